Background: an optimization exercise with open tools, aiming at small area, a short achievable clock period and few clock cycles per item. Do not read the settings as production practice.
The RTL was checked by simulation tests, not by an equivalence proof against the original design.
Runs are listed by start time; runs that overlapped did not see each other's results, and the first one shown may already differ from the original design.
Some runs may be left out. An edit can pass the tests and still lose a function that they never use.
Power and IR drop assume default switching activity.

<file path="flow/config.mk">
export PLATFORM = sky130hd
export DESIGN_NAME = lab08_md5
export DESIGN_NICKNAME = lab08_md5
export VERILOG_FILES = /design/flow/design.v
export SDC_FILE = /design/flow/constraint.sdc
export NUM_CORES = 4
export LEC_CHECK = 0
export CAP_MARGIN = 20
export CORE_MARGIN = 2
export CORE_UTILIZATION = 40
export SLEW_MARGIN = 20
</file>
<file path="flow/constraint.sdc">
create_clock -name core_clock -period 11.0 [get_ports {clk}]
set_input_delay 2.2000 -clock core_clock [delete_from_list [all_inputs] [get_ports {clk}]]
set_output_delay 2.2000 -clock core_clock [all_outputs]
set_load 0.01 [all_outputs]
</file>
<file path="flow/design.v">
`timescale 1ns / 1ps
module lab08_md5(
  input            clk,
  input            reset_n,
  input            start,
  input  [63:0]    msg_in,
  output           ready,
  output           done,
  output [127:0]   digest
);
localparam [3:0]  S_MAIN_INIT = 4'b0000, S_MAIN_SMD5 = 4'b0001,
                  S_MAIN_16WD = 4'b0010, S_MAIN_FGCA = 4'b0011,
                  S_MAIN_SHIF = 4'b0100, S_ADD2_ANSW = 4'b0101,
                  S_ANS2_HASH = 4'b0110, S_HASH2_128 = 4'b0111;
reg  [3:0] P, P_next;
reg  [0:511] msg;
reg  [0:31] h0,h1,h2,h3;
reg  [31:0] a,b,c,d;
reg  [31:0] f,g;
reg  [9:0] i;
reg  [0:63] guess_num;
reg  [0:127] guess_hash;
reg  [4:0]  r_i;
reg  [31:0] k_i;
always @(*) begin
  case (i[5:4])
    2'd0: case (i[1:0]) 2'd0: r_i = 5'd7; 2'd1: r_i = 5'd12; 2'd2: r_i = 5'd17; default: r_i = 5'd22; endcase
    2'd1: case (i[1:0]) 2'd0: r_i = 5'd5; 2'd1: r_i = 5'd9;  2'd2: r_i = 5'd14; default: r_i = 5'd20; endcase
    2'd2: case (i[1:0]) 2'd0: r_i = 5'd4; 2'd1: r_i = 5'd11; 2'd2: r_i = 5'd16; default: r_i = 5'd23; endcase
    default: case (i[1:0]) 2'd0: r_i = 5'd6; 2'd1: r_i = 5'd10; 2'd2: r_i = 5'd15; default: r_i = 5'd21; endcase
  endcase
end
always @(*) begin
  case (i[5:0])
    6'd0:  k_i = 32'hd76aa478; 6'd1:  k_i = 32'he8c7b756; 6'd2:  k_i = 32'h242070db; 6'd3:  k_i = 32'hc1bdceee;
    6'd4:  k_i = 32'hf57c0faf; 6'd5:  k_i = 32'h4787c62a; 6'd6:  k_i = 32'ha8304613; 6'd7:  k_i = 32'hfd469501;
    6'd8:  k_i = 32'h698098d8; 6'd9:  k_i = 32'h8b44f7af; 6'd10: k_i = 32'hffff5bb1; 6'd11: k_i = 32'h895cd7be;
    6'd12: k_i = 32'h6b901122; 6'd13: k_i = 32'hfd987193; 6'd14: k_i = 32'ha679438e; 6'd15: k_i = 32'h49b40821;
    6'd16: k_i = 32'hf61e2562; 6'd17: k_i = 32'hc040b340; 6'd18: k_i = 32'h265e5a51; 6'd19: k_i = 32'he9b6c7aa;
    6'd20: k_i = 32'hd62f105d; 6'd21: k_i = 32'h02441453; 6'd22: k_i = 32'hd8a1e681; 6'd23: k_i = 32'he7d3fbc8;
    6'd24: k_i = 32'h21e1cde6; 6'd25: k_i = 32'hc33707d6; 6'd26: k_i = 32'hf4d50d87; 6'd27: k_i = 32'h455a14ed;
    6'd28: k_i = 32'ha9e3e905; 6'd29: k_i = 32'hfcefa3f8; 6'd30: k_i = 32'h676f02d9; 6'd31: k_i = 32'h8d2a4c8a;
    6'd32: k_i = 32'hfffa3942; 6'd33: k_i = 32'h8771f681; 6'd34: k_i = 32'h6d9d6122; 6'd35: k_i = 32'hfde5380c;
    6'd36: k_i = 32'ha4beea44; 6'd37: k_i = 32'h4bdecfa9; 6'd38: k_i = 32'hf6bb4b60; 6'd39: k_i = 32'hbebfbc70;
    6'd40: k_i = 32'h289b7ec6; 6'd41: k_i = 32'heaa127fa; 6'd42: k_i = 32'hd4ef3085; 6'd43: k_i = 32'h04881d05;
    6'd44: k_i = 32'hd9d4d039; 6'd45: k_i = 32'he6db99e5; 6'd46: k_i = 32'h1fa27cf8; 6'd47: k_i = 32'hc4ac5665;
    6'd48: k_i = 32'hf4292244; 6'd49: k_i = 32'h432aff97; 6'd50: k_i = 32'hab9423a7; 6'd51: k_i = 32'hfc93a039;
    6'd52: k_i = 32'h655b59c3; 6'd53: k_i = 32'h8f0ccc92; 6'd54: k_i = 32'hffeff47d; 6'd55: k_i = 32'h85845dd1;
    6'd56: k_i = 32'h6fa87e4f; 6'd57: k_i = 32'hfe2ce6e0; 6'd58: k_i = 32'ha3014314; 6'd59: k_i = 32'h4e0811a1;
    6'd60: k_i = 32'hf7537e82; 6'd61: k_i = 32'hbd3af235; 6'd62: k_i = 32'h2ad7d2bb; default: k_i = 32'heb86d391;
  endcase
end
always @(posedge clk) begin
  if (~reset_n)
    P <= S_MAIN_INIT;
  else
    P <= P_next;
end
always @(*) begin
  case (P)
    S_MAIN_INIT:
      if (start == 1) P_next = S_MAIN_SMD5;
      else P_next = S_MAIN_INIT;
    S_MAIN_SMD5:
      P_next = S_MAIN_16WD;
    S_MAIN_16WD:
      if (i < 64) P_next = S_MAIN_FGCA;
      else P_next = S_ADD2_ANSW;
    S_MAIN_FGCA:
      P_next = S_MAIN_SHIF;
    S_MAIN_SHIF:
      P_next = S_MAIN_16WD;
    S_ADD2_ANSW:
      P_next = S_ANS2_HASH;
    S_ANS2_HASH:
      P_next = S_HASH2_128;
    S_HASH2_128:
      P_next = S_MAIN_INIT;
    default:
      P_next = S_MAIN_INIT;
  endcase
end
assign ready  = (P == S_MAIN_INIT);
assign done   = (P == S_HASH2_128);
assign digest = guess_hash;
always @(posedge clk) begin
  if (P == S_MAIN_INIT && start)
    guess_num <= msg_in;
end
always @(posedge clk) begin
  if (~reset_n || P_next == S_MAIN_SMD5)
    msg <= 0;
  else if (P == S_MAIN_SMD5) begin
    msg[0:63]    <= guess_num;
    msg[64:71]   <= 128;
    msg[448:455] <= 64;
  end
end
always @(posedge clk) begin
  if (~reset_n || (P == S_MAIN_SMD5)) begin
    a <= h0; b <= h1; c <= h2; d <= h3; i <= 0;
  end
  else if (P == S_MAIN_16WD && P_next == S_MAIN_FGCA) begin
    if (i < 16) begin
      f <= (b & c) | ((~b) & d);
      g <= i;
    end else if (i < 32) begin
      f <= (d & b) | ((~d) & c);
      g <= 5*i + 1;
    end else if (i < 48) begin
      f <= b ^ c ^ d;
      g <= 3*i + 5;
    end else if (i < 64) begin
      f <= c ^ (b | (~d));
      g <= 7*i;
    end
  end
  else if (P == S_MAIN_FGCA && P_next == S_MAIN_SHIF) begin
    if (i > 15) g <= {28'b0, g[3:0]};  
  end else if (P == S_MAIN_SHIF && P_next == S_MAIN_16WD) begin
    i <= i + 1;
    d <= c;
    c <= b;
    a <= d;
    b <= b + (((a + f + k_i + {msg[(32*g+24)+:8], msg[(32*g+16)+:8], msg[(32*g+8)+:8], msg[(32*g)+:8]}) << (r_i)) |
              ((a + f + k_i + {msg[(32*g+24)+:8], msg[(32*g+16)+:8], msg[(32*g+8)+:8], msg[(32*g)+:8]}) >> (32 - r_i)));
  end
end
always @(posedge clk) begin
  if (~reset_n || P_next == S_MAIN_SMD5) begin
    h0 <= 32'h67452301;
    h1 <= 32'hefcdab89;
    h2 <= 32'h98badcfe;
    h3 <= 32'h10325476;
  end else if (P == S_ADD2_ANSW && P_next == S_ANS2_HASH) begin
    h0 <= h0 + a;
    h1 <= h1 + b;
    h2 <= h2 + c;
    h3 <= h3 + d;
  end
end
always @(posedge clk) begin
  if (~reset_n || P_next == S_MAIN_SMD5)
    guess_hash <= 0;
  else if (P == S_ANS2_HASH && P_next == S_HASH2_128) begin
    guess_hash[ 0:  7] <= h0[24:31]; guess_hash[  8: 15] <= h0[16:23]; guess_hash[ 16: 23] <= h0[8:15]; guess_hash[ 24: 31] <= h0[0:7];
    guess_hash[32: 39] <= h1[24:31]; guess_hash[ 40: 47] <= h1[16:23]; guess_hash[ 48: 55] <= h1[8:15]; guess_hash[ 56: 63] <= h1[0:7];
    guess_hash[64: 71] <= h2[24:31]; guess_hash[ 72: 79] <= h2[16:23]; guess_hash[ 80: 87] <= h2[8:15]; guess_hash[ 88: 95] <= h2[0:7];
    guess_hash[96:103] <= h3[24:31]; guess_hash[104:111] <= h3[16:23]; guess_hash[112:119] <= h3[8:15]; guess_hash[120:127] <= h3[0:7];
  end
end
endmodule
</file>
<file path="flow/run.sh">
#!/bin/bash
# synth_recipe.tcl (not shown) runs the flow's synth.tcl, then flattens the netlist and writes it again
# the make line also repeats each setting of config.mk as NAME=value (left out here)
make -C /OpenROAD-flow-scripts/flow DESIGN_CONFIG=/design/flow/config.mk WORK_HOME=/design/flow/orfs CLKGATE_MAP_FILE= SYNTH_SCRIPT=/design/flow/synth_recipe.tcl finish
</file>
==> flow_summary_export.csv, run 1 <==
group,metric,value,unit
timing,fmax,110,MHz
worst_setup_path,arrival,9.46,ns
routing,via_count,39700,
logic_synthesis,synth-main-ff-cell,"dfxtp_1",
grt,grt_overflow,0,
grt,grtUsageTotal,28.0,%
clocking,cts_made_buffers,72,
timing,setup_viol,0,
logic_synthesis,yosysWarnings,1,
routing,wl,155000,microns
grt,antenna_found_initial,12,
power,power_leakage,18.1,nW
min_path,hp-start,"guess_hash[2]$_SDFFE_PP0P_",
floorplanning,core,104000,sq um
cells_and_area,nets,5604,
cells_and_area,syn_to_final_growth,12.3,%
logic_synthesis,synth-edff-count,230,
power,power.density,178,nW/um^2
routing,drc,0,
clocking,max-clock-path-buffers,3,
logic_synthesis,async_flop_share,0,%
min_path,hold_class,"reg -> reg",
logic_synthesis,seq_area_frac_synth,33.9,%
timing,tightest_slew,1.28,ns
timing,min_period_over_period,82.6,%
floorplanning,dieHeight,328,microns
logic_synthesis,ys_types,105,
timing,clock_skew,0.0366,ns
routing,drt-initial-drc-count,4583,
worst_setup_path,cp_common_cell,"fa_1",
worst_setup_path,critPathMaxStageDelay,0.65,ns
worst_setup_path,worst-path-max-fanout,30,
floorplanning,start_util,40.4,%
worst_setup_path,cp-start-kind,"register",
power,ir_worst_vdd,0.106,mV
floorplanning,rows,118,
logic_synthesis,netlist_instances,5283,
grt,grt_pass1_vias,36400,
timing,report.final.slew_viol_count,0,
clocking,clock-root-buffer,"clkbuf_16",
cells_and_area,layout-drive-gt1-share,5.86,%
cells_and_area,seqCellArea,14200,sq um
logic_synthesis,syn_area,42000,sq um
grt,grt_pass1_wl,231000,microns
power,power,0.00839,W
placement,port_buffers,196,
run,cap_violations,0,
clocking,htree_levels,3,
floorplanning,ioPinCount,197,
timing,final.min_clock_period,9.08,ns
clocking,clkTransAtPathRegs,0.06,ns
logic_synthesis,synth_nets,5654,
grt,grt_max_degree,165,
timing,fin_tns_setup,0,ns
floorplanning,die-area,108000,sq um
routing,ant_nets,0,
clocking,postCtsHoldBufs,0,
worst_setup_path,required,11.37,ns
cells_and_area,multi_input_area,26000,sq um
worst_setup_path,crit_path_start,"g[3]$_DFFE_PP_",
routing,routedWlPerCell,23.3,microns
timing,hold_viol,0,
cells_and_area,nFillCells,10300,
clocking,clock_latency,0.66,ns
clocking,tritoncts,"built",
routing,vias_per_cell,5.95,
worst_setup_path,critPathCaptureType,"register",
floorplanning,die_w,328,microns
placement,hpwl,113000,microns
logic_synthesis,synth_seq_cells,596,
placement,gp_congestion,0.993,
clocking,post_cts.repair.setup_buffers,0,
worst_setup_path,slowest_stage,"a2111oi_0",
worst_setup_path,r2r_start,"g[3]$_DFFE_PP_",
routing,drt_first_pass_iters,6,
run_status,status,"no timing/DRC/antenna violations",
logic_synthesis,synth_area_per_cell,7.95,sq um
timing,relSlewSlack,14.4,%
clocking,cts_resized,0,
worst_setup_path,critPathKind,"reg -> reg",
timing,rsz0062_at_grt,"no",
clocking,clock-sinks,596,
## through the flow
step,setup WS (ns),instance area (sq um),hold WS [ns],util (%),cells
after floorplan,3.18,42000,0.436,-,5283
after global placement,1.90,44800,0.441,43.2,6538
after detailed placement,1.80,44800,0.446,43.2,6538
after CTS,1.75,47100,0.453,45.4,6671
after global routing,1.31,47100,0.475,45.4,6672
final,1.92,47100,0.451,45.4,6673
## cell type report
cell class | count | area share [%]
Clock buffer | 102 | 4.38
Antenna cell | 1 | 0.00531
Timing Repair Buffer | 260 | 5.22
Inverter | 94 | 0.749
Sequential cell | 596 | 30.2
Tap cell | 1380 | 3.66
Multi-Input combinational cell | 4209 | 55.2
Clock inverter | 31 | 0.541
## layer usage
layer	vias to the layer above	GRT usage (%)	part of all wire (%)
met2	1697	42.6	43
met4	2	11.2	4.1
met3	279	5.14	9.0
met5	-	0.177	0.0084
li1	18800	-	-
met1	19000	39.2	44
## cell families (layout without fill, tap and decap cells)
logic type,count (synthesis),in the layout,synth area share [%]
xor gates and xnor gates,209,209,4.39
AOI/OAI and AO/OA,1608,1608,23.7
adders and majority gates,304,304,10.3
DFF,596,596,33.9
buffers and inverters,478,487,4.39
and+or+nand+nor,1939,1939,19.2
other,0,1,0
muxes,149,149,4.00
## flip-flops by register name (all words and copies together) (netlist names)
| signal | flops |
|---|---|
| b | 32 |
| h3 | 32 |
| a | 32 |
| k_i | 32 |
| guess_num | 64 |
| guess_hash | 128 |
| P | 3 |
| i | 10 |
| h1 | 32 |
| d | 32 |
| h2 | 32 |
| g | 6 |
| h0 | 32 |
| msg | 65 |
| c | 32 |
| f | 32 |
## worst max-delay path: cells and delay by family (launching register included)
kind	cells	cell delay, ns
AOI/OAI and AO/OA	16	4.30
adders and majority gates	5	1.86
and+or+nand+nor	6	1.38
muxes	2	0.44
DFF	1	0.41
buffers and inverters	1	0.25
xor gates and xnor gates	1	0.17
## report_power, final
part	switching (W)	internal (W)
sequential	0.000349	0.00248
clock	0.00102	0.00135
combinational	0.00191	0.00127
total	0.00328	0.00510
## worst paths after layout
kind         slack, ns  cells after the start                         end
max               1.92                     31             b[24]$_DFFE_PP_
min               0.45                      2  guess_hash[2]$_SDFFE_PP0P_
max reg2reg       1.92                     31             b[24]$_DFFE_PP_
min reg2reg       0.45                      2  guess_hash[2]$_SDFFE_PP0P_
## synth_stat cells, types with 27 or more instances
cell type  number  area share, %
mux2i_1        90            2.1
clkbuf_1      323            2.9
a21oi_1       668            8.0
nand3_1        88            1.0
fa_1           72            3.4
ha_1          232            6.9
a211oi_1       65            1.2
o21ai_0       254            3.0
o22ai_1        78            1.2
nand2b_1       29           0.43
buf_1          33           0.30
nor2_1        415            3.7
xnor2_1       144            3.0
inv_1          90           0.80
a21o_1        107            1.9
nor3_1         80           0.95
mux2_2         49            1.3
a31oi_1        65           0.97
nand2_1      1149             10
edfxtp_1      230             16
or3_1          31           0.46
nand4_1        27           0.40
dfxtp_1       366             17
o211ai_1       70            1.3
o21a_1         35           0.63
xor2_1         64            1.3
## cell usage in the layout, fill, tap and decap left out, types with 24 or more instances in the layout
cell type and count:
a211oi_1 65, a21o_1 107, a21oi_1 668, a31oi_1 65, buf_4 62, clkbuf_16 74, clkdlybuf4s50_1 196, dfxtp_1 366
edfxtp_1 230, fa_1 72, ha_1 232, inv_1 88, mux2_2 49, mux2i_1 90, nand2_1 1142, nand2b_1 27
nand3_1 87, nand4_1 27, nor2_1 412, nor3_1 78, o211ai_1 70, o21a_1 35, o21ai_0 253, o21bai_1 25
o221ai_1 25, o22ai_1 78, o31ai_1 24, or3_1 31, xnor2_1 141, xor2_1 64
Testbench counts, summed over its fixed seeds: cycles 38,016, hashes 192.
==> inputs of run 2 (changes only) <==
==> flow/design.v (replaced) <==
`timescale 1ns / 1ps
module lab08_md5(
  input            clk,
  input            reset_n,
  input            start,
  input  [63:0]    msg_in,
  output           ready,
  output           done,
  output [127:0]   digest
);
reg  [6:0]  i;
reg         pend;             
reg         dn;
reg  [31:0] w0, w1;           
reg  [31:0] q, b, c, d;
wire acc  = start & ready;
wire idle = (i == 7'd127);
wire go   = idle & pend;
wire fin  = i[6];
assign ready  = ~pend & (i >= 7'd54);
assign done   = dn;
function [31:0] bswap(input [31:0] x);
  bswap = {x[7:0], x[15:8], x[23:16], x[31:24]};
endfunction
assign digest = {bswap(d), bswap(q), bswap(b), bswap(c)};
wire [6:0] n = i + 7'd1;
reg  [31:0] kn;
always @(*) begin
  case (n)
      7'd0: kn = 32'h3eafc779;
      7'd1: kn = 32'he8c7b756;
      7'd2: kn = 32'h2420715b;
      7'd3: kn = 32'hc1bdceee;
      7'd4: kn = 32'hf57c0faf;
      7'd5: kn = 32'h4787c62a;
      7'd6: kn = 32'ha8304613;
      7'd7: kn = 32'hfd469501;
      7'd8: kn = 32'h698098d8;
      7'd9: kn = 32'h8b44f7af;
      7'd10: kn = 32'hffff5bb1;
      7'd11: kn = 32'h895cd7be;
      7'd12: kn = 32'h6b901122;
      7'd13: kn = 32'hfd987193;
      7'd14: kn = 32'ha67943ce;
      7'd15: kn = 32'h49b40821;
      7'd16: kn = 32'hf61e2562;
      7'd17: kn = 32'hc040b340;
      7'd18: kn = 32'h265e5a51;
      7'd19: kn = 32'he9b6c7aa;
      7'd20: kn = 32'hd62f105d;
      7'd21: kn = 32'h02441453;
      7'd22: kn = 32'hd8a1e681;
      7'd23: kn = 32'he7d3fbc8;
      7'd24: kn = 32'h21e1cde6;
      7'd25: kn = 32'hc3370816;
      7'd26: kn = 32'hf4d50d87;
      7'd27: kn = 32'h455a14ed;
      7'd28: kn = 32'ha9e3e905;
      7'd29: kn = 32'hfcefa478;
      7'd30: kn = 32'h676f02d9;
      7'd31: kn = 32'h8d2a4c8a;
      7'd32: kn = 32'hfffa3942;
      7'd33: kn = 32'h8771f681;
      7'd34: kn = 32'h6d9d6122;
      7'd35: kn = 32'hfde5384c;
      7'd36: kn = 32'ha4beea44;
      7'd37: kn = 32'h4bdecfa9;
      7'd38: kn = 32'hf6bb4b60;
      7'd39: kn = 32'hbebfbc70;
      7'd40: kn = 32'h289b7ec6;
      7'd41: kn = 32'heaa127fa;
      7'd42: kn = 32'hd4ef3085;
      7'd43: kn = 32'h04881d05;
      7'd44: kn = 32'hd9d4d039;
      7'd45: kn = 32'he6db99e5;
      7'd46: kn = 32'h1fa27cf8;
      7'd47: kn = 32'hc4ac56e5;
      7'd48: kn = 32'hf4292244;
      7'd49: kn = 32'h432aff97;
      7'd50: kn = 32'hab9423e7;
      7'd51: kn = 32'hfc93a039;
      7'd52: kn = 32'h655b59c3;
      7'd53: kn = 32'h8f0ccc92;
      7'd54: kn = 32'hffeff47d;
      7'd55: kn = 32'h85845dd1;
      7'd56: kn = 32'h6fa87e4f;
      7'd57: kn = 32'hfe2ce6e0;
      7'd58: kn = 32'ha3014314;
      7'd59: kn = 32'h4e0811a1;
      7'd60: kn = 32'hf7537e82;
      7'd61: kn = 32'hbd3af235;
      7'd62: kn = 32'h2ad7d33b;
      7'd63: kn = 32'heb86d391;
      7'd64: kn = 32'h67452301;
      7'd65: kn = 32'h10325476;
      7'd66: kn = 32'h98badcfe;
      7'd67: kn = 32'hefcdab89;
    default: kn = 32'h0;
  endcase
end
reg [3:0] gn;
always @(*) begin
  case (n[5:4])
    2'd0: gn = n[3:0];
    2'd1: gn = n[3:0] * 4'd5 + 4'd1;
    2'd2: gn = n[3:0] * 4'd3 + 4'd5;
    default: gn = n[3:0] * 4'd7;
  endcase
end
wire [31:0] wn = n[6] ? 32'h0 : (gn == 4'd0) ? w0 : (gn == 4'd1) ? w1 : 32'h0;
reg [31:0] f;
always @(*) begin
  if (fin) f = 32'h0;
  else case (i[5:4])
    2'd0: f = d ^ (b & (c ^ d));
    2'd1: f = c ^ (d & (b ^ c));
    2'd2: f = b ^ c ^ d;
    default: f = c ^ (b | ~d);
  endcase
end
reg [4:0] s;
always @(*) begin
  if (fin) s = 5'd0;
  else case ({i[5:4], i[1:0]})
    4'd0:  s = 5'd7;  4'd1:  s = 5'd12; 4'd2:  s = 5'd17; 4'd3:  s = 5'd22;
    4'd4:  s = 5'd5;  4'd5:  s = 5'd9;  4'd6:  s = 5'd14; 4'd7:  s = 5'd20;
    4'd8:  s = 5'd4;  4'd9:  s = 5'd11; 4'd10: s = 5'd16; 4'd11: s = 5'd23;
    4'd12: s = 5'd6;  4'd13: s = 5'd10; 4'd14: s = 5'd15; default: s = 5'd21;
  endcase
end
wire [31:0] t  = q + f;
wire [31:0] r0 = s[0] ? {t[30:0],  t[31]}     : t;
wire [31:0] r1 = s[1] ? {r0[29:0], r0[31:30]} : r0;
wire [31:0] r2 = s[2] ? {r1[27:0], r1[31:28]} : r1;
wire [31:0] r3 = s[3] ? {r2[23:0], r2[31:24]} : r2;
wire [31:0] r4 = s[4] ? {r3[15:0], r3[31:16]} : r3;
wire [31:0] bn = (fin ? 32'h0 : b) + r4;
wire [31:0] qn = (go ? 32'h0 : d) + kn + wn;
always @(posedge clk) begin
  q <= qn;
  b <= go ? 32'hefcdab89 : bn;
  c <= go ? 32'h98badcfe : b;
  d <= go ? 32'h10325476 : c;
end
always @(posedge clk) begin
  if (acc) begin
    w0 <= bswap(msg_in[63:32]);
    w1 <= bswap(msg_in[31:0]);
  end
end
always @(posedge clk) begin
  if (~reset_n) begin
    i    <= 7'd127;
    pend <= 1'b0;
    dn   <= 1'b0;
  end else begin
    dn <= (i == 7'd66);
    if (acc) pend <= 1'b1;
    else if (go) pend <= 1'b0;
    if (i == 7'd66) i <= 7'd127;
    else if (~idle | go) i <= n;
  end
end
endmodule
==> run 2 against run 1 <==
- cell area shrank 50%
- area after synthesis shrank 53%
- synthesized cell count shrank 52%
- register-to-register slack lost 0.17 ns
- via count shrank 48%
- still clean on timing, DRC and antenna
- die area shrank 52%
- highest routed layer is now met4
- sequential share of layout area shrank 9.8 points
- flip-flop and latch count shrank 390
- critical endpoint is now b[30]$_SDFF_PP1_
- routed wire length shrank 48%
- utilization grew 2.4 points
- fmax shrank 1.8%
==> flow_summary_export.csv, run 2 <==
group,metric,value,unit
run_status,status,"no timing/DRC/antenna violations",
logic_synthesis,synth-main-ff-cell,"dfxtp_1",
placement,hpwl,62000,microns
placement,port_buffers,196,
worst_setup_path,r2r_start,"i[4]$_SDFFE_PP1N_",
routing,ant_nets,0,
clocking,clock-root-buffer,"clkbuf_16",
cells_and_area,syn_to_final_growth,17.8,%
timing,setup_viol,0,
floorplanning,die-area,51500,sq um
clocking,clock-sinks,206,
logic_synthesis,async_flop_share,0,%
timing,fin_tns_setup,0,ns
worst_setup_path,cp-start-kind,"register",
timing,min_period_over_period,84.1,%
cells_and_area,stdcell_count,3324,
placement,gp_congestion,1.03,
worst_setup_path,critPathKind,"reg -> reg",
floorplanning,core,49000,sq um
timing,tightest_slew,1.19,ns
logic_synthesis,synth_commonest_cells,"260 x nand2_1, 254 x o21ai_0, 217 x a21oi_1, 199 x nor2_1, 142 x dfxtp_1",
worst_setup_path,critPathCaptureType,"register",
clocking,max-clock-path-buffers,3,
logic_synthesis,synth_compound_area_share,28.0,%
logic_synthesis,synth_top_family_by_area,"compound AO/OA/AOI/OAI gates",
worst_setup_path,crit_path_start,"i[4]$_SDFFE_PP1N_",
min_path,hold_class,"reg -> reg",
grt,antenna_found_initial,1,
clocking,clock_latency,0.59,ns
logic_synthesis,synth_nets,2760,
placement,dp_cells,3276,
logic_synthesis,synth_fa_ha_area_share,11.3,%
clocking,clkTransAtPathRegs,0.06,ns
logic_synthesis,synth_area_per_cell,7.84,sq um
timing,rsz0062_at_grt,"no",
cells_and_area,final_cell_mix,"260 x nand2_1, 253 x o21ai_0, 217 x a21oi_1",
timing,final.min_clock_period,9.25,ns
cells_and_area,nets,2864,
timing,hold_viol,0,
logic_synthesis,seq_area_frac_synth,24.0,%
clocking,htree_levels,1,
cells_and_area,layout_commonest_cell,"nand2_1",
worst_setup_path,arrival,9.70,ns
clocking,tritoncts,"built",
timing,relSlewSlack,19.7,%
logic_synthesis,synth_area_leaders,"dfxtp_1 14%, edfxtp_1 9.7%, ha_1 7.6%",
worst_setup_path,required,11.45,ns
grt,grt_max_degree,80,
routing,drt_first_pass_iters,7,
logic_synthesis,netlist_instances,2536,
timing,fmax,108,MHz
grt,grtUsageTotal,30.9,%
routing,wl,81300,microns
worst_setup_path,worst-path-max-fanout,60,
timing,report.final.slew_viol_count,0,
logic_synthesis,yosysWarnings,1,
floorplanning,rows,81,
floorplanning,die_w,227,microns
min_path,hp-start,"c[13]$_SDFF_PP0_",
logic_synthesis,synth_top_area_share,14.3,%
clocking,cts_resized,0,
grt,grt_pass1_vias,19200,
run,cap_violations,0,
cells_and_area,final_area,23400,sq um
grt,grt_pass1_wl,121000,microns
clocking,post_cts.repair.setup_buffers,0,
routing,routedWlPerCell,24.5,microns
grt,grt_overflow,0,
logic_synthesis,syn_area,19900,sq um
routing,drc,0,
routing,vias_per_cell,6.22,
logic_synthesis,yosys.area_share.simple,19.5,%
logic_synthesis,synth-edff-count,64,
logic_synthesis,synth_seq_cells,206,
floorplanning,dieHeight,227,microns
clocking,cts_made_buffers,26,
floorplanning,ioPinCount,197,
routing,drt-initial-drc-count,2575,
logic_synthesis,synthMuxAreaShare,6.90,%
cells_and_area,fin_util,47.8,%
routing,via_count,20700,
logic_synthesis,yosys.area.top_type,"dfxtp_1",
timing,clock_skew,0.0476,ns
logic_synthesis,synth.most_common_cell,"nand2_1",
floorplanning,start_util,40.6,%
cells_and_area,layout-drive-gt1-share,8.31,%
worst_setup_path,slowest_stage,"dfxtp_4",
worst_setup_path,critPathMaxStageDelay,0.69,ns
logic_synthesis,synthXorXnorAreaFrac,5.63,%
clocking,postCtsHoldBufs,0,
placement,dpl_cell_area,22500,sq um
logic_synthesis,ys_types,90,
==> run 2: cell types whose count changed after synthesis, sizes merged, moves of 43 or more <==
cell / before / now
o211ai: 70 / 27
ha: 232 / 121
clkbuf: 324 / 139
a21o: 107 / 39
nor2: 415 / 200
dfxtp: 366 / 142
xnor2: 144 / 92
nand2: 1150 / 260
edfxtp: 230 / 64
nand3: 89 / 44
a21oi: 670 / 218
o22ai: 79 / 10
==> run 2: path summary, 6_finish.rpt <==
path / to / slack [ns] / cells after the start
max: b[30]$_SDFF_PP1_ / 1.75 / 30
min: d[13]$_SDFF_PP0_ / 0.54 / 1
max reg2reg: b[30]$_SDFF_PP1_ / 1.75 / 30
min reg2reg: d[13]$_SDFF_PP0_ / 0.54 / 1
==> run 2: cell type report <==
| type | instances | area, sq um |
|---|---|---|
| Clock inverter | 15 | 229 |
| Multi-Input combinational cell | 2082 | 14300 |
| Sequential cell | 206 | 4770 |
| Clock buffer | 32 | 693 |
| Inverter | 81 | 304 |
| Timing Repair Buffer | 243 | 2310 |
| Fill cell | 4817 | 25500 |
| Antenna cell | 1 | 2.50 |
| Tap cell | 664 | 831 |
==> run 2: critical path: cells and delay by family (launching register included) <==
family	cells	cell delay (ns)
AO/OA/AOI/OAI	18	4.87
adder cells (fa/ha/maj)	3	1.13
multiplexers	2	0.82
flip-flops	1	0.69
buffers and inverters	1	0.68
AND/OR/NAND/NOR	4	0.48
XOR/XNOR	2	0.36
==> run 2: logic make-up (layout without fill, tap and decap cells) <==
| family | count (synthesis) | after routing |
|---|---|---|
| AO/OA/AOI/OAI | 872 | 872 |
| AND/OR/NAND/NOR | 816 | 816 |
| buffers and inverters | 248 | 371 |
| other | 0 | 1 |
| flip-flops | 206 | 206 |
| XOR/XNOR | 127 | 127 |
| multiplexers | 109 | 109 |
| adder cells (fa/ha/maj) | 158 | 158 |
==> run 2: stage by stage <==
| stage | hold slack (ns) | setup slack (ns) |
|---|---|---|
| after floorplan | 0.516 | 3.19 |
| after global placement | 0.517 | 2.03 |
| after detailed placement | 0.527 | 1.90 |
| after CTS | 0.535 | 1.91 |
| after global routing | 0.561 | 1.17 |
| final | 0.539 | 1.75 |
==> run 2: routing by layer <==
layer / wire (microns) / track usage (%) / part of all wire (%) / vias up
met5: 0 / 0 / 0 / -
met4: 3260 / 11.7 / 4.0 / 0
li1: - / - / - / 9493
met3: 7090 / 4.81 / 8.7 / 174
met2: 36500 / 48.5 / 45 / 1075
met1: 34500 / 42.6 / 42 / 9936
Testbench counts for the RTL of run 2, summed over its fixed seeds: cycles 13,072, hashes 192.
Power of run 2 is left out: the tool's default activity adds up to more than one toggle a clock period on the data nets, which glitch-free logic cannot reach.
==> inputs of run 3 (changes only) <==
--- a/flow/config.mk
+++ b/flow/config.mk
@@ -5,6 +5,7 @@
 export SDC_FILE = /design/flow/constraint.sdc
 export NUM_CORES = 4
 export LEC_CHECK = 0
+export ABC_AREA = 1
 export CAP_MARGIN = 20
 export CORE_MARGIN = 2
 export CORE_UTILIZATION = 40
==> run 3 against run 2 <==
- fmax rose by 10%
- non-clock buffer count fell by 18
- die area rose by 0.98%
- still clean on timing, DRC and antenna
- critical path type unchanged
==> flow_summary_export.csv, run 3 <==
group,metric,value,unit
logic_synthesis,yosysWarnings,1,
grt,grtUsageMet3,8.23,%
logic_synthesis,synth_seq_cells,206,
worst_setup_path,required,11.42,ns
cells_and_area,n_antenna_cell,0,
floorplanning,dieHeight,228,microns
worst_setup_path,slowest_stage,"a21boi_0",
logic_synthesis,syn_area,20100,sq um
timing,rsz0062_at_grt,"no",
logic_synthesis,ys_types,65,
grt,grt_overflow,0,
worst_setup_path,worst-path-max-fanout,60,
logic_synthesis,synth_area_per_cell,6.40,sq um
timing,min_period_over_period,76.3,%
worst_setup_path,arrival,8.81,ns
placement,gp_congestion,1.07,
grt,antenna_found_initial,3,
logic_synthesis,synth-main-ff-cell,"dfxtp_1",
worst_setup_path,critPathCaptureType,"register",
clocking,cts_made_buffers,27,
routing,ant_nets,0,
timing,report.final.slew_viol_count,0,
clocking,clock-root-buffer,"clkbuf_16",
cells_and_area,syn_to_final_growth,17.1,%
grt,gr-max-usage-layer,"met2",
cells_and_area,nFillCells,5213,
cells_and_area,layout-drive-gt1-share,4.47,%
cells_and_area,nets,3489,
timing,hold_slack,0.511,ns
logic_synthesis,netlist_instances,3139,
grt,grtUsageMet1,50.3,%
timing,fin_tns_setup,0,ns
routing,wl,93800,microns
logic_synthesis,synth_top_area_share,14.2,%
clocking,clkTransAtPathRegs,0.06,ns
logic_synthesis,async_flop_share,0,%
worst_setup_path,cp-start-kind,"register",
clocking,cts_resized,0,
routing,vias_per_cell,5.77,
floorplanning,die-area,52000,sq um
worst_setup_path,critPathKind,"reg -> reg",
cells_and_area,layout_commonest_cell,"nand2_1",
logic_synthesis,seq_area_frac_synth,23.7,%
min_path,hold_class,"reg -> reg",
floorplanning,start_util,40.3,%
logic_synthesis,synth.most_common_cell,"nand2_1",
timing,clock_skew,0.0153,ns
routing,drt-initial-drc-count,2636,
logic_synthesis,synth_area_leaders,"dfxtp_1 14%, nand2_1 13%, edfxtp_1 9.6%",
clocking,clock_latency,0.57,ns
grt,met2_usage,51.2,%
cells_and_area,final_cell_mix,"712 x nand2_1, 416 x inv_1, 372 x nand3_1",
grt,grt_max_degree,74,
clocking,htree_levels,1,
worst_setup_path,r2r_slack,2.61,ns
logic_synthesis,yosys.area.top_type,"dfxtp_1",
clocking,postCtsHoldBufs,0,
timing,setup_viol,0,
clocking,max-clock-path-buffers,3,
timing,fmax,119,MHz
routing,routedWlPerCell,23.7,microns
routing,via_count,22800,
logic_synthesis,synth-edff-count,64,
grt,grtUsageTotal,35.0,%
clocking,post_cts.repair.setup_buffers,0,
logic_synthesis,synth_nets,3363,
floorplanning,core,49900,sq um
clocking,clock-sinks,206,
run_status,status,"no timing/DRC/antenna violations",
routing,drc,0,
floorplanning,rows,82,
floorplanning,die_w,228,microns
timing,final.min_clock_period,8.39,ns
grt,grt_pass1_vias,21200,
floorplanning,ioPinCount,197,
grt,grt_pass1_wl,138000,microns
placement,port_buffers,196,
run,cap_violations,0,
timing,hold_viol,0,
timing,tightest_slew,1.13,ns
routing,drt_first_pass_iters,8,
logic_synthesis,synth_commonest_cells,"712 x nand2_1, 417 x inv_1, 372 x nand3_1, 301 x nor2_1, 234 x o21ai_0",
timing,relSlewSlack,23.9,%
clocking,tritoncts,"built",
placement,hpwl,75200,microns
worst_setup_path,critPathMaxStageDelay,0.88,ns
[run 3: cell count changes after synthesis, sizes merged, moves of 52 or more]
cell,delta
nand2,+460
inv,+345
a211oi,-68
nand2b,-52
mux2i,-53
nor2,+107
clkbuf,-64
nand3,+339
[run 3: worst paths after layout]
kind                                        start          endpoint  depth (start not counted)
worst max-delay path            i[4]$_SDFFE_PP1N_  b[24]$_SDFF_PP1_                         36
worst min-delay path              c[0]$_SDFF_PP0_   d[0]$_SDFF_PP0_                          2
worst max register to register  i[4]$_SDFFE_PP1N_  b[24]$_SDFF_PP1_                         36
worst min register to register    c[0]$_SDFF_PP0_   d[0]$_SDFF_PP0_                          2
[run 3: cells by family (layout without fill, tap and decap cells)]
logic type	Yosys count	count (layout)	share of synthesized area, %
buf+inv	558	705	11.0
xor+xnor	77	77	3.36
compound gates	616	616	18.1
mux	3	3	0.150
flops	206	206	23.7
simple gates	1522	1522	32.5
fa+ha+maj	157	157	11.1
[run 3: final cells by class]
class	count	area (sq um)	area share (%)
clock inverters	20	282	1.20
clock buffers	30	707	3.01
well taps	672	841	3.58
flip-flops and latches	206	4770	20.3
multi-input cells	2375	13100	55.8
repair buffers	225	2180	9.27
inverters	430	1620	6.89
[run 3: per-stage QoR]
| stage | cell area [sq um] | instances | util, % | setup WS (ns) |
|---|---|---|---|---|
| floorplan | 20100 | 3139 | - | 5.03 |
| global placement | 22500 | 3908 | 45.2 | 3.11 |
| detailed placement | 22500 | 3908 | 45.2 | 2.98 |
| CTS | 23500 | 3958 | 47.2 | 2.98 |
| global route | 23500 | 3958 | 47.2 | 1.99 |
| finish | 23500 | 3958 | 47.2 | 2.61 |
[run 3: routing by layer]
| layer | vias up | part of all wire (%) |
|---|---|---|
| li1 | 10700 | - |
| met1 | 10700 | 45 |
| met2 | 1207 | 41 |
| met3 | 146 | 11 |
| met4 | 4 | 3.6 |
| met5 | - | 0.029 |
[run 3: worst max-delay path, delay by kind of cell (launching register included)]
family                     cells  cell delay [ns]
and+or+nand+nor               15             2.00
buffers and inverters          5             1.46
AOI/OAI and AO/OA             12             3.12
xor gates and xnor gates       1             0.23
DFF                            1             0.31
adders and majority gates      3             1.05
Power of run 3 is left out for the same reason.
==> inputs of run 4 (changes only) <==
--- a/flow/design.v
+++ b/flow/design.v
@@ -11,19 +11,44 @@
 reg  [6:0]  i;
 reg         pend;             
 reg         dn;
+reg         go;               
 reg  [31:0] w0, w1;           
 reg  [31:0] q, b, c, d;
+reg  [3:0]  fs;               
+reg  [4:0]  s;                
+reg         fin;              
+reg  [6:0]  n;                
 wire acc  = start & ready;
 wire idle = (i == 7'd127);
-wire go   = idle & pend;
-wire fin  = i[6];
 assign ready  = ~pend & (i >= 7'd54);
 assign done   = dn;
 function [31:0] bswap(input [31:0] x);
   bswap = {x[7:0], x[15:8], x[23:16], x[31:24]};
 endfunction
 assign digest = {bswap(d), bswap(q), bswap(b), bswap(c)};
-wire [6:0] n = i + 7'd1;
+wire [6:0] i_nx = (~reset_n | (i == 7'd66)) ? 7'd127 : (go | ~idle) ? i + 7'd1 : i;
+wire pend_nx = reset_n & (acc | (pend & ~go));
+wire go_nx   = (i_nx == 7'd127) & pend_nx;
+reg  [4:0] s_nx;
+always @(*) begin
+  case ({i_nx[5:4], i_nx[1:0]})
+    4'd0:  s_nx = 5'd7;  4'd1:  s_nx = 5'd12; 4'd2:  s_nx = 5'd17; 4'd3:  s_nx = 5'd22;
+    4'd4:  s_nx = 5'd5;  4'd5:  s_nx = 5'd9;  4'd6:  s_nx = 5'd14; 4'd7:  s_nx = 5'd20;
+    4'd8:  s_nx = 5'd4;  4'd9:  s_nx = 5'd11; 4'd10: s_nx = 5'd16; 4'd11: s_nx = 5'd23;
+    4'd12: s_nx = 5'd6;  4'd13: s_nx = 5'd10; 4'd14: s_nx = 5'd15; default: s_nx = 5'd21;
+  endcase
+  if (i_nx[6]) s_nx = 5'd0;
+end
+always @(posedge clk) begin
+  i    <= i_nx;
+  pend <= pend_nx;
+  go   <= go_nx;
+  dn   <= reset_n & (i == 7'd66);
+  fin  <= i_nx[6];
+  fs   <= i_nx[6] ? 4'b0000 : (4'b0001 << i_nx[5:4]);
+  s    <= s_nx;
+  n    <= i_nx + 7'd1;
+end
 reg  [31:0] kn;
 always @(*) begin
   case (n)
@@ -108,26 +133,10 @@
   endcase
 end
 wire [31:0] wn = n[6] ? 32'h0 : (gn == 4'd0) ? w0 : (gn == 4'd1) ? w1 : 32'h0;
-reg [31:0] f;
-always @(*) begin
-  if (fin) f = 32'h0;
-  else case (i[5:4])
-    2'd0: f = d ^ (b & (c ^ d));
-    2'd1: f = c ^ (d & (b ^ c));
-    2'd2: f = b ^ c ^ d;
-    default: f = c ^ (b | ~d);
-  endcase
-end
-reg [4:0] s;
-always @(*) begin
-  if (fin) s = 5'd0;
-  else case ({i[5:4], i[1:0]})
-    4'd0:  s = 5'd7;  4'd1:  s = 5'd12; 4'd2:  s = 5'd17; 4'd3:  s = 5'd22;
-    4'd4:  s = 5'd5;  4'd5:  s = 5'd9;  4'd6:  s = 5'd14; 4'd7:  s = 5'd20;
-    4'd8:  s = 5'd4;  4'd9:  s = 5'd11; 4'd10: s = 5'd16; 4'd11: s = 5'd23;
-    4'd12: s = 5'd6;  4'd13: s = 5'd10; 4'd14: s = 5'd15; default: s = 5'd21;
-  endcase
-end
+wire [31:0] f = ({32{fs[0]}} & (d ^ (b & (c ^ d)))) |
+                ({32{fs[1]}} & (c ^ (d & (b ^ c)))) |
+                ({32{fs[2]}} & (b ^ c ^ d)) |
+                ({32{fs[3]}} & (c ^ (b | ~d)));
 wire [31:0] t  = q + f;
 wire [31:0] r0 = s[0] ? {t[30:0],  t[31]}     : t;
 wire [31:0] r1 = s[1] ? {r0[29:0], r0[31:30]} : r0;
@@ -148,17 +157,4 @@
     w1 <= bswap(msg_in[31:0]);
   end
 end
-always @(posedge clk) begin
-  if (~reset_n) begin
-    i    <= 7'd127;
-    pend <= 1'b0;
-    dn   <= 1'b0;
-  end else begin
-    dn <= (i == 7'd66);
-    if (acc) pend <= 1'b1;
-    else if (go) pend <= 1'b0;
-    if (i == 7'd66) i <= 7'd127;
-    else if (~idle | go) i <= n;
-  end
-end
 endmodule
--- a/flow/config.mk
+++ b/flow/config.mk
@@ -9,4 +9,5 @@
 export CAP_MARGIN = 20
 export CORE_MARGIN = 2
 export CORE_UTILIZATION = 40
+export SETUP_SLACK_MARGIN = 5
 export SLEW_MARGIN = 20
==> run 4 against run 3 <==
- fmax grew 46%
- clock skew is 0.012 ns higher
- routed wire length down 1.7%
- sequential share of layout area is 1.9 points higher
- flip-flop and latch count rose by 44
- still clean
- synthesized cell count increased by 10%
- global-route usage down 2.8 points
- cell area up 9.0%
- die area increased by 7.8%
- critical path depth is 16 lower
- non-clock buffer count up 6
- critical endpoint is now kn[30]$_DFF_P_
==> flow_summary_export.csv, run 4 <==
group,metric,value,unit
logic_synthesis,synthXorXnorAreaFrac,2.22,%
worst_setup_path,worst-path-max-fanout,26,
worst_setup_path,ff2ff_path_depth,34,
logic_synthesis,ys_types,52,
placement,hpwl,71900,microns
timing,clock_skew,0.0277,ns
logic_synthesis,synth_area_per_cell,6.27,sq um
logic_synthesis,yosys.area_share.simple,37.2,%
routing,drt_first_pass_iters,8,
grt,grt_max_degree,99,
routing,via_count,24000,
logic_synthesis,async_flop_share,0,%
worst_setup_path,worstPathCellList,"clkdlybuf4s50_1 -> nand2_2 -> inv_2 -> nand2_2 -> ha_1 -> inv_1 -> ha_4 -> clkinvlp_4 -> buf_4 -> nor2_1 -> inv_1 -> nand2_1 -> nand2_1 -> nand2_1 -> nand2_1 -> o21ai_1 -> nand2_1 -> nand2_1 -> nand2_1 -> nand2_1",
worst_setup_path,slowest_stage,"ha_4",
logic_synthesis,synth-edff-count,64,
logic_synthesis,syn_area,21700,sq um
timing,relSlewSlack,35.6,%
timing,rsz0062_at_grt,"yes",
cells_and_area,layout-drive-gt1-share,6.18,%
timing,hold_viol,0,
logic_synthesis,yosys.area.top_type,"nand2_1",
min_path,holdPathStages,2,
timing,fmax,173,MHz
worst_setup_path,arrival,6.28,ns
worst_setup_path,r2r_end,"b[24]$_SDFF_PP1_",
clocking,postCtsHoldBufs,0,
timing,report.final.slew_viol_count,0,
clocking,clock-root-buffer,"clkbuf_16",
timing,min_period_over_period,52.4,%
worst_setup_path,cp-start-kind,"input port",
clocking,cts_made_buffers,31,
worst_setup_path,r2r_slack,5.29,ns
routing,dr_wl_met2,41600,microns
placement,port_buffers,196,
min_path,hold_end,"d[0]$_SDFF_PP0_",
clocking,clock-sinks,250,
cells_and_area,n_antenna_cell,0,
floorplanning,die_w,237,microns
floorplanning,dieHeight,237,microns
logic_synthesis,synth_area_leaders,"nand2_1 18%, dfxtp_1 17%, nand3_1 10%",
timing,tightest_slew,0.962,ns
logic_synthesis,synth-main-ff-cell,"dfxtp_1",
cells_and_area,layout_commonest_cell,"nand2_1",
grt,grt_pass1_wl,138000,microns
logic_synthesis,synth.most_common_cell,"nand2_1",
timing,setup_viol,0,
logic_synthesis,synth_nets,3678,
cells_and_area,final_cell_mix,"1006 x nand2_1, 434 x inv_1, 434 x nand3_1",
logic_synthesis,synth_commonest_cells,"1012 x nand2_1, 437 x inv_1, 437 x nand3_1, 313 x nor2_1, 208 x o21ai_0",
worst_setup_path,r2r_start,"fs[2]$_SDFF_PP0_",
floorplanning,die-area,56000,sq um
logic_synthesis,synth_compound_area_share,14.0,%
worst_setup_path,critPathKind,"in -> reg",
floorplanning,core,53700,sq um
logic_synthesis,synth_fa_ha_area_share,10.2,%
logic_synthesis,netlist_instances,3456,
cells_and_area,multi_input_area,14000,sq um
cells_and_area,nets,3822,
clocking,clock_latency,0.60,ns
timing,fin_tns_setup,0,ns
logic_synthesis,synth_top_area_share,17.5,%
run,cap_violations,0,
placement,gp_congestion,1.05,
routing,drt-initial-drc-count,2573,
floorplanning,start_util,40.3,%
floorplanning,ioPinCount,197,
clocking,max-clock-path-buffers,3,
grt,antenna_found_initial,1,
routing,dr_wl_met3,6980,microns
routing,ant_nets,0,
routing,wl,92200,microns
worst_setup_path,critPathMaxStageDelay,0.50,ns
clocking,htree_levels,1,
logic_synthesis,synth_seq_cells,250,
routing,vias_per_cell,5.56,
logic_synthesis,seq_area_frac_synth,26.1,%
routing,drc,0,
clocking,tritoncts,"built",
routing,top_layer_used,"met4",
grt,grt_overflow,0,
clocking,clkTransAtPathRegs,0.06,ns
grt,grt_pass1_vias,22200,
cells_and_area,syn_to_final_growth,18.2,%
logic_synthesis,synth_top_family_by_area,"simple AND/OR/NAND/NOR gates",
routing,m1WireLength,38600,microns
worst_setup_path,critPathCaptureType,"register",
min_path,hp-start,"c[0]$_SDFF_PP0_",
cells_and_area,seqCellArea,5680,sq um
cells_and_area,nFillCells,5615,
timing,final.min_clock_period,5.76,ns
floorplanning,rows,85,
worst_setup_path,cp_common_cell,"nand2_1",
logic_synthesis,synthMuxAreaShare,0,%
logic_synthesis,yosysWarnings,1,
grt,grtUsageTotal,32.2,%
min_path,hold_class,"reg -> reg",
run_status,status,"no timing/DRC/antenna violations",
worst_setup_path,required,11.51,ns
routing,routedWlPerCell,21.3,microns
worst_setup_path,crit_path_start,"reset_n",
==> run 4: metal layers <==
metal,GRT usage (%),up-vias
li1,-,11600
met3,4.19,194
met1,42.6,11200
met2,52.1,1076
met5,0,-
met4,14.9,0
==> run 4: cell families after synthesis <==
logic type,Yosys count
AND/OR/NAND/NOR,1892
buffers and inverters,574
AO/OA/AOI/OAI,530
flip-flops,250
adder cells (fa/ha/maj),155
XOR/XNOR,55
==> run 4: how the worst max path moves through the flow <==
stage                                  end  slack [ns]
after floorplan              q[23]$_DFF_P_        5.95
after global placement      kn[12]$_DFF_P_        4.33
after detailed placement    kn[30]$_DFF_P_        4.11
after CTS                 b[24]$_SDFF_PP1_        5.00
after global routing      b[24]$_SDFF_PP1_        4.82
final                       kn[30]$_DFF_P_        5.24
==> run 4: final cells by class <==
class                      instances  share of cell area [%]
multi-input combinational       2632                    54.7
sequential                       250                    22.2
timing repair buffer             231                    8.94
inverter                         454                    6.71
tap                              696                    3.40
clock buffer                      38                    3.21
clock inverter                    19                   0.840
==> run 4: through the flow <==
stage          hold WS [ns]  util (%)  cell area, sq um  setup slack (ns)  std cells
2_1_floorplan         0.505         -             21700              5.95       3456
3_3_place_gp          0.501      45.0             24200              4.33       4256
3_5_place_dp          0.506      45.0             24200              4.11       4256
4_1_cts               0.514      47.0             25300              5.00       4315
5_1_grt               0.500      47.7             25600              4.82       4320
6_report              0.492      47.7             25600              5.24       4320
==> run 4: critical path: cells and delay by family <==
| kind | cells | cell delay [ns] |
|---|---|---|
| adder cells (fa/ha/maj) | 2 | 0.93 |
| AND/OR/NAND/NOR | 11 | 1.48 |
| AO/OA/AOI/OAI | 1 | 0.10 |
| buffers and inverters | 6 | 1.54 |
==> run 4: timing repair <==
action	in CTS	in global routing
pin swaps	1	11
buffers inserted	2	5
endpoints found under the setup margin	34	58
gates resized for setup	6	105
Testbench counts for the RTL of run 4, summed over its fixed seeds: cycles 13,072, hashes 192.
Power of run 4 is left out for the same reason.
==> inputs of run 5 (changes only) <==
--- a/flow/config.mk
+++ b/flow/config.mk
@@ -9,5 +9,5 @@
 export CAP_MARGIN = 20
 export CORE_MARGIN = 2
 export CORE_UTILIZATION = 40
-export SETUP_SLACK_MARGIN = 5
+export SETUP_SLACK_MARGIN = 3
 export SLEW_MARGIN = 20
==> run 5 against run 4 <==
- still clean
- count of clock-buffer cells in the layout unchanged
- clock skew decreased by 0.0074 ns
- area after synthesis unchanged
- die area unchanged
- flip-flop and latch count unchanged
==> flow_summary_export.csv, run 5 <==
group,metric,value,unit
clocking,max-clock-path-buffers,3,
timing,relSlewSlack,33.1,%
logic_synthesis,synth_top_area_share,17.5,%
logic_synthesis,ys_types,52,
clocking,clock_latency,0.60,ns
run,cap_violations,0,
floorplanning,die_w,237,microns
cells_and_area,layout-drive-gt1-share,4.12,%
timing,report.final.slew_viol_count,0,
worst_setup_path,cp-start-kind,"input port",
placement,gp_congestion,1.05,
worst_setup_path,r2r_start,"fs[2]$_SDFF_PP0_",
grt,grt_max_degree,99,
routing,drc,0,
floorplanning,start_util,40.3,%
logic_synthesis,yosys.area.top_type,"nand2_1",
timing,min_period_over_period,58.7,%
timing,clock_skew,0.0203,ns
cells_and_area,layout_commonest_cell,"nand2_1",
worst_setup_path,critPathKind,"in -> reg",
logic_synthesis,synth.most_common_cell,"nand2_1",
worst_setup_path,required,11.52,ns
cells_and_area,nFillCells,5638,
floorplanning,die-area,56000,sq um
run_status,status,"no timing/DRC/antenna violations",
logic_synthesis,seq_area_frac_synth,26.1,%
clocking,clkTransAtPathRegs,0.06,ns
routing,vias_per_cell,5.54,
logic_synthesis,synth_seq_cells,250,
grt,antenna_found_initial,0,
cells_and_area,syn_to_final_growth,16.4,%
cells_and_area,nets,3815,
worst_setup_path,r2r_slack,4.74,ns
routing,via_count,23900,
logic_synthesis,async_flop_share,0,%
grt,grtUsageTotal,32.1,%
logic_synthesis,synth-edff-count,64,
timing,final.min_clock_period,6.46,ns
timing,rsz0062_at_grt,"no",
clocking,cts_resized,0,
clocking,postCtsHoldBufs,0,
timing,fmax,155,MHz
routing,drt_first_pass_iters,6,
worst_setup_path,ff2ff_path_depth,35,
grt,grt_overflow,0,
cells_and_area,n_antenna_cell,0,
logic_synthesis,synth_nets,3678,
floorplanning,ioPinCount,197,
timing,fin_tns_setup,0,ns
worst_setup_path,crit_end,"kn[30]$_DFF_P_",
logic_synthesis,synth_commonest_cells,"1012 x nand2_1, 437 x inv_1, 437 x nand3_1, 313 x nor2_1, 208 x o21ai_0",
clocking,clock-sinks,250,
worst_setup_path,worst-path-max-fanout,26,
logic_synthesis,synth_area_per_cell,6.27,sq um
timing,hold_viol,0,
logic_synthesis,yosysWarnings,1,
routing,drt-initial-drc-count,2488,
worst_setup_path,crit_path_start,"reset_n",
worst_setup_path,r2r_end,"b[24]$_SDFF_PP1_",
worst_setup_path,arrival,6.98,ns
grt,grt_pass1_wl,138000,microns
clocking,post_cts.repair.setup_buffers,0,
logic_synthesis,synth-main-ff-cell,"dfxtp_1",
clocking,htree_levels,1,
floorplanning,core,53700,sq um
floorplanning,rows,85,
cells_and_area,final_cell_mix,"1012 x nand2_1, 437 x nand3_1, 435 x inv_1",
clocking,clock-root-buffer,"clkbuf_16",
routing,routedWlPerCell,21.3,microns
timing,tightest_slew,0.999,ns
timing,setup_viol,0,
placement,hpwl,71900,microns
worst_setup_path,critPathCaptureType,"register",
logic_synthesis,synth_area_leaders,"nand2_1 18%, dfxtp_1 17%, nand3_1 10%",
min_path,hold_class,"reg -> reg",
logic_synthesis,syn_area,21700,sq um
clocking,cts_made_buffers,31,
logic_synthesis,netlist_instances,3456,
routing,ant_nets,0,
routing,wl,91800,microns
grt,grt_pass1_vias,22100,
placement,port_buffers,196,
floorplanning,dieHeight,237,microns
clocking,tritoncts,"built",
-- run 5: how the worst min path moves through the flow --
stage,depth (start not counted),startpoint,slack (ns),endpoint
after global placement,2,b[26]$_SDFF_PP1_,0.50,c[26]$_SDFF_PP0_
after floorplan,2,b[0]$_SDFF_PP1_,0.51,c[0]$_SDFF_PP0_
after CTS,2,b[0]$_SDFF_PP1_,0.51,c[0]$_SDFF_PP0_
after global routing,2,c[0]$_SDFF_PP0_,0.54,d[0]$_SDFF_PP0_
final,2,c[25]$_SDFF_PP0_,0.52,d[25]$_SDFF_PP0_
after detailed placement,2,b[0]$_SDFF_PP1_,0.51,c[0]$_SDFF_PP0_
-- run 5: kinds of logic after synthesis --
| group | synth area share, % |
|---|---|
| simple gates | 37.2 |
| fa+ha+maj | 10.2 |
| buf+inv | 10.4 |
| flops | 26.1 |
| compound gates | 14.0 |
| xor+xnor | 2.22 |
-- run 5: through the flow --
stage / hold slack [ns] / instance area [sq um] / instances / util [%] / setup WS [ns]
6_report: 0.520 / 25200 / 4313 / 47.0 / 4.54
5_1_grt: 0.541 / 25200 / 4313 / 47.0 / 4.24
4_1_cts: 0.514 / 25200 / 4313 / 47.0 / 4.70
3_5_place_dp: 0.506 / 24200 / 4256 / 45.0 / 4.11
3_3_place_gp: 0.501 / 24200 / 4256 / 45.0 / 4.33
2_1_floorplan: 0.505 / 21700 / 3456 / - / 5.95
-- run 5: final cells by class --
class	count	area (sq um)	share of cell area, %
timing repair buffer	224	2170	8.61
sequential	250	5650	22.4
multi-input combinational	2632	13800	54.6
clock inverter	19	215	0.853
tap	696	871	3.45
clock buffer	38	822	3.26
inverter	454	1710	6.79
-- run 5: worst max-delay path, stage by stage --
cell and delay, ns:
clkdlybuf4s50_1 0.43, nand2_2 0.13, inv_2 0.09, nand2_2 0.32
ha_1 0.43, inv_1 0.17, ha_1 0.89, clkinv_1 0.61
buf_4 0.39, nor2_1 0.32, inv_1 0.17, nand2_1 0.17
nand2_1 0.11, nand2_1 0.11, nand2_1 0.05, o21ai_1 0.10
nand2_1 0.06, nand2_1 0.07, nand2_1 0.05, nand2_1 0.07
-- run 5: routing by layer --
layer	global-route usage, %	vias up	part of all wire [%]
met4	14.9	0	5.4
met2	52.0	1027	45
met5	0	-	0
met3	4.10	209	7.3
met1	42.7	11100	42
li1	-	11600	-
Power of run 5 is left out for the same reason.
==> inputs of run 6 (changes only) <==
==> flow/design.v (replaced) <==
`timescale 1ns / 1ps
module lab08_md5(
  input            clk,
  input            reset_n,
  input            start,
  input  [63:0]    msg_in,
  output           ready,
  output           done,
  output [127:0]   digest
);
function [31:0] bswap(input [31:0] x);
  bswap = {x[7:0], x[15:8], x[23:16], x[31:24]};
endfunction
function [31:0] rotr4(input [31:0] x);
  rotr4 = {x[3:0], x[31:4]};
endfunction
reg         ph;                  
reg         ap;                  
reg  [1:0]  pend;                
reg         rdy;
reg  [31:0] w0a, w1a, w0b, w1b;    
reg  [31:0] q, b, c, d;          
reg  [6:0]  im;
reg  [3:0]  fs;                  
reg  [1:0]  dl;                  
reg         dn;
reg  [31:0] u, bm, cm, dm;       
reg  [6:0]  ix;
reg  [1:0]  bs;                  
reg         fin;
reg         go;                  
reg  [31:0] kr;                  
reg  [3:0]  ws;                  
wire acc = start & rdy;
assign ready = rdy;
assign done  = dn;
assign digest = {bswap(rotr4(d)), bswap(q), bswap(rotr4(b)), bswap(rotr4(c))};
wire [31:0] f = ({32{fs[0]}} & (d ^ (b & (c ^ d)))) |
                ({32{fs[1]}} & (c ^ (d & (b ^ c)))) |
                ({32{fs[2]}} & (b ^ c ^ d)) |
                ({32{fs[3]}} & (c ^ (b | ~d)));
wire [31:0] t = q + f;
reg  [31:0] t1;
always @(*) begin
  case (dl)
    2'd0: t1 = t;
    2'd1: t1 = {t[30:0], t[31]};
    2'd2: t1 = {t[29:0], t[31:30]};
    default: t1 = {t[28:0], t[31:29]};
  endcase
end
reg  [31:0] r;
always @(*) begin
  case (bs)
    2'd0: r = {u[27:0], u[31:28]};
    2'd1: r = {u[22:0], u[31:23]};
    2'd2: r = {u[17:0], u[31:18]};
    default: r = {u[11:0], u[31:12]};
  endcase
end
wire [31:0] bn = (fin ? 32'h0 : bm) + r;
wire [31:0] wn = ({32{ws[0]}} & w0a) | ({32{ws[1]}} & w1a) |
                 ({32{ws[2]}} & w0b) | ({32{ws[3]}} & w1b);
wire [31:0] qn = (go ? 32'h0 : dm) + kr + wn;
always @(posedge clk) begin
  u  <= t1;
  bm <= b;
  cm <= c;
  dm <= d;
  q  <= qn;
  b  <= go ? 32'hefcdab89 : bn;
  c  <= go ? 32'h98badcfe : bm;
  d  <= go ? 32'h10325476 : cm;
end
wire [6:0] i_nx = go ? 7'd0 : (ix == 7'd66 || ix == 7'd127) ? 7'd127 : ix + 7'd1;
wire [6:0] n1   = im + 7'd1;       
reg [1:0] dl_nx;
always @(*) begin
  case ({i_nx[5:4], i_nx[1:0]})
    4'd0: dl_nx = 2'd3; 4'd1: dl_nx = 2'd3; 4'd2: dl_nx = 2'd3; 4'd3: dl_nx = 2'd2;
    4'd4: dl_nx = 2'd1; 4'd5: dl_nx = 2'd0; 4'd6: dl_nx = 2'd0; 4'd7: dl_nx = 2'd0;
    4'd8: dl_nx = 2'd0; 4'd9: dl_nx = 2'd2; 4'd10: dl_nx = 2'd2; 4'd11: dl_nx = 2'd3;
    4'd12: dl_nx = 2'd2; 4'd13: dl_nx = 2'd1; 4'd14: dl_nx = 2'd1; default: dl_nx = 2'd1;
  endcase
  if (i_nx[6]) dl_nx = 2'd0;
end
reg [31:0] k_nx;
always @(*) begin
  case (n1)
      7'd0: k_nx = 32'h3eafc779;
      7'd1: k_nx = 32'he8c7b756;
      7'd2: k_nx = 32'h2420715b;
      7'd3: k_nx = 32'hc1bdceee;
      7'd4: k_nx = 32'hf57c0faf;
      7'd5: k_nx = 32'h4787c62a;
      7'd6: k_nx = 32'ha8304613;
      7'd7: k_nx = 32'hfd469501;
      7'd8: k_nx = 32'h698098d8;
      7'd9: k_nx = 32'h8b44f7af;
      7'd10: k_nx = 32'hffff5bb1;
      7'd11: k_nx = 32'h895cd7be;
      7'd12: k_nx = 32'h6b901122;
      7'd13: k_nx = 32'hfd987193;
      7'd14: k_nx = 32'ha67943ce;
      7'd15: k_nx = 32'h49b40821;
      7'd16: k_nx = 32'hf61e2562;
      7'd17: k_nx = 32'hc040b340;
      7'd18: k_nx = 32'h265e5a51;
      7'd19: k_nx = 32'he9b6c7aa;
      7'd20: k_nx = 32'hd62f105d;
      7'd21: k_nx = 32'h02441453;
      7'd22: k_nx = 32'hd8a1e681;
      7'd23: k_nx = 32'he7d3fbc8;
      7'd24: k_nx = 32'h21e1cde6;
      7'd25: k_nx = 32'hc3370816;
      7'd26: k_nx = 32'hf4d50d87;
      7'd27: k_nx = 32'h455a14ed;
      7'd28: k_nx = 32'ha9e3e905;
      7'd29: k_nx = 32'hfcefa478;
      7'd30: k_nx = 32'h676f02d9;
      7'd31: k_nx = 32'h8d2a4c8a;
      7'd32: k_nx = 32'hfffa3942;
      7'd33: k_nx = 32'h8771f681;
      7'd34: k_nx = 32'h6d9d6122;
      7'd35: k_nx = 32'hfde5384c;
      7'd36: k_nx = 32'ha4beea44;
      7'd37: k_nx = 32'h4bdecfa9;
      7'd38: k_nx = 32'hf6bb4b60;
      7'd39: k_nx = 32'hbebfbc70;
      7'd40: k_nx = 32'h289b7ec6;
      7'd41: k_nx = 32'heaa127fa;
      7'd42: k_nx = 32'hd4ef3085;
      7'd43: k_nx = 32'h04881d05;
      7'd44: k_nx = 32'hd9d4d039;
      7'd45: k_nx = 32'he6db99e5;
      7'd46: k_nx = 32'h1fa27cf8;
      7'd47: k_nx = 32'hc4ac56e5;
      7'd48: k_nx = 32'hf4292244;
      7'd49: k_nx = 32'h432aff97;
      7'd50: k_nx = 32'hab9423e7;
      7'd51: k_nx = 32'hfc93a039;
      7'd52: k_nx = 32'h655b59c3;
      7'd53: k_nx = 32'h8f0ccc92;
      7'd54: k_nx = 32'hffeff47d;
      7'd55: k_nx = 32'h85845dd1;
      7'd56: k_nx = 32'h6fa87e4f;
      7'd57: k_nx = 32'hfe2ce6e0;
      7'd58: k_nx = 32'ha3014314;
      7'd59: k_nx = 32'h4e0811a1;
      7'd60: k_nx = 32'hf7537e82;
      7'd61: k_nx = 32'hbd3af235;
      7'd62: k_nx = 32'h2ad7d33b;
      7'd63: k_nx = 32'heb86d391;
      7'd64: k_nx = 32'h67452301;
      7'd65: k_nx = 32'h10325476;
      7'd66: k_nx = 32'h98badcfe;
      7'd67: k_nx = 32'hefcdab89;
    default: k_nx = 32'h0;
  endcase
end
reg [3:0] g1;
always @(*) begin
  case (n1[5:4])
    2'd0: g1 = n1[3:0];
    2'd1: g1 = n1[3:0] * 4'd5 + 4'd1;
    2'd2: g1 = n1[3:0] * 4'd3 + 4'd5;
    default: g1 = n1[3:0] * 4'd7;
  endcase
end
wire w0sel = ~n1[6] & (g1 == 4'd0);
wire w1sel = ~n1[6] & (g1 == 4'd1);
wire [1:0] pend_nx;
assign pend_nx[0] = (acc & ~ap) | (pend[0] & ~(go &  ph));
assign pend_nx[1] = (acc &  ap) | (pend[1] & ~(go & ~ph));
wire       ap_nx  = ap ^ acc;
wire [6:0] step_ap = (ap_nx == ~ph) ? i_nx : im;
wire       rdy_nx  = ~pend_nx[ap_nx] & (step_ap >= 7'd55);
always @(posedge clk) begin
  if (~reset_n) begin
    ph   <= 1'b0;
    ap   <= 1'b0;
    pend <= 2'b00;
    rdy  <= 1'b1;
    im   <= 7'd127;
    ix   <= 7'd127;
    go   <= 1'b0;
    dn   <= 1'b0;
  end else begin
    ph   <= ~ph;
    ap   <= ap_nx;
    pend <= pend_nx;
    rdy  <= rdy_nx;
    im   <= i_nx;
    ix   <= im;
    go   <= (im == 7'd127) & pend_nx[ph];
    dn   <= (ix == 7'd66);
  end
end
always @(posedge clk) begin
  fs  <= i_nx[6] ? 4'b0000 : (4'b0001 << i_nx[5:4]);
  dl  <= dl_nx;
  bs  <= im[6] ? 2'd0 : im[1:0];
  fin <= im[6];
  kr  <= k_nx;
  ws  <= ph ? {w1sel, w0sel, 2'b00} : {2'b00, w1sel, w0sel};
end
always @(posedge clk) begin
  if (acc & ~ap) begin
    w0a <= bswap(msg_in[63:32]);
    w1a <= bswap(msg_in[31:0]);
  end
  if (acc & ap) begin
    w0b <= bswap(msg_in[63:32]);
    w1b <= bswap(msg_in[31:0]);
  end
end
endmodule
==> flow/flow/run.sh (new file) <==
#!/bin/bash
set -euo pipefail
bash standard.sh SETUP_SLACK_MARGIN=7.7 "BUFFER_PORTS_ARGS=-buffer_cell sky130_fd_sc_hd__buf_1" finish > flow_make.log 2>&1
==> flow/standard.sh (new file) <==
#!/bin/bash
# synth_recipe.tcl (not shown) runs the flow's synth.tcl, then flattens the netlist and writes it again
# the make line also repeats each setting of config.mk as NAME=value (left out here)
make -C /OpenROAD-flow-scripts/flow DESIGN_CONFIG=/design/flow/config.mk WORK_HOME=/design/flow/orfs CLKGATE_MAP_FILE= SYNTH_SCRIPT=/design/flow/synth_recipe.tcl "${@:-finish}"
--- a/flow/config.mk
+++ b/flow/config.mk
@@ -9,5 +9,4 @@
 export CAP_MARGIN = 20
 export CORE_MARGIN = 2
 export CORE_UTILIZATION = 40
-export SETUP_SLACK_MARGIN = 3
 export SLEW_MARGIN = 20
removed: flow/run.sh
==> run 6 against run 5 <==
- worst setup slack improved by 3.1 ns
- utilization increased by 2.3 points
- highest routed layer is now met5
- synthesized cell count up 4.1%
- non-clock buffer count is 107 higher
- die area rose by 22%
- fmax rose by 90%
- hold slack got worse by 0.13 ns
- cell count rose by 11%
- global-route usage down 3.6 points
- routed wire length grew 9.6%
- flip-flop and latch count up 200
- register-to-register slack better by 3.0 ns
==> flow_summary_export.csv, run 6 <==
group,metric,value,unit
run_status,status,"no timing/DRC/antenna violations",
timing,hold_slack,0.385,ns
floorplanning,die_w,261,microns
grt,antenna_found_initial,3,
clocking,htree_levels,2,
timing,report.final.slew_viol_count,0,
grt,grt_pass1_vias,24700,
logic_synthesis,synth.most_common_cell,"nand2_1",
logic_synthesis,seq_area_frac_synth,38.9,%
routing,drt-initial-drc-count,2721,
worst_setup_path,worstPathCellList,"buf_6",
clocking,clkTransAtPathRegs,0.06,ns
worst_setup_path,r2r_end,"q[26]$_DFF_P_",
logic_synthesis,synth-edff-count,128,
placement,port_buffers,196,
clocking,clock_latency,0.61,ns
cells_and_area,nFillCells,6472,
timing,relSlewSlack,27.1,%
cells_and_area,layout_commonest_cell,"nand2_1",
placement,gp_congestion,1.06,
logic_synthesis,synth_commonest_cells,"838 x nand2_1, 537 x inv_1, 343 x nor2_1, 322 x dfxtp_1, 273 x o21ai_0",
grt,grt_overflow,0,
logic_synthesis,yosys.area.top_type,"dfxtp_1",
worst_setup_path,required,8.80,ns
grt,grt_pass1_wl,148000,microns
logic_synthesis,synth_area_per_cell,7.35,sq um
clocking,clock-root-buffer,"clkbuf_16",
logic_synthesis,synth_area_leaders,"dfxtp_1 24%, edfxtp_1 15%, nand2_1 12%",
cells_and_area,n_antenna_cell,0,
grt,grt_max_degree,66,
worst_setup_path,r2r_slack,7.73,ns
min_path,hold_end,"d[29]$_SDFF_PP0_",
clocking,clock-sinks,450,
clocking,postCtsHoldBufs,0,
worst_setup_path,worst-path-max-fanout,4,
placement,hpwl,73900,microns
cells_and_area,layout-drive-gt1-share,15.7,%
floorplanning,rows,94,
cells_and_area,final_cell_mix,"831 x nand2_1, 533 x inv_1, 337 x nor2_1",
run,cap_violations,0,
clocking,tritoncts,"built",
min_path,hold_class,"reg -> reg",
min_path,hp-start,"cm[29]$_DFF_P_",
routing,vias_per_cell,5.48,
floorplanning,ioPinCount,197,
min_path,holdPathStages,2,
floorplanning,dieHeight,261,microns
logic_synthesis,synth_top_area_share,24.4,%
logic_synthesis,yosysWarnings,1,
logic_synthesis,syn_area,26500,sq um
logic_synthesis,ys_types,54,
clocking,cts_made_buffers,51,
timing,hold_viol,0,
timing,rsz0062_at_grt,"yes",
worst_setup_path,crit_family,"flip-flops",
routing,wl,101000,microns
logic_synthesis,async_flop_share,0,%
worst_setup_path,critPathMaxStageDelay,0.45,ns
routing,ant_nets,0,
timing,min_period_over_period,30.9,%
worst_setup_path,ff2ff_path_depth,14,
logic_synthesis,synth_nets,3822,
timing,clock_skew,0.0293,ns
worst_setup_path,crit_path_start,"d[10]$_SDFF_PP1_",
routing,via_count,26200,
worst_setup_path,arrival,1.20,ns
timing,tightest_slew,1.09,ns
floorplanning,start_util,40.3,%
routing,drt_first_pass_iters,8,
timing,final.min_clock_period,3.40,ns
cells_and_area,nets,4103,
routing,routedWlPerCell,21.0,microns
timing,fmax,295,MHz
clocking,max-clock-path-buffers,3,
logic_synthesis,netlist_instances,3599,
floorplanning,core,65600,sq um
worst_setup_path,r2r_start,"ws[0]$_SDFF_PP0_",
worst_setup_path,cp_num_buf_inv,1,
routing,drc,0,
logic_synthesis,synth_seq_cells,450,
timing,setup_viol,0,
worst_setup_path,slowest_stage,"dfxtp_4",
floorplanning,die-area,68200,sq um
worst_setup_path,critPathCaptureType,"primary output",
grt,grtUsageTotal,28.5,%
logic_synthesis,synth-main-ff-cell,"dfxtp_1",
worst_setup_path,cp-start-kind,"register",
cells_and_area,syn_to_final_growth,22.1,%
timing,fin_tns_setup,0,ns
worst_setup_path,critPathKind,"reg -> out",
==> run 6: tightest hold or removal path, cell delays in order (launching register included) <==
cell and delay (ns):
dfxtp_1 0.30, inv_1 0.04, nor2_1 0.03
==> run 6: worst max path at each step <==
stage / endpoint / depth (start not counted)
6_report: digest[126] / 1
3_5_place_dp: q[27]$_DFF_P_ / 16
2_1_floorplan: rdy$_SDFF_PN1_ / 8
4_1_cts: digest[126] / 1
3_3_place_gp: q[27]$_DFF_P_ / 16
5_1_grt: digest[126] / 1
==> run 6: cell families (layout without fill, tap and decap cells) <==
kind of cell	count (synthesis)	after routing	share of synthesized area (%)
AND/OR/NAND/NOR	1546	1547	24.4
AO/OA/AOI/OAI	750	750	17.2
buffers and inverters	653	974	9.69
flip-flops	450	450	38.9
adder cells (fa/ha/maj)	156	156	8.34
XOR/XNOR	44	44	1.46
==> run 6: metrics by stage <==
| stage | area, sq um | cells | util (%) | setup WS [ns] |
|---|---|---|---|---|
| floorplan | 26500 | 3599 | - | 7.64 |
| global placement | 28000 | 4570 | 42.6 | 7.09 |
| detailed placement | 28000 | 4570 | 42.6 | 7.07 |
| CTS | 31700 | 4772 | 48.4 | 7.60 |
| global route | 32300 | 4785 | 49.2 | 7.59 |
| finish | 32300 | 4785 | 49.2 | 7.60 |
==> run 6: cell type report <==
cell class / instances / area [sq um] / share of cell area, %
clock buffer: 64 / 1380 / 4.25
sequential: 450 / 10800 / 33.3
timing repair buffer: 331 / 2580 / 8.00
clock inverter: 30 / 320 / 0.991
multi-input combinational: 2497 / 14100 / 43.6
inverter: 548 / 2080 / 6.45
timing repair inverter: 1 / 7.51 / 0.0232
tap: 864 / 1080 / 3.34
==> run 6: what timing repair did <==
item	4_1_cts	5_1_grt
endpoints found under the setup margin	233	155
pin swaps	5	12
resized for setup	522	86
cloned	2	2
setup buffers	106	11
==> run 6: routing by layer <==
| layer | vias up | wire length (microns) | part of all wire (%) | GRT usage, % |
|---|---|---|---|---|
| met5 | - | 30 | 0.030 | 0 |
| met3 | 252 | 8170 | 8.1 | 4.83 |
| met1 | 12300 | 42100 | 42 | 37.9 |
| met4 | 4 | 4770 | 4.7 | 13.1 |
| met2 | 1114 | 45500 | 45 | 45.4 |
| li1 | 12500 | - | - | - |
Testbench counts for the RTL of run 6, summed over its fixed seeds: cycles 13,072, hashes 192.
Power of run 6 is not shown: the default activity estimate is doubtful for this run.
==> inputs of run 7 (changes only) <==
==> flow/design.v (replaced) <==
`timescale 1ns / 1ps
module lab08_md5(
  input            clk,
  input            reset_n,
  input            start,
  input  [63:0]    msg_in,
  output           ready,
  output           done,
  output [127:0]   digest
);
function [31:0] bswap(input [31:0] x);
  bswap = {x[7:0], x[15:8], x[23:16], x[31:24]};
endfunction
function [31:0] rotr4(input [31:0] x);
  rotr4 = {x[3:0], x[31:4]};
endfunction
reg         ph;                  
reg         ap;                  
reg  [1:0]  pend;                
reg         rdy;
reg  [31:0] w0m, w1m;            
reg  [31:0] w0x, w1x;            
reg  [31:0] q, b, c, d;          
reg  [6:0]  im;
reg  [3:0]  fs;                  
reg  [1:0]  dl;                  
reg         dn;
reg         idl;                 
reg  [31:0] kr;                  
reg  [1:0]  ws;                  
reg  [31:0] u, bm, cm, qm;       
reg  [6:0]  ix;
reg  [1:0]  bs;                  
reg         fin;
reg         go;                  
wire acc = start & rdy;           
assign ready = rdy;
assign done  = dn;
assign digest = {bswap(rotr4(d)), bswap(q), bswap(rotr4(b)), bswap(rotr4(c))};
wire [31:0] f = ({32{fs[0]}} & (d ^ (b & (c ^ d)))) |
                ({32{fs[1]}} & (c ^ (d & (b ^ c)))) |
                ({32{fs[2]}} & (b ^ c ^ d)) |
                ({32{fs[3]}} & (c ^ (b | ~d)));
wire [31:0] t = q + f;
reg  [31:0] t1;
always @(*) begin
  case (dl)
    2'd0: t1 = t;
    2'd1: t1 = {t[30:0], t[31]};
    2'd2: t1 = {t[29:0], t[31:30]};
    default: t1 = {t[28:0], t[31:29]};
  endcase
end
wire [31:0] wn = ({32{ws[0]}} & w0m) | ({32{ws[1]}} & w1m);
wire [31:0] qn = (idl ? 32'h0 : d) + kr + wn;
reg  [31:0] r;
always @(*) begin
  case (bs)
    2'd0: r = {u[27:0], u[31:28]};
    2'd1: r = {u[22:0], u[31:23]};
    2'd2: r = {u[17:0], u[31:18]};
    default: r = {u[11:0], u[31:12]};
  endcase
end
wire [31:0] bn = (fin ? 32'h0 : bm) + r;
always @(posedge clk) begin
  u  <= t1;
  bm <= b;
  cm <= c;
  qm <= qn;
  q  <= qm;
  b  <= go ? 32'hefcdab89 : bn;
  c  <= go ? 32'h98badcfe : bm;
  d  <= go ? 32'h10325476 : cm;
end
wire [6:0] i_nx = go ? 7'd0 : (ix == 7'd66 || ix == 7'd127) ? 7'd127 : ix + 7'd1;
wire [6:0] n1   = go ? 7'd1 : (ix == 7'd66 || ix == 7'd127) ? 7'd0 : ix + 7'd2;
reg [1:0] dl_nx;
always @(*) begin
  case ({i_nx[5:4], i_nx[1:0]})
    4'd0: dl_nx = 2'd3; 4'd1: dl_nx = 2'd3; 4'd2: dl_nx = 2'd3; 4'd3: dl_nx = 2'd2;
    4'd4: dl_nx = 2'd1; 4'd5: dl_nx = 2'd0; 4'd6: dl_nx = 2'd0; 4'd7: dl_nx = 2'd0;
    4'd8: dl_nx = 2'd0; 4'd9: dl_nx = 2'd2; 4'd10: dl_nx = 2'd2; 4'd11: dl_nx = 2'd3;
    4'd12: dl_nx = 2'd2; 4'd13: dl_nx = 2'd1; 4'd14: dl_nx = 2'd1; default: dl_nx = 2'd1;
  endcase
  if (i_nx[6]) dl_nx = 2'd0;
end
reg [31:0] k_ix;
always @(*) begin
  case (ix)
      7'd0: k_ix = 32'h2420715b;
      7'd1: k_ix = 32'hc1bdceee;
      7'd2: k_ix = 32'hf57c0faf;
      7'd3: k_ix = 32'h4787c62a;
      7'd4: k_ix = 32'ha8304613;
      7'd5: k_ix = 32'hfd469501;
      7'd6: k_ix = 32'h698098d8;
      7'd7: k_ix = 32'h8b44f7af;
      7'd8: k_ix = 32'hffff5bb1;
      7'd9: k_ix = 32'h895cd7be;
      7'd10: k_ix = 32'h6b901122;
      7'd11: k_ix = 32'hfd987193;
      7'd12: k_ix = 32'ha67943ce;
      7'd13: k_ix = 32'h49b40821;
      7'd14: k_ix = 32'hf61e2562;
      7'd15: k_ix = 32'hc040b340;
      7'd16: k_ix = 32'h265e5a51;
      7'd17: k_ix = 32'he9b6c7aa;
      7'd18: k_ix = 32'hd62f105d;
      7'd19: k_ix = 32'h02441453;
      7'd20: k_ix = 32'hd8a1e681;
      7'd21: k_ix = 32'he7d3fbc8;
      7'd22: k_ix = 32'h21e1cde6;
      7'd23: k_ix = 32'hc3370816;
      7'd24: k_ix = 32'hf4d50d87;
      7'd25: k_ix = 32'h455a14ed;
      7'd26: k_ix = 32'ha9e3e905;
      7'd27: k_ix = 32'hfcefa478;
      7'd28: k_ix = 32'h676f02d9;
      7'd29: k_ix = 32'h8d2a4c8a;
      7'd30: k_ix = 32'hfffa3942;
      7'd31: k_ix = 32'h8771f681;
      7'd32: k_ix = 32'h6d9d6122;
      7'd33: k_ix = 32'hfde5384c;
      7'd34: k_ix = 32'ha4beea44;
      7'd35: k_ix = 32'h4bdecfa9;
      7'd36: k_ix = 32'hf6bb4b60;
      7'd37: k_ix = 32'hbebfbc70;
      7'd38: k_ix = 32'h289b7ec6;
      7'd39: k_ix = 32'heaa127fa;
      7'd40: k_ix = 32'hd4ef3085;
      7'd41: k_ix = 32'h04881d05;
      7'd42: k_ix = 32'hd9d4d039;
      7'd43: k_ix = 32'he6db99e5;
      7'd44: k_ix = 32'h1fa27cf8;
      7'd45: k_ix = 32'hc4ac56e5;
      7'd46: k_ix = 32'hf4292244;
      7'd47: k_ix = 32'h432aff97;
      7'd48: k_ix = 32'hab9423e7;
      7'd49: k_ix = 32'hfc93a039;
      7'd50: k_ix = 32'h655b59c3;
      7'd51: k_ix = 32'h8f0ccc92;
      7'd52: k_ix = 32'hffeff47d;
      7'd53: k_ix = 32'h85845dd1;
      7'd54: k_ix = 32'h6fa87e4f;
      7'd55: k_ix = 32'hfe2ce6e0;
      7'd56: k_ix = 32'ha3014314;
      7'd57: k_ix = 32'h4e0811a1;
      7'd58: k_ix = 32'hf7537e82;
      7'd59: k_ix = 32'hbd3af235;
      7'd60: k_ix = 32'h2ad7d33b;
      7'd61: k_ix = 32'heb86d391;
      7'd62: k_ix = 32'h67452301;
      7'd63: k_ix = 32'h10325476;
      7'd64: k_ix = 32'h98badcfe;
      7'd65: k_ix = 32'hefcdab89;
      7'd66: k_ix = 32'h3eafc779;
      7'd127: k_ix = 32'h3eafc779;
    default: k_ix = 32'h0;
  endcase
end
wire [31:0] k_nx = go ? 32'he8c7b756 : k_ix;
reg [3:0] g1;
always @(*) begin
  case (n1[5:4])
    2'd0: g1 = n1[3:0];
    2'd1: g1 = n1[3:0] * 4'd5 + 4'd1;
    2'd2: g1 = n1[3:0] * 4'd3 + 4'd5;
    default: g1 = n1[3:0] * 4'd7;
  endcase
end
wire w0sel = ~n1[6] & (g1 == 4'd0);
wire w1sel = ~n1[6] & (g1 == 4'd1);
wire [1:0] pend_nx;
assign pend_nx[0] = (acc & ~ap) | (pend[0] & ~(go &  ph));
assign pend_nx[1] = (acc &  ap) | (pend[1] & ~(go & ~ph));
wire       ap_nx  = ap ^ acc;
wire [6:0] step_ap = im;      
wire       rdy_nx  = (ap_nx == ph) & ~pend_nx[ap_nx] & (step_ap >= 7'd55);
always @(posedge clk) begin
  if (~reset_n) begin
    ph   <= 1'b1;
    ap   <= 1'b0;
    pend <= 2'b00;
    rdy  <= 1'b1;
    im   <= 7'd127;
    ix   <= 7'd127;
    go   <= 1'b0;
    dn   <= 1'b0;
  end else begin
    ph   <= ~ph;
    ap   <= ap_nx;
    pend <= pend_nx;
    rdy  <= rdy_nx;
    im   <= i_nx;
    ix   <= im;
    go   <= (im == 7'd127) & pend[ph];
    dn   <= (ix == 7'd66);
  end
end
always @(posedge clk) begin
  fs  <= i_nx[6] ? 4'b0000 : (4'b0001 << i_nx[5:4]);
  dl  <= dl_nx;
  bs  <= im[6] ? 2'd0 : im[1:0];
  fin <= im[6];
  idl <= (i_nx == 7'd127);
  kr  <= k_nx;
  ws  <= {w1sel, w0sel};
end
always @(posedge clk) begin
  w0x <= w0m;
  w1x <= w1m;
  w0m <= acc ? bswap(msg_in[63:32]) : w0x;
  w1m <= acc ? bswap(msg_in[31:0])  : w1x;
end
endmodule
==> flow/flow/run.sh (replaced) <==
#!/bin/bash
set -euo pipefail
bash standard.sh SETUP_SLACK_MARGIN=7.5 "BUFFER_PORTS_ARGS=-buffer_cell sky130_fd_sc_hd__buf_1" finish > flow_make.log 2>&1
==> run 7 against run 6 <==
- first-iteration DRC count up 1.2%
- die area down 4.4%
- largest cell class unchanged
- critical path depth unchanged
- routed wire length down 2.5%
- highest routed layer unchanged
==> flow_summary_export.csv, run 7 <==
group,metric,value,unit
routing,routedWlPerCell,20.9,microns
routing,drc,0,
power,power_leakage,13.9,nW
worst_setup_path,r2r_end,"u[29]$_DFF_P_",
run_status,status,"no timing/DRC/antenna violations",
timing,tightest_slew,0.927,ns
power,ir_worst_vdd,0.194,mV
logic_synthesis,synth-edff-count,0,
clocking,clock_latency,0.63,ns
worst_setup_path,required,8.80,ns
worst_setup_path,worstPathCellList,"buf_2",
grt,gr-max-usage-layer,"met2",
logic_synthesis,synth.most_common_cell,"nand2_1",
clocking,htree_levels,2,
cells_and_area,syn_to_final_growth,14.2,%
floorplanning,ioPinCount,197,
placement,hpwl,75100,microns
cells_and_area,layout_commonest_cell,"nand2_1",
timing,rsz0062_at_grt,"no",
grt,grt_max_degree,72,
placement,gp_congestion,1.03,
grt,grtUsageMet3,3.87,%
cells_and_area,nets,4028,
timing,report.final.slew_viol_count,0,
clocking,max-clock-path-buffers,3,
clocking,postCtsHoldBufs,0,
floorplanning,die-area,65300,sq um
worst_setup_path,arrival,1.29,ns
routing,via_count,25200,
worst_setup_path,critPathMaxStageDelay,0.47,ns
floorplanning,dieHeight,255,microns
worst_setup_path,critPathKind,"reg -> out",
floorplanning,core,62900,sq um
worst_setup_path,ff2ff_path_depth,12,
grt,grtUsageMet1,37.2,%
timing,fmax,286,MHz
grt,met2_usage,48.2,%
min_path,hp-start,"qm[11]$_DFF_P_",
logic_synthesis,synth_seq_cells,449,
cells_and_area,layout-drive-gt1-share,7.54,%
power,power_switching,0.00490,W
routing,ant_nets,0,
logic_synthesis,synth_nets,3851,
power,combPwrFrac,50.9,%
floorplanning,rows,92,
grt,grtUsageTotal,29.0,%
timing,setup_viol,0,
floorplanning,die_w,255,microns
logic_synthesis,seq_area_frac_synth,35.5,%
routing,drt_first_pass_iters,6,
timing,final.min_clock_period,3.49,ns
routing,drt-initial-drc-count,2753,
clocking,clock-root-buffer,"clkbuf_16",
grt,antenna_found_initial,2,
timing,min_period_over_period,31.7,%
min_path,holdPathStages,0,
timing,relSlewSlack,38.2,%
worst_setup_path,worst-path-max-fanout,4,
timing,fin_tns_setup,0,ns
clocking,cts_made_buffers,50,
logic_synthesis,ys_types,62,
floorplanning,start_util,40.2,%
logic_synthesis,syn_area,25300,sq um
timing,hold_viol,0,
logic_synthesis,yosysWarnings,1,
grt,grt_pass1_wl,146000,microns
run,cap_violations,0,
min_path,hold_end,"q[11]$_DFF_P_",
cells_and_area,final_cell_mix,"862 x nand2_1, 514 x inv_1, 362 x dfxtp_1",
power,internal_power,0.00509,W
logic_synthesis,synth_area_per_cell,6.99,sq um
grt,grt_overflow,0,
worst_setup_path,cp_num_buf_inv,1,
worst_setup_path,cp-start-kind,"register",
power,power.density,346,nW/um^2
power,p_clk_share,17.0,%
logic_synthesis,synth-main-ff-cell,"dfxtp_1",
cells_and_area,nFillCells,6629,
clocking,clock-sinks,449,
worst_setup_path,critPathCaptureType,"primary output",
timing,clock_skew,0.0332,ns
logic_synthesis,synth_area_leaders,"dfxtp_1 36%, nand2_1 13%, inv_1 7.7%",
worst_setup_path,slowest_stage,"dfxtp_2",
worst_setup_path,r2r_start,"fs[2]$_SDFF_PP0_",
min_path,hold_class,"reg -> reg",
routing,wl,98000,microns
power,seq_power_share,32.1,%
power,switching_share,49.1,%
clocking,tritoncts,"built",
routing,vias_per_cell,5.39,
logic_synthesis,yosys.area.top_type,"dfxtp_1",
placement,port_buffers,196,
logic_synthesis,async_flop_share,0,%
logic_synthesis,synth_top_area_share,35.5,%
worst_setup_path,r2r_slack,7.68,ns
worst_setup_path,crit_family,"flip-flops",
grt,grt_pass1_vias,24000,
clocking,clkTransAtPathRegs,0.06,ns
cells_and_area,multi_input_area,13900,sq um
timing,hold_slack,0.325,ns
power,power,0.00999,W
cells_and_area,seqCellArea,9140,sq um
logic_synthesis,synth_commonest_cells,"868 x nand2_1, 518 x inv_1, 449 x dfxtp_1, 322 x nor2_1, 302 x o21ai_0",
logic_synthesis,netlist_instances,3620,
==> run 7: how the worst max path moves through the flow <==
stage / startpoint / end / slack, ns / cells after the start
2_1_floorplan: start / rdy$_SDFF_PN1_ / 7.69 / 7
3_3_place_gp: idl$_DFF_P_ / qm[22]$_DFF_P_ / 6.74 / 12
3_5_place_dp: start / rdy$_SDFF_PN1_ / 6.81 / 11
4_1_cts: c[14]$_SDFF_PP1_ / digest[18] / 7.50 / 1
5_1_grt: ix[2]$_SDFF_PN1_ / ws[1]$_DFF_P_ / 7.45 / 21
6_report: d[20]$_SDFF_PP1_ / digest[104] / 7.51 / 1
==> run 7: what timing repair did <==
action	in CTS	in global routing
resized for setup	99	49
endpoints found under the setup margin	114	77
gates cloned	1	0
pin swaps	2	5
buffers inserted	2	13
==> run 7: power groups by stage <==
stage               logic, W  registers [W]  clock network [W]
detailed placement   0.00494        0.00317                  0
global route         0.00569        0.00326            0.00179
finish               0.00509        0.00320            0.00170
CTS                  0.00498        0.00318            0.00172
global placement     0.00493        0.00318                  0
floorplan            0.00342        0.00286                  0
==> run 7: per-stage QoR <==
stage	cell area, sq um	cells	util [%]	setup WS [ns]
2_1_floorplan	25300	3620	-	7.69
4_1_cts	28700	4666	45.6	7.50
3_3_place_gp	26800	4575	42.7	6.74
6_report	28900	4680	45.9	7.51
5_1_grt	28900	4679	45.9	7.45
3_5_place_dp	26800	4575	42.7	6.81
==> run 7: cell families after synthesis <==
kind of cell	count (synthesis)	synth area share [%]
flops	449	35.5
fa+ha+maj	164	9.18
simple gates	1554	25.6
compound gates	767	18.2
xor+xnor	51	1.77
buf+inv	635	9.70
==> run 7: layout make-up <==
class                      instances  area share (%)
multi-input combinational       2537            48.3
sequential                       449            31.6
timing repair buffer             236            3.76
inverter                         523            6.85
clock buffer                      66            4.75
tap                              846            3.67
clock inverter                    22            1.03
antenna                            1         0.00867
==> run 7: per-layer routing <==
| layer | vias to the layer above | share of wire [%] |
|---|---|---|
| met2 | 1042 | 46 |
| met1 | 11700 | 42 |
| met3 | 250 | 7.0 |
| met5 | - | 0.013 |
| met4 | 2 | 5.1 |
| li1 | 12200 | - |
Testbench counts for the RTL of run 7, summed over its fixed seeds: cycles 13,080, hashes 192.

## port drivers added, routing unchanged
In the flow no input, the clock included, has a driving cell. The finished layouts below were timed again as built, in two steps. Step 1 sets driving cells, clkbuf_16 on the clock port and buf_2 on the other inputs (assumed; they add their load-dependent delay and slew). Step 2 moves the port delays by t, midway between the first and last clock arrival at a register: inputs arrive t later, outputs are due t later. That takes back most of the time a late clock gives input paths. Three values: ideal, step 1, step 2; two values: the first two.
run | shift t [ns] | setup slack, ns | worst setup path after step 2 | worst register clock-pin slew, ns | worst slew at a driven data input, ns
run 1 | 0.721 | 1.916 / 1.916 / 1.916 | register to register | 0.08 / 0.08 | 0.05
run 2 | 0.617 | 1.750 / 1.750 / 1.750 | register to register | 0.07 / 0.07 | 0.06
run 3 | 0.625 | 2.612 / 2.612 / 2.612 | register to register | 0.07 / 0.07 | 0.05
run 4 | 0.653 | 5.236 / 5.276 / 4.622 | input to register | 0.07 / 0.07 | 0.06
run 5 | 0.653 | 4.540 / 4.580 / 3.926 | input to register | 0.07 / 0.07 | 0.06
run 6 | 0.655 | 7.605 / 7.544 / 7.270 | input to register | 0.07 / 0.07 | 0.06
run 7 | 0.688 | 7.509 / 7.442 / 7.073 | input to register | 0.07 / 0.07 | 0.05
After both steps setup and hold are still met in every run listed.
